From an optimization exercise on the open Yosys and OpenROAD flow, aimed at a short achievable clock period and few clock cycles; shortcuts taken in it are not production practice.
Function was checked by simulation only, so behaviour that the tests miss may differ from the original.
Order is by start time. A run may have started before the one above it ended, and the first run may already hold edits.
The series may have gaps, and a smaller design here may also do less where the tests do not look.

===== design/flow/config.mk =====
export PLATFORM = sky130hd
export DESIGN_NAME = uProcessor
export DESIGN_NICKNAME = uProcessor
export VERILOG_FILES = /design/flow/design.v
export SDC_FILE = /design/flow/constraint.sdc
export NUM_CORES = 4
export LEC_CHECK = 0
export CAP_MARGIN = 20
export CORE_MARGIN = 2
export CORE_UTILIZATION = 40
export SLEW_MARGIN = 20

===== design/flow/constraint.sdc =====
create_clock -name core_clock -period 10.0 [get_ports {MAIN_CLK}]
set_input_delay 2.0000 -clock core_clock [delete_from_list [all_inputs] [get_ports {MAIN_CLK}]]
set_output_delay 2.0000 -clock core_clock [all_outputs]
set_load 0.01 [all_outputs]

===== design/flow/design.v =====
`timescale 1 ns / 1 ps
module alu (flag,regA,regB,opcode,alu_out,eq_flag);
input flag;
input [15:0] regA,regB;
input [3:0] opcode;
output reg [15:0] alu_out;
output reg eq_flag;
always@(*)
begin
	eq_flag = (alu_out == 16'b0) ? 1'b1 : 1'b0;
	case (opcode)
		4'b0000 : alu_out = (flag ? ($signed(regA) + $signed(regB)) : ($unsigned(regA) + $unsigned(regB)));  
		4'b0001 : alu_out = (flag ? ($signed(regA) - $signed(regB)) : ($unsigned(regA) - $unsigned(regB)));  
		4'b0010 : alu_out = regA | regB;  
		4'b0011 : alu_out = regA ^ regB;  
		4'b0100 : alu_out = regA & regB;  
		4'b0101 : alu_out = ~ regA;  
		4'b1001 : alu_out = flag ? ($signed(regA) == $signed(regB) ? 16'b1 : 16'b0) : ($unsigned(regA) == $unsigned(regB) ? 16'b1 : 16'b0);  
		4'b1010 : alu_out =  flag ? ($signed(regA) != $signed(regB) ? 16'b1 : 16'b0) : ($unsigned(regA) != $unsigned(regB) ? 16'b1 : 16'b0);  
		4'b1011 : alu_out = flag ? ($signed(regA) < $signed(regB) ? 16'b1 : 16'b0) : ($unsigned(regA) < $unsigned(regB) ? 16'b1 : 16'b0);  
		4'b1100 : alu_out = flag ? ($signed(regA) >= $signed(regB) ? 16'b1 : 16'b0) : ($unsigned(regA) >= $unsigned(regB) ? 16'b1 : 16'b0);  
		default : alu_out = 16'b0;
	endcase
end
endmodule
`timescale 1 ns / 1 ps
module instr_decoder (reset,clk,inst_wr,inst,opcode,rD,rA,rB,imm,flag);
input reset, clk,inst_wr;
input [15:0] inst;
output reg [3:0] opcode;
output reg [2:0] rD, rA, rB;
output reg [7:0] imm;
output reg flag;
always @(posedge clk or posedge reset)
begin
	if (reset == 1)  
	begin
		opcode <= 4'b0;
		rD <= 3'b0;
		rA <= 3'b0;
		rB <= 3'b0;
		imm <= 8'b0;
		flag <= 1'b0;
	end
	else
	begin
		if (inst_wr == 1)  
		begin
			opcode <= inst[15:12];
			rD <= inst[11:9];
			flag <= inst[8];
			rA <= inst[7:5];
			rB <= inst[4:2];
			imm <= inst[7:0];  
		end
	end
end
endmodule
`timescale 1 ns / 1 ps
module pc(reset,clk,pc_op,pc_in,pc_out);
input reset,clk;
input [1:0] pc_op;
input [15:0] pc_in;
output reg [15:0] pc_out;
reg [15:0] temp_val;
always@ (posedge clk or posedge reset)
begin
	if (reset == 1)
	begin
		pc_out <= 16'd0;
		temp_val <= 16'd0;
	end
	else
	begin
		case (pc_op)
			2'd0 : pc_out <= 16'd0;  
			2'd1 : begin
				pc_out <= pc_in;  
				temp_val <= pc_in;
				end
			2'd2 : begin
				pc_out <= pc_out + 16'd1;  
				temp_val <= pc_out + 16'd1;
				end
			2'd3 : pc_out <= temp_val;  
			default : pc_out <= pc_in;
		endcase
	end
end
endmodule
`timescale 1 ns / 1 ps
module internal_registers (reset,clk,en_reg,rD,rA,rB,regD_wr,regD,regA,regB);
input reset,clk,en_reg,regD_wr;
input [2:0] rD;  
input [2:0] rA,rB;  
input [15:0] regD;
output reg [15:0] regA;
output reg [15:0] regB;
reg [15:0] int_reg [7:0]; 
always @(posedge clk or posedge reset)
begin
	if (reset == 1)
	begin
		int_reg[0] <= 16'b0;
		int_reg[1] <= 16'b0;
		int_reg[2] <= 16'b0;
		int_reg[3] <= 16'b0;
		int_reg[4] <= 16'b0;
		int_reg[5] <= 16'b0;
		int_reg[6] <= 16'b0;
		int_reg[7] <= 16'b0;
	end
	else
	begin
		if (regD_wr == 1)  
		begin
			case (rD)
				3'b000 : int_reg[0] <= regD;
				3'b001 : int_reg[1] <= regD;
				3'b010 : int_reg[2] <= regD;
				3'b011 : int_reg[3] <= regD;
				3'b100 : int_reg[4] <= regD;
				3'b101 : int_reg[5] <= regD;
				3'b110 : int_reg[6] <= regD;
				3'b111 : int_reg[7] <= regD;
			endcase
		end
		if (en_reg == 1 && regD_wr == 0)  
		begin
			case (rA)
				3'b000 : regA <= int_reg[0]; 
				3'b001 : regA <= int_reg[1];
				3'b010 : regA <= int_reg[2];
				3'b011 : regA <= int_reg[3];
				3'b100 : regA <= int_reg[4];
				3'b101 : regA <= int_reg[5];
				3'b110 : regA <= int_reg[6];
				3'b111 : regA <= int_reg[7];
			endcase
			case (rB)
				3'b000 : regB <= int_reg[0]; 
				3'b001 : regB <= int_reg[1];
				3'b010 : regB <= int_reg[2];
				3'b011 : regB <= int_reg[3];
				3'b100 : regB <= int_reg[4];
				3'b101 : regB <= int_reg[5];
				3'b110 : regB <= int_reg[6];
				3'b111 : regB <= int_reg[7];
			endcase
		end
	end
end
endmodule
`timescale 1 ns / 1 ps
module control_unit (clk,reset,flag,opcode,inst_wr,pc_op,en_reg,regD_wr,imm_en,adrs_ctrl,mem_rd,mem_wr);
input clk,reset,flag;
input [3:0] opcode;
output reg inst_wr,regD_wr,imm_en,adrs_ctrl,mem_rd,mem_wr,en_reg;
output reg [1:0] pc_op;
reg [1:0] state;
reg [1:0] next_state;
parameter [1:0] Fetch = 2'b00;
parameter [1:0] Decode = 2'b01;
parameter [1:0] Execute = 2'b10;
parameter [1:0] Write_back = 2'b11;
always @(posedge clk or posedge reset)
begin
	if (reset == 1)
	begin
		state <= 2'b00;
	end
	else 
	begin
		state <= next_state;
	end
end
always @(*)
begin
	inst_wr = 1'b0;
	en_reg = 1'b0;
	regD_wr = 1'b0;
	imm_en = 1'b0;
	adrs_ctrl = 1'b0;
	mem_rd = 1'b0;
	mem_wr = 1'b0;
	pc_op = 2'b11;
	next_state = Fetch;
	case(state)
	Fetch:
		begin
			inst_wr = 1'b1;		
			en_reg = 1'b0;
			regD_wr = 1'b0;
			imm_en = 1'b0;
			adrs_ctrl = 1'b1;
			mem_rd = 1'b1;
			mem_wr = 1'b0;
			if (reset == 1)
			begin
				pc_op = 2'b00;
				next_state = Fetch;
			end
			else
			begin
				pc_op = 2'b11;				
				next_state = Decode;
			end
		end
	Decode: 
		begin
			if (opcode == 4'b0110 || opcode == 4'b0111)
			begin
			inst_wr = 1'b0;
			pc_op = 2'b11;
			en_reg = 1'b1;
			regD_wr = 1'b0;
			imm_en = 1'b1;
			adrs_ctrl = 1'b0;
			mem_rd = 1'b0;
			mem_wr = 1'b0;
			next_state = Execute;
		end
		else 
		begin
			inst_wr = 1'b0;
			pc_op = 2'b11;
			en_reg = 1'b1;
			regD_wr = 1'b0;
			imm_en = 1'b0;
			adrs_ctrl = 1'b1;
			mem_rd = 1'b0;
			mem_wr = 1'b0;
			next_state = Execute;
		end
		end
	Execute: 
		begin
			imm_en = 1'b0;
			en_reg = 1'b0;
			adrs_ctrl = 1'b0;
			inst_wr = 1'b0;
			regD_wr = 1'b0;
			mem_wr = 1'b0;
			mem_rd = 1'b0;
			pc_op = 2'b11;
			if (opcode == 4'b0000 || opcode == 4'b0010 || opcode == 4'b0011 || opcode == 4'b0100 || opcode == 4'b0101 || opcode == 4'b1001 || opcode == 4'b1010 || opcode == 4'b1011 || opcode == 4'b1100 || opcode == 4'b0001)
			begin
				en_reg = 1'b1;
				regD_wr = 1'b0;
				adrs_ctrl = 1'b1;
				mem_rd = 1'b1;
			end
			else if (opcode == 4'b1000)
			begin
				en_reg = 1'b0;
				imm_en = 1'b1;
			end
			else if (opcode == 4'b0110)
			begin
				mem_rd = 1'b1;
				adrs_ctrl = 1'b0;
				imm_en = 1'b1;
			end
			else if (opcode == 4'b1101)
			begin
				pc_op = 2'b01;
					if (flag == 0)
					begin
						imm_en = 1'b1;
					end
					else 
					begin
						en_reg = 1'b1;
						regD_wr = 1'b0;
						adrs_ctrl = 1'b1;
						mem_rd = 1'b1;
					end
			end
			else if (opcode == 4'b1110)
			begin
				adrs_ctrl = 1'b0;
			end
			next_state = Write_back;
		end				
	Write_back:
		begin
			inst_wr = 1'b0;
			en_reg = 1'b1;
			imm_en = 1'b0; 
			adrs_ctrl = 1'b0;
			mem_rd = 1'b0;
			if (opcode == 4'b0111)
			begin
				mem_wr = 1'b1;
				regD_wr = 1'b0;
				imm_en = 1'b1;
				adrs_ctrl = 1'b0;
			end
			else if (opcode == 4'b1000)
			begin
				imm_en = 1'b1;
				mem_wr = 1'b0;
				regD_wr = 1'b1;
				adrs_ctrl = 1'b1;
			end
		else if (opcode == 4'b0110)
		begin
			mem_rd = 1'b1;
			imm_en = 1'b0;
			mem_wr = 1'b0;
			regD_wr = 1'b1;
			adrs_ctrl = 1'b0;
		end
		else if (opcode == 4'b0000 || opcode == 4'b0001 || opcode == 4'b0010 || opcode == 4'b0011 || opcode == 4'b0100 || opcode == 4'b0101 || opcode == 4'b1001 || opcode == 4'b1010 || opcode == 4'b1011 || opcode == 4'b1100)
		begin
			mem_wr = 1'b0;
			regD_wr = 1'b1;
			adrs_ctrl = 1'b1;
		end
		pc_op = (opcode == 4'b1101) ? 2'b11 : 2'b10;
		next_state = Fetch;
		end
		default : next_state = Fetch;
	endcase
end
endmodule
`timescale 1 ns / 1 ps
module immediate_operation (clk,imm_en,imm,flag,imm_out,reset);
input clk,imm_en,flag,reset;
input [7:0] imm;
output reg [15:0] imm_out;
always @(posedge clk or posedge reset)
begin
	if (reset == 1)
	begin
		imm_out <= 16'd0;
	end
	else if (imm_en == 1)
	begin
		if (flag == 1)
			imm_out <= {imm[7:0],8'd0};
		else
			imm_out <= {8'd0,imm[7:0]};
	end
	else
		imm_out <= 16'b0;
end
endmodule
`timescale 1 ns / 1 ps
module program_counter_preset (imm_out,regA,flag,pc_in);
input [15:0] imm_out, regA;
input flag;
output reg [15:0] pc_in;
always @(*)
begin
	if (flag)
	begin
		pc_in = regA;
	end
	else
	begin
		pc_in = imm_out;	
	end
end
endmodule
`timescale 1 ns / 1 ps 
module data_mux (read_data_bus,imm_out,alu_out,imm_en,opcode,regD);
input [15:0] alu_out, read_data_bus, imm_out;
input [3:0] opcode;
input imm_en;
output reg [15:0] regD;
always@(*)
begin
	if (opcode == 4'b0110)
		regD = read_data_bus;
	else if (imm_en == 1'b1)  
		regD = imm_out;
	else
		regD = alu_out;
end
endmodule
`timescale 1 ns / 1 ps
module address_mux (pc_out,regA,adrs_ctrl,adrs_bus);
input [15:0] pc_out, regA;
input adrs_ctrl;
output reg [15:0] adrs_bus;
always@(*)
begin
	if (adrs_ctrl)
	begin
		adrs_bus = pc_out;
	end
	else
	begin
		adrs_bus = regA;
	end
end
endmodule
`timescale 1 ns / 1 ps
module uProcessor (MAIN_CLK, MAIN_RST, WRITE_DATA_BUS, READ_DATA_BUS, ADDR_BUS, MEM_WR, MEM_RD);
input MAIN_CLK, MAIN_RST;
input [15:0] READ_DATA_BUS;
output [15:0] WRITE_DATA_BUS, ADDR_BUS;
output MEM_WR;
output MEM_RD;
wire flag;
wire [3:0] opcode;
wire inst_wr;
wire [1:0] pc_op;
wire en_reg;
wire regD_wr;
wire imm_en;
wire adrs_ctrl;
wire [2:0] rD,rA,rB;
wire [7:0] imm;
wire [15:0] regA,regB;
wire [15:0] alu_out;
wire eq_flag;
wire [15:0] regD;
wire [15:0] pc_in;
wire [15:0] pc_out; 
wire [15:0] imm_out;
alu l1 (.flag(flag),.regA(regA),.regB(regB),.opcode(opcode),.alu_out(alu_out),.eq_flag(eq_flag));
instr_decoder l2 (.reset(MAIN_RST),.clk(MAIN_CLK),.inst_wr(inst_wr),.inst(READ_DATA_BUS),.opcode(opcode),.rD(rD),.rA(rA),.rB(rB),.imm(imm),.flag(flag));
pc l3 (.reset(MAIN_RST),.clk(MAIN_CLK),.pc_op(pc_op),.pc_in(pc_in),.pc_out(pc_out));
internal_registers l4 (.reset(MAIN_RST),.clk(MAIN_CLK),.en_reg(en_reg),.rD(rD),.rA(rA),.rB(rB),.regD_wr(regD_wr),.regD(regD),.regA(regA),.regB(regB));
control_unit l5 (.clk(MAIN_CLK),.reset(MAIN_RST),.flag(flag),.opcode(opcode),.inst_wr(inst_wr),.pc_op(pc_op),.en_reg(en_reg),.regD_wr(regD_wr),.imm_en(imm_en),.adrs_ctrl(adrs_ctrl),.mem_rd(MEM_RD),.mem_wr(MEM_WR));
immediate_operation l6 (.reset(MAIN_RST),.clk(MAIN_CLK),.imm_en(imm_en),.imm(imm),.flag(flag),.imm_out(imm_out));
program_counter_preset l7 (.imm_out(imm_out),.regA(regA),.flag(flag),.pc_in(pc_in));
data_mux l8 (.read_data_bus(READ_DATA_BUS),.imm_out(imm_out),.alu_out(alu_out),.imm_en(imm_en),.opcode(opcode),.regD(regD));
address_mux l9 (.pc_out(pc_out),.regA(regA),.adrs_ctrl(adrs_ctrl),.adrs_bus(ADDR_BUS));
assign WRITE_DATA_BUS = regB;
endmodule		

===== design/flow/run.sh =====
#!/bin/bash
# synth_recipe.tcl (not shown) runs the flow's synth.tcl, then flattens the netlist and writes it again
# the make line also repeats each setting of config.mk as NAME=value (left out here)
make -C /OpenROAD-flow-scripts/flow DESIGN_CONFIG=/design/flow/config.mk WORK_HOME=/design/flow/orfs CLKGATE_MAP_FILE= SYNTH_SCRIPT=/design/flow/synth_recipe.tcl finish

==> impl_metrics.toml, run 1 <==
[critical_path]
r2r-end = "l3.temp_val[7]"
regToRegSetupSlack_ps = 6480
path_class = "flop to primary output"
cp-endpoint = "ADDR_BUS[1]"
worstReg2RegStart = "l2.opcode[0]"
cp_max_fo = 32
start_kind = "flop"
cp-end-kind = "primary output"
cp.arrival_ps = 3730
worstSetupStartpoint = "l2.opcode[3]"
cp.required_ps = 8000
reg2regPathDepth = 10

[placed_design]
gp_congestion = 0.952
io_buffer_count = 51
hpwl_um = 33300

[floorplan]
die_height_um = 195
core_um2 = 35700
dieArea_um2 = 37800
die_x_um = 195
pin_count = 52
rows = 69
initial_utilization = 0.407

[routing]
wl_per_cell_um = 23.1
wl_um = 48900
firstDrtPassIters = 6
drc = 0
drt-initial-drc-count = 1260
ant_nets = 0
vias = 12700
avgViaCountPerCell = 6.02

[logic_synthesis]
synth_top_area_share = 0.334
yosys_warnings = 10
synth_compound_area_frac = 0.244
ys.flop_type = "dfrtp_1"
synthArstFlopShare = 0.858
synth_largest_area_cell = "dfrtp_1"
synth_edf_count = 32
ys_ff_latch = 226
seq_area_frac_synth = 0.400
synth_cell_types = 97
ys_top_cells_by_area = "dfrtp_1, edfxtp_1, nand2_1"
syn_inst = 1650
synth_commonest_cells = "nand2_1, dfrtp_1, nor2_1"
synthesis.area_um2 = 14500
synth-adder-area-share = 0.0534
syn_nets = 1728
synth_xor_area_frac = 0.0127
yosysMostFrequentCell = "nand2_1"
synthMuxAreaShare = 0.0764
synth_area_per_cell_um2 = 8.80
yosys.area_share.simple = 0.161
synth_top_family_by_area = "compound AO/OA/AOI/OAI gates"

[sta]
fin_worst_skew_ps = 20.8
rsz0062_at_grt = "false"
max_clock_freq_ghz = 0.175
relSlewSlack = 0.323
post-route-period-util = 0.573
maxSlewViolCount = 0
hold_viol = 0
worstMarginPinSlew_ps = 1010
setup_tns_ps = 0
period_needed_ps = 5730
setup_violations = 0

[clock_tree]
htreeDepth = 1
cts_tree = "yes"
cts_buffers = 26
clk_latency_ps = 550
post-cts-setup-buffer-count = 0
cts_hold_buf = 0
numClockSinks = 226
clk_root_buffer_cell = "clkbuf_16"
cts_max_path_buffers = 3
post_cts_resize_count = 0
path_clk_slew_ps = 60

[final_layout]
largest_reg_flops = 128
layout-drive-gt1-share = 0.0925
nets = 1712
antenna_cells = 0
fillCellCount = 3477
syn2layout_area_growth_pct = 11.0

[grt]
grt_max_degree = 120
first_global_vias = 12300
grt_pass1_wl_um = 75800
grt_usage = 0.258
antenna_found_initial = 0
grt_overflow = 0

[outcome]
status = "finished clean"

[job]
maxCapViolations = 0

[worst_hold_path]
min_path_type = "flop to flop"
-- cell type report --
type	instances	area [um2]	share of cell area
clock buffers	35	726	0.0450
clock inverters	13	67.6	0.00419
well taps	461	577	0.0358
repair buffers	76	702	0.0435
flip-flops and latches	226	5820	0.361
multi-input cells	1234	7950	0.493
inverters	70	270	0.0168
-- critical path, cell delays in order (launching register included) --
cell             delay (ps)
dfrtp_1                 840
nor2b_1                 280
nand2_1                 100
nand3_1                 150
nand3_1                 710
o21ai_0                 480
clkdlybuf4s50_1         600
-- cell families (layout without fill, tap and decap cells) --
family                   Yosys count  count (layout)
AO/OA/AOI/OAI                    536             536
flip-flops                       226             226
AND/OR/NAND/NOR                  525             525
buffers and inverters            190             194
adder cells (fa/ha/maj)           61              61
multiplexers                      91              91
XOR/XNOR                          21              21
-- placed cells by master (no fill, tap or decap), types with 15 or more instances in the layout --
cell type	n
inv_1	61
buf_4	24
o22ai_1	34
clkbuf_16	27
mux2_2	38
nand2b_1	18
o21ai_0	87
and3_1	17
a221oi_1	18
a21oi_1	90
o21ai_1	110
ha_1	58
o31ai_1	27
clkdlybuf4s50_1	51
nor2b_1	15
dfrtp_1	189
mux2i_1	40
nor2_1	124
a22oi_1	34
a211oi_1	15
nand3_1	36
nor3_1	17
nand2_1	247
edfxtp_1	32
-- per-layer routing --
layer | share of wire | GRT usage | vias to the layer above
met2 | 0.46 | 0.413 | 476
li1 | - | - | 5944
met1 | 0.44 | 0.358 | 6217
met5 | 0 | 0 | -
met4 | 0.039 | 0.103 | 0
met3 | 0.064 | 0.0290 | 99
-- how the worst min path moves through the flow --
stage	slack [ps]	depth (start not counted)	from	endpoint
after detailed placement	480	2	l3.temp_val[14]	l3.temp_val[14]
after CTS	490	2	l4.int_reg[4][4]	l4.int_reg[4][4]
after floorplan	450	1	l3.temp_val[15]	l3.temp_val[15]
after global routing	510	2	l4.int_reg[4][3]	l4.int_reg[4][3]
final	490	2	l4.int_reg[4][11]	l4.int_reg[4][11]
after global placement	460	1	l3.temp_val[2]	l3.temp_val[2]
-- through the flow --
| step | instances | utilization | cell area [um2] | hold slack, ps | setup WS [ps] |
|---|---|---|---|---|---|
| finish | 2115 | 0.452 | 16100 | 487 | 4270 |
| global route | 2115 | 0.452 | 16100 | 510 | 3960 |
| CTS | 2115 | 0.452 | 16100 | 489 | 4270 |
| detailed placement | 2067 | 0.430 | 15300 | 475 | 4870 |
| global placement | 2067 | 0.430 | 15300 | 465 | 5020 |
| floorplan | 1650 | - | 14500 | 450 | 2300 |
Testbench counts, summed over its fixed seeds: cycles 83,976.
Power of run 1 is not shown: the default activity estimate is doubtful for this run.
==> run 2: changes to the inputs <==
==> design/flow/design.v (replaced) <==
`timescale 1 ns / 1 ps
module uProcessor (MAIN_CLK, MAIN_RST, WRITE_DATA_BUS, READ_DATA_BUS, ADDR_BUS, MEM_WR, MEM_RD);
input MAIN_CLK, MAIN_RST;
input [15:0] READ_DATA_BUS;
output [15:0] WRITE_DATA_BUS, ADDR_BUS;
output MEM_WR;
output MEM_RD;
reg [15:0] addr;       
reg        mrd, mwr;   
reg [15:0] wdata;      
reg        ldc, stc;   
reg [15:0] rpc;        
reg [2:0]  ldrd;       
reg        smc;        
reg [15:0] ir;         
reg        irv;        
reg [15:0] r0, r1, r2, r3, r4, r5, r6, r7;
assign ADDR_BUS = addr;
assign MEM_RD = mrd;
assign MEM_WR = mwr;
assign WRITE_DATA_BUS = wdata;
function [15:0] rsel;
	input [2:0] s;
	input [15:0] q0, q1, q2, q3, q4, q5, q6, q7;
	case (s)
		3'd0: rsel = q0;
		3'd1: rsel = q1;
		3'd2: rsel = q2;
		3'd3: rsel = q3;
		3'd4: rsel = q4;
		3'd5: rsel = q5;
		3'd6: rsel = q6;
		default: rsel = q7;
	endcase
endfunction
wire        dcyc = ldc | stc;
wire        xv = irv & ~dcyc;
wire [3:0]  op = ir[15:12];
wire [2:0]  rd = ir[11:9];
wire        fl = ir[8];
wire [15:0] a = rsel(ir[7:5], r0, r1, r2, r3, r4, r5, r6, r7);
wire [15:0] b = rsel(ir[4:2], r0, r1, r2, r3, r4, r5, r6, r7);
wire        op_alu = (op <= 4'd5) | (op >= 4'd9 && op <= 4'd12);
wire        x_li = xv & (op == 4'd8);
wire        x_ld = xv & (op == 4'd6);
wire        x_st = xv & (op == 4'd7);
wire        x_jmp = xv & (op == 4'd13);
wire        x_wr = xv & (op_alu | op == 4'd8);
wire [15:0] sum = a + b;
wire [15:0] diff = a - b;
wire        ltu = a < b;
wire        lts = $signed(a) < $signed(b);
wire        lt = fl ? lts : ltu;
wire        eq = a == b;
wire [15:0] liv = fl ? {ir[7:0], 8'h00} : {8'h00, ir[7:0]};
reg [15:0] xres;
always @(*) begin
	case (op)
		4'd0: xres = sum;
		4'd1: xres = diff;
		4'd2: xres = a | b;
		4'd3: xres = a ^ b;
		4'd4: xres = a & b;
		4'd5: xres = ~a;
		4'd8: xres = liv;
		4'd9: xres = {15'd0, eq};
		4'd10: xres = {15'd0, ~eq};
		4'd11: xres = {15'd0, lt};
		4'd12: xres = {15'd0, ~lt};
		default: xres = 16'd0;
	endcase
end
wire [15:0] w = READ_DATA_BUS;
wire        w_jmp = (w[15:12] == 4'd13);
wire        haz = x_wr & (rd == w[7:5]);
wire        x_add = op == 4'd0;
wire        fwd_ok = ~haz | x_li | x_add;
wire [15:0] fwdv = x_li ? liv : sum;
wire [15:0] wa = rsel(w[7:5], r0, r1, r2, r3, r4, r5, r6, r7);
wire [15:0] ftgt = ~w[8] ? 16'd0 : (haz ? fwdv : wa);
wire        fj = ~dcyc & w_jmp & ~x_ld & ~x_st & ~x_jmp & (~w[8] | fwd_ok);
wire [15:0] ainc = addr + 16'd1;
always @(posedge MAIN_CLK or posedge MAIN_RST) begin
	if (MAIN_RST) begin
		addr <= 16'd0;
		mrd <= 1'b1;
		mwr <= 1'b0;
		wdata <= 16'd0;
		ldc <= 1'b0;
		stc <= 1'b0;
		rpc <= 16'd0;
		ldrd <= 3'd0;
		smc <= 1'b0;
		ir <= 16'd0;
		irv <= 1'b0;
	end else if (dcyc) begin
		addr <= rpc;
		mrd <= 1'b1;
		mwr <= 1'b0;
		ldc <= 1'b0;
		stc <= 1'b0;
		if (stc && smc)
			ir <= wdata;
	end else if (x_jmp) begin
		addr <= fl ? a : 16'd0;
		irv <= 1'b0;
	end else if (x_ld || x_st) begin
		addr <= a;
		wdata <= b;
		mrd <= x_ld;
		mwr <= x_st;
		ldc <= x_ld;
		stc <= x_st;
		rpc <= ainc;
		ldrd <= rd;
		smc <= x_st & (a == addr);
		ir <= w;
		irv <= 1'b1;
	end else if (fj) begin
		addr <= ftgt;
		irv <= 1'b0;
	end else begin
		addr <= ainc;
		ir <= w;
		irv <= 1'b1;
	end
end
wire [15:0] wrv = ldc ? READ_DATA_BUS : xres;
wire [2:0]  wrd = ldc ? ldrd : rd;
wire        we = ldc | x_wr;
always @(posedge MAIN_CLK or posedge MAIN_RST) begin
	if (MAIN_RST) begin
		r0 <= 16'd0; r1 <= 16'd0; r2 <= 16'd0; r3 <= 16'd0;
		r4 <= 16'd0; r5 <= 16'd0; r6 <= 16'd0; r7 <= 16'd0;
	end else if (we) begin
		case (wrd)
			3'd0: r0 <= wrv;
			3'd1: r1 <= wrv;
			3'd2: r2 <= wrv;
			3'd3: r3 <= wrv;
			3'd4: r4 <= wrv;
			3'd5: r5 <= wrv;
			3'd6: r6 <= wrv;
			default: r7 <= wrv;
		endcase
	end
end
endmodule
==> run 2 against run 1 <==
  * Fmax decreased by 4.6%
  * Die area increased by 2.1%
  * Worst setup slack got worse by 280 ps
  * Largest cell class unchanged
  * Register-to-register slack worse by 2500 ps
  * First-iteration DRC count rose by 51%
  * Design area grew 0.47%
  * Flip-flop and latch count down 26
  * Routed wire length is 19% higher
  * Sequential share of layout area decreased by 5.2 points
  * Critical path depth grew 6
  * Critical path type is now flop to flop
  * Global-route usage rose by 4.6 points
  * Via count increased by 17%
  * Still clean on timing, DRC and antenna
==> impl_metrics.toml, run 2 <==
[critical_path]
cp-end-kind = "flop"
cp.required_ps = 10320
cp.arrival_ps = 6330
cp_max_fo = 36
regToRegSetupSlack_ps = 4000
crit_path_max_incr_delay_ps = 1060
cp_cell_sequence = "nand3_1 > o21ai_0 > inv_1 > ha_1 > nor2_1 > a2bb2oi_1 > a41oi_1 > o2111ai_1 > and4_1 > o211a_1 > a211oi_2 > a21oi_1"
critPathSlowestCell = "o21ai_0"
start_kind = "flop"
path_class = "flop to flop"

[routing]
wl_um = 58300
firstDrtPassIters = 8
ant_nets = 0
vias = 14800
drc = 0
top_layer = "met4"
wl_met1_um = 24700
wl_per_cell_um = 25.7
avgViaCountPerCell = 6.55
drt-initial-drc-count = 1903
route.met2.wl_um = 25200
wl_met3_um = 5470

[sta]
post-route-period-util = 0.600
worstMarginPinSlew_ps = 1140
whs_ps = 486
hold_viol = 0
period_needed_ps = 6000
setup_violations = 0
max_clock_freq_ghz = 0.167
maxSlewViolCount = 0
fin_worst_skew_ps = 16.1
setup_tns_ps = 0
rsz0062_at_grt = "false"
relSlewSlack = 0.232

[clock_tree]
htreeDepth = 4
post-cts-setup-buffer-count = 0
clk_root_buffer_cell = "clkbuf_16"
post_cts_resize_count = 0
numClockSinks = 200
cts_max_path_buffers = 2
clk_latency_ps = 480
path_clk_slew_ps = 80
cts_hold_buf = 0
cts_buffers = 17
cts_tree = "yes"

[logic_synthesis]
yosys_warnings = 1
syn_nets = 1871
synth_commonest_cells = "nand2_1, dfrtp_1, o21ai_0"
ys_top_cells_by_area = "dfrtp_1, nand2_1, o21ai_0"
seq_area_frac_synth = 0.337
synth_area_per_cell_um2 = 8.16
synth_edf_count = 0
synthArstFlopShare = 1.00
yosysMostFrequentCell = "nand2_1"
synth_top_area_share = 0.336
synth_largest_area_cell = "dfrtp_1"
ys.flop_type = "dfrtp_1"
ys_ff_latch = 200
synthesis.area_um2 = 14800
synth_cell_types = 82
syn_inst = 1818

[final_layout]
nets = 1839
multiInputGateArea_um2 = 9120
syn2layout_area_growth_pct = 9.16
final_cell_mix = "nand2_1, dfrtp_1, o21ai_0, nor2_1, a21oi_1"
layout-drive-gt1-share = 0.0734
fillCellCount = 3697
layout_commonest_cell = "nand2_1"
instances_no_fill = 2267
antenna_cells = 0
register_area_um2 = 5010

[grt]
grt_pass1_wl_um = 88800
grt_usage = 0.304
antenna_found_initial = 0
grt_overflow = 0
first_global_vias = 14200
grt_max_degree = 79

[worst_hold_path]
min_path_type = "flop to flop"

[placed_design]
hpwl_um = 41700
dpl.cell_count = 2235
gp_congestion = 0.984
io_buffer_count = 51

[job]
maxCapViolations = 0

[floorplan]
dieArea_um2 = 38600
rows = 70
die_x_um = 197
initial_utilization = 0.405
die_height_um = 197
core_um2 = 36600
pin_count = 52

[outcome]
status = "finished clean"
==> run 2: cell types whose count changed in the layout (fill, tap and decap cells not counted), sizes merged, moves of 18 or more <==
cell,before,now
ha,58,35
xnor2,12,31
clkbuf,35,17
nor2,124,154
a31oi,4,53
edfxtp,32,0
mux2i,40,64
==> run 2: worst paths after layout <==
kind / startpoint / end / cells past startpoint
worst min register to register: rpc[1] / addr[1] / 2
max in group asynchronous: MAIN_RST / r2[10] / 3
worst min-delay path: rpc[1] / addr[1] / 2
min in group asynchronous: MAIN_RST / ir[5] / 2
worst max register to register: ir[7] / r0[13] / 12
worst max-delay path: ir[7] / r0[13] / 12
==> run 2: per-stage QoR <==
step	instance area [um2]	setup slack, ps	util
after floorplan	14800	2550	-
after global placement	15600	4260	0.426
after detailed placement	15600	4190	0.426
after CTS	16200	4200	0.442
after global routing	16200	3690	0.442
final	16200	4000	0.442
==> run 2: cell type report <==
type | count | area share
repair buffers | 75 | 0.0417
inverters | 56 | 0.0134
clock buffers | 17 | 0.0263
clock inverters | 15 | 0.00997
well taps | 468 | 0.0362
multi-input cells | 1436 | 0.563
flip-flops and latches | 200 | 0.309
==> run 2: logic make-up after synthesis <==
| logic type | Yosys count | share of synthesized area |
|---|---|---|
| AO/OA/AOI/OAI | 639 | 0.287 |
| XOR/XNOR | 52 | 0.0307 |
| adder cells (fa/ha/maj) | 35 | 0.0295 |
| buffers and inverters | 182 | 0.0493 |
| flip-flops | 200 | 0.337 |
| multiplexers | 103 | 0.0811 |
| AND/OR/NAND/NOR | 607 | 0.185 |
==> run 2: routing by layer <==
layer / track usage / up-vias
li1: - / 6648
met1: 0.412 / 7105
met2: 0.457 / 907
met3: 0.0630 / 186
met4: 0.159 / 0
met5: 0 / -
==> run 2: worst max-delay path, delay by kind of cell, from the launching register on <==
kind	cells	cell delay, ps
compound gates	7	3120
fa+ha+maj	1	370
buf+inv	1	180
flops	1	890
simple gates	3	1280
Testbench counts for the RTL of run 2, summed over its fixed seeds: cycles 25,052.
Power of run 2 is left out: the tool's default activity adds up to more than one toggle a clock period on the data nets, which glitch-free logic cannot reach.
==> run 3: changes to the inputs <==
==> design/flow/design.v (replaced) <==
`timescale 1 ns / 1 ps
module uProcessor (MAIN_CLK, MAIN_RST, WRITE_DATA_BUS, READ_DATA_BUS, ADDR_BUS, MEM_WR, MEM_RD);
input MAIN_CLK, MAIN_RST;
input [15:0] READ_DATA_BUS;
output [15:0] WRITE_DATA_BUS, ADDR_BUS;
output MEM_WR;
output MEM_RD;
reg [15:0] addr;       
reg        mrd, mwr;   
reg [15:0] wdata;      
reg        ldc, stc;   
reg [15:0] rpc;        
reg [2:0]  ldrd;       
reg        smc;        
reg [15:0] ir;         
reg        irv;        
reg [15:0] ra, rb;     
reg [15:0] r0, r1, r2, r3, r4, r5, r6, r7;
reg [7:0]  rv;         
localparam NC = 4;     
reg [NC-1:0] cv;       
reg [15:0] ct [0:NC-1];   
reg [15:0] cd [0:NC-1];   
reg [1:0]  cptr;       
reg d_add, d_sub, d_or, d_xor, d_and, d_not, d_li, d_eq, d_ne, d_lt, d_ge;
reg d_ld, d_st, d_wr, d_jmp;
assign ADDR_BUS = addr;
assign MEM_RD = mrd;
assign MEM_WR = mwr;
assign WRITE_DATA_BUS = wdata;
wire [15:0] q [0:7];
assign q[0] = rv[0] ? r0 : 16'd0;
assign q[1] = rv[1] ? r1 : 16'd0;
assign q[2] = rv[2] ? r2 : 16'd0;
assign q[3] = rv[3] ? r3 : 16'd0;
assign q[4] = rv[4] ? r4 : 16'd0;
assign q[5] = rv[5] ? r5 : 16'd0;
assign q[6] = rv[6] ? r6 : 16'd0;
assign q[7] = rv[7] ? r7 : 16'd0;
function [15:0] rsel;
	input [2:0] s;
	input [15:0] x0, x1, x2, x3, x4, x5, x6, x7;
	case (s)
		3'd0: rsel = x0;
		3'd1: rsel = x1;
		3'd2: rsel = x2;
		3'd3: rsel = x3;
		3'd4: rsel = x4;
		3'd5: rsel = x5;
		3'd6: rsel = x6;
		default: rsel = x7;
	endcase
endfunction
function [16:0] ks_add;
	input [15:0] x, y;
	input ci;
	reg [15:0] g, p, pp;
	integer i, d;
	begin
		g = x & y;
		p = x ^ y;
		pp = p;
		g[0] = g[0] | (p[0] & ci);
		for (d = 1; d < 16; d = d * 2)
			for (i = 15; i >= d; i = i - 1) begin
				g[i] = g[i] | (p[i] & g[i - d]);
				p[i] = p[i] & p[i - d];
			end
		ks_add = {g[15], pp ^ {g[14:0], ci}};
	end
endfunction
wire        dcyc = ldc | stc;
wire        xv = irv & ~dcyc;
wire [2:0]  rd = ir[11:9];
wire        fl = ir[8];
reg  [NC-1:0] chit;
reg  [15:0] cdat;
integer c;
always @(*) begin
	cdat = 16'd0;
	for (c = 0; c < NC; c = c + 1) begin
		chit[c] = cv[c] & (ct[c] == ra);
		cdat = cdat | ({16{chit[c]}} & cd[c]);
	end
end
wire        hit = |chit;
wire        x_wr = xv & (d_wr | (d_ld & hit));
wire        x_ldst = xv & ((d_ld & ~hit) | d_st);
wire        x_jmp = xv & d_jmp;
wire [16:0] add_o = ks_add(ra, rb, 1'b0);
wire [16:0] sub_o = ks_add(ra, ~rb, 1'b1);
wire        ltu = ~sub_o[16];
wire        lt = ltu ^ (fl & (ra[15] ^ rb[15]));
wire        eq = ra == rb;
wire [15:0] liv = fl ? {ir[7:0], 8'h00} : {8'h00, ir[7:0]};
wire        cmp = (d_eq & eq) | (d_ne & ~eq) | (d_lt & lt) | (d_ge & ~lt);
wire [15:0] xres = ({16{d_add}} & add_o[15:0]) | ({16{d_sub}} & sub_o[15:0]) |
                   ({16{d_or}} & (ra | rb)) | ({16{d_xor}} & (ra ^ rb)) |
                   ({16{d_and}} & (ra & rb)) | ({16{d_not}} & ~ra) |
                   ({16{d_li}} & liv) | ({16{d_ld}} & cdat) | {15'd0, cmp};
wire        smc_st = stc & smc;
wire [15:0] ire = smc_st ? wdata : ir;   
wire        ire_jmp = ire[15:12] == 4'd13;
wire [15:0] a_dc = smc_st ? rsel(wdata[7:5], q[0], q[1], q[2], q[3], q[4], q[5], q[6], q[7]) :
                   (ldc && ldrd == ir[7:5]) ? READ_DATA_BUS : ra;
wire [15:0] b_dc = smc_st ? rsel(wdata[4:2], q[0], q[1], q[2], q[3], q[4], q[5], q[6], q[7]) :
                   (ldc && ldrd == ir[4:2]) ? READ_DATA_BUS : rb;
wire [15:0] w = READ_DATA_BUS;
wire        w_jmp = w[15:12] == 4'd13;
wire [15:0] ainc = addr + 16'd1;
reg  [7:0]  sa, sb;
reg         sax, sbx;
integer k;
always @(*) begin
	sax = 1'b0;
	sbx = 1'b0;
	for (k = 0; k < 8; k = k + 1) begin
		sa[k] = ~dcyc & (w[7:5] == k) & ~(x_wr & (rd == k));
		sb[k] = ~dcyc & (w[4:2] == k) & ~(x_wr & (rd == k));
		sax = sax | (~dcyc & (w[7:5] == k) & x_wr & (rd == k));
		sbx = sbx | (~dcyc & (w[4:2] == k) & x_wr & (rd == k));
	end
end
wire        fbusy = dcyc | x_ldst | x_jmp;
wire        fj = w_jmp & (~w[8] | (x_wr & (rd == w[7:5])));
wire        fjx = ~fbusy & w_jmp & w[8] & x_wr & (rd == w[7:5]);
reg [15:0] a_nx, b_nx, addr_nx;
always @(*) begin
	a_nx = ({16{dcyc}} & a_dc) | ({16{sax}} & xres);
	b_nx = ({16{dcyc}} & b_dc) | ({16{sbx}} & xres);
	for (k = 0; k < 8; k = k + 1) begin
		a_nx = a_nx | ({16{sa[k]}} & q[k]);
		b_nx = b_nx | ({16{sb[k]}} & q[k]);
	end
	addr_nx = ({16{dcyc & ~(irv & ire_jmp)}} & rpc) |
	          ({16{dcyc & irv & ire_jmp & ire[8]}} & a_dc) |
	          ({16{~dcyc & (x_ldst | (x_jmp & fl))}} & ra) |
	          ({16{~fbusy & ~fj}} & ainc) |
	          ({16{fjx}} & xres);
end
task dec;
	input [15:0] i;
	begin
		d_add <= i[15:12] == 4'd0;
		d_sub <= i[15:12] == 4'd1;
		d_or  <= i[15:12] == 4'd2;
		d_xor <= i[15:12] == 4'd3;
		d_and <= i[15:12] == 4'd4;
		d_not <= i[15:12] == 4'd5;
		d_ld  <= i[15:12] == 4'd6;
		d_jmp <= i[15:12] == 4'd13;
		d_st  <= i[15:12] == 4'd7;
		d_li  <= i[15:12] == 4'd8;
		d_eq  <= i[15:12] == 4'd9;
		d_ne  <= i[15:12] == 4'd10;
		d_lt  <= i[15:12] == 4'd11;
		d_ge  <= i[15:12] == 4'd12;
		d_wr  <= i[15:12] <= 4'd5 || (i[15:12] >= 4'd8 && i[15:12] <= 4'd12);
	end
endtask
always @(posedge MAIN_CLK or posedge MAIN_RST) begin
	if (MAIN_RST) begin
		addr <= 16'd0;
		mrd <= 1'b1;
		mwr <= 1'b0;
		ldc <= 1'b0;
		stc <= 1'b0;
		irv <= 1'b0;
	end else begin
		addr <= addr_nx;
		if (dcyc) begin
			mrd <= 1'b1;
			mwr <= 1'b0;
			ldc <= 1'b0;
			stc <= 1'b0;
			if (irv && ire_jmp)
				irv <= 1'b0;
		end else if (x_jmp) begin
			irv <= 1'b0;
		end else if (x_ldst) begin
			mrd <= d_ld;
			mwr <= d_st;
			ldc <= d_ld;
			stc <= d_st;
			irv <= 1'b1;
		end else begin
			irv <= ~fj;
		end
	end
end
always @(posedge MAIN_CLK) begin
	ra <= a_nx;
	rb <= b_nx;
	if (dcyc) begin
		if (smc_st) begin
			ir <= wdata;
			dec(wdata);
		end
	end else begin
		ir <= w;
		dec(w);
		if (x_ldst) begin
			wdata <= rb;
			rpc <= ainc;
			ldrd <= rd;
			smc <= d_st & (ra == addr);
		end
	end
end
always @(posedge MAIN_CLK or posedge MAIN_RST) begin
	if (MAIN_RST) begin
		cv <= {NC{1'b0}};
		cptr <= 2'd0;
	end else if (ldc) begin
		cv[cptr] <= 1'b1;
		cptr <= cptr + 2'd1;
	end else if (xv && d_st) begin
		if (!hit) begin
			cv[cptr] <= 1'b1;
			cptr <= cptr + 2'd1;
		end
	end
end
always @(posedge MAIN_CLK) begin
	for (c = 0; c < NC; c = c + 1) begin
		if (ldc && cptr == c) begin
			ct[c] <= addr;
			cd[c] <= READ_DATA_BUS;
		end else if (xv && d_st && (chit[c] || (!hit && cptr == c))) begin
			ct[c] <= ra;
			cd[c] <= rb;
		end
	end
end
wire [15:0] wrv = ldc ? READ_DATA_BUS : xres;
wire [2:0]  wrd = ldc ? ldrd : rd;
wire        we = ldc | x_wr;
always @(posedge MAIN_CLK or posedge MAIN_RST) begin
	if (MAIN_RST)
		rv <= 8'd0;
	else if (we)
		rv[wrd] <= 1'b1;
end
always @(posedge MAIN_CLK) begin
	if (we) begin
		case (wrd)
			3'd0: r0 <= wrv;
			3'd1: r1 <= wrv;
			3'd2: r2 <= wrv;
			3'd3: r3 <= wrv;
			3'd4: r4 <= wrv;
			3'd5: r5 <= wrv;
			3'd6: r6 <= wrv;
			default: r7 <= wrv;
		endcase
	end
end
endmodule
--- a/design/flow/config.mk
+++ b/design/flow/config.mk
@@ -7,5 +7,6 @@
 export LEC_CHECK = 0
 export CAP_MARGIN = 20
 export CORE_MARGIN = 2
-export CORE_UTILIZATION = 40
+export CORE_UTILIZATION = 60
+export SETUP_SLACK_MARGIN = 5
 export SLEW_MARGIN = 20
==> run 3 against run 2 <==
  * Critical path depth decreased by 4
  * Core utilization increased by 23 points
  * Global-route usage increased by 19 points
  * Final cell count increased by 39%
  * Clock skew increased by 11 ps
  * Flip-flop and latch count increased by 189
  * Register-to-register slack improved by 980 ps
  * Synthesized cell count increased by 43%
  * Worst setup slack improved by 980 ps
==> impl_metrics.toml, run 3 <==
[final_layout]
syn2layout_area_growth_pct = 10.8
layout_commonest_cell = "nand2_1"
layout-drive-gt1-share = 0.115
nets = 2664
final_cell_mix = "nand2_1, edfxtp_1, nor2_1, o21ai_0, a21oi_1"
top_regs = "cd x64, ct x64"

[logic_synthesis]
yosys_warnings = 3
synth_cell_types = 86
yosys.area_share.simple = 0.169
syn_nets = 2683
synth_area_per_cell_um2 = 9.50
synth-adder-area-share = 0.0341
ys_ff_latch = 389
ys.flop_type = "edfxtp_1"
synthMuxAreaShare = 0.0536
ys_top_cells_by_area = "edfxtp_1, nand2_1, mux2_2"
synth_edf_count = 318
yosysMostFrequentCell = "nand2_1"
synthesis.area_um2 = 24700
synth_largest_area_cell = "edfxtp_1"
syn_inst = 2599
synthArstFlopShare = 0.0874
synth_top_area_share = 0.387
synth_top_family_by_area = "compound AO/OA/AOI/OAI gates"
synth_compound_area_frac = 0.202
synth_commonest_cells = "nand2_1, edfxtp_1, nor2_1, o21ai_0, clkbuf_1"
seq_area_frac_synth = 0.451
synth_xor_area_frac = 0.0426

[floorplan]
rows = 74
die_height_um = 207
dieArea_um2 = 42800
die_x_um = 207
initial_utilization = 0.606
pin_count = 52
core_um2 = 40700

[sta]
setup_ws_ps = 4970
hold_viol = 0
fin_worst_skew_ps = 27.2
max_clock_freq_ghz = 0.199
post-route-period-util = 0.503
maxSlewViolCount = 0
worstMarginPinSlew_ps = 1200
rsz0062_at_grt = "false"
relSlewSlack = 0.174
period_needed_ps = 5030
setup_tns_ps = 0
setup_violations = 0

[clock_tree]
cts_max_path_buffers = 3
cts_tree = "yes"
clk_latency_ps = 620
post_cts_resize_count = 0
clk_root_buffer_cell = "clkbuf_16"
path_clk_slew_ps = 60
numClockSinks = 389
cts_buffers = 43
htreeDepth = 2
post-cts-setup-buffer-count = 0
cts_hold_buf = 0

[outcome]
status = "finished clean"

[critical_path]
cp-end-kind = "flop"
start_kind = "flop"
crit_path_max_incr_delay_ps = 990
cp_cell_sequence = "xnor2_1 > nand4_1 > nor4_4 > a22oi_2 > a31oi_1 > nor2_1 > o21bai_2 > and2_1"
path_class = "flop to flop"
critPathSlowestCell = "dfxtp_1"
regToRegSetupSlack_ps = 4970
cp_max_fo = 16
reg2regPathDepth = 8
cp.required_ps = 10220
cp.arrival_ps = 5240

[routing]
firstDrtPassIters = 9
drt-initial-drc-count = 3820
ant_nets = 0
wl_per_cell_um = 34.1
wl_um = 107000
drc = 0
vias = 24100
avgViaCountPerCell = 7.65

[grt]
antenna_found_initial = 5
grt_overflow = 0
grt_pass1_wl_um = 153000
grt_usage = 0.497
grt_max_degree = 54
first_global_vias = 23000

[worst_hold_path]
min_path_type = "flop to flop"
hold_depth = 2

[placed_design]
pre_cts_ws_ps = 4840
gp_congestion = 1.08
hpwl_um = 71500
io_buffer_count = 51

[job]
maxCapViolations = 0
-- run 3: changes by cell type after synthesis, sizes merged, moves of 36 or more --
cell / delta
dfrtp: -166
nor3: +36
mux2: +58
edfxtp: +318
nand2: +66
dfxtp: +37
nand3: +73
nor4: +38
xnor2: +65
mux2i: -42
clkbuf: +84
-- run 3: critical path, delay by kind of cell (launching register included) --
kind / cells / cell delay (ps)
compound gates: 3 / 1270
simple gates: 4 / 2070
flops: 1 / 990
xor+xnor: 1 / 250
-- run 3: per-layer routing --
metal  global-route usage  wire (um)  up-vias  part of all wire
met5                    0         49        -           0.00046
met3                0.161      16400      676              0.15
met4                0.372       9730        8             0.091
met1                0.623      36600    11400              0.34
met2                0.719      44600     2265              0.42
li1                     -          -     9767                 -
-- run 3: stage by stage --
step,hold slack (ps),instance area [um2],utilization,instances
global placement,457,25800,0.633,3063
floorplan,441,24700,-,2599
detailed placement,462,25900,0.635,3066
global route,490,27300,0.671,3145
finish,478,27300,0.671,3146
CTS,475,27300,0.671,3144
-- run 3: final timing paths --
kind,from,endpoint
max in group asynchronous,MAIN_RST,mrd
min in group asynchronous,MAIN_RST,rv[7]
hold reg to reg,ir[15],ir[15]
hold / removal,ir[15],ir[15]
setup reg to reg,ra[4],r4[0]
setup / recovery,ra[4],r4[0]
-- run 3: logic make-up after synthesis --
family	Yosys count
simple gates	881
compound gates	736
flops	389
fa+ha+maj	66
xor+xnor	120
buf+inv	293
mux	114
-- run 3: layout make-up --
type	instances	area, um2
fillers	3144	13400
multi-input cells	1917	12500
flip-flops and latches	389	11100
clock buffers	61	1210
repair buffers	139	1210
well taps	532	666
inverters	90	338
clock inverters	17	249
diodes	1	2.50
Testbench counts for the RTL of run 3, summed over its fixed seeds: cycles 24,551.
Power of run 3 is not shown: the default activity estimate is doubtful for this run.
==> run 4: changes to the inputs <==
--- a/design/flow/design.v
+++ b/design/flow/design.v
@@ -191,6 +191,7 @@
 always @(posedge MAIN_CLK) begin
 	ra <= a_nx;
 	rb <= b_nx;
+	wdata <= rb;
 	if (dcyc) begin
 		if (smc_st) begin
 			ir <= wdata;
@@ -200,7 +201,6 @@
 		ir <= w;
 		dec(w);
 		if (x_ldst) begin
-			wdata <= rb;
 			rpc <= ainc;
 			ldrd <= rd;
 			smc <= d_st & (ra == addr);
==> design/flow/flow/run.sh (new file) <==
#!/bin/bash
set -euo pipefail
bash standard.sh SETUP_SLACK_MARGIN=7.5 finish > make_finish.log 2>&1
==> design/flow/standard.sh (new file) <==
#!/bin/bash
# synth_recipe.tcl (not shown) runs the flow's synth.tcl, then flattens the netlist and writes it again
# the make line also repeats each setting of config.mk as NAME=value (left out here)
make -C /OpenROAD-flow-scripts/flow DESIGN_CONFIG=/design/flow/config.mk WORK_HOME=/design/flow/orfs CLKGATE_MAP_FILE= SYNTH_SCRIPT=/design/flow/synth_recipe.tcl "${@:-finish}"
--- a/design/flow/config.mk
+++ b/design/flow/config.mk
@@ -8,5 +8,6 @@
 export CAP_MARGIN = 20
 export CORE_MARGIN = 2
 export CORE_UTILIZATION = 60
-export SETUP_SLACK_MARGIN = 5
+export CTS_CLUSTER_DIAMETER = 100
+export CTS_CLUSTER_SIZE = 30
 export SLEW_MARGIN = 20
removed: design/flow/run.sh
==> run 4 against run 3 <==
  * The flow now stops in 5_1_grt
  * Synthesized area barely moved
  * Synthesized cell count shrank 2.2%
==> impl_metrics.toml, run 4 <==
[outcome]
status = "stopped before the end"
haltStage = "5_1_grt"
firstError = "[ERROR GRT-0232] Routing congestion too high. Check the congestion heatmap in the GUI."

[logic_synthesis]
synth_commonest_cells = "edfxtp_1, nand2_1, o21ai_0"
synth_edf_count = 302
synth_area_per_cell_um2 = 9.71
yosysMostFrequentCell = "edfxtp_1"
synth_largest_area_cell = "edfxtp_1"
synth_top_area_share = 0.367
seq_area_frac_synth = 0.445
syn_nets = 2625
syn_inst = 2541
synthesis.area_um2 = 24700
ys_ff_latch = 389
synth_cell_types = 96
ys_top_cells_by_area = "edfxtp_1, nand2_1, mux2_2"
synthArstFlopShare = 0.0874
yosys_warnings = 3
ys.flop_type = "edfxtp_1"

[floorplan]
rows = 74
die_height_um = 207
initial_utilization = 0.606
die_x_um = 207
pin_count = 52

[placed_design]
dpl.cell_count = 2969
gp_congestion = 1.08
hpwl_um = 71200
io_buffer_count = 51

[clock_tree]
htreeDepth = 1
cts_hold_buf = 0
cts_buffers = 18
cts_max_path_buffers = 3
clk_root_buffer_cell = "clkbuf_16"
numClockSinks = 389

[grt]
grt_max_degree = 47
grt_overflow = 5
grt_usage = 0.754
==> run 4: repair_timing <==
action / 4_1_cts
resized for setup: 721
gates cloned: 26
pin swaps: 155
endpoints found under the setup margin: 637
buffers inserted: 334
==> run 4: kinds of logic after synthesis <==
| group | after synthesis | synth area share |
|---|---|---|
| buf+inv | 288 | 0.0471 |
| xor+xnor | 122 | 0.0451 |
| compound gates | 703 | 0.199 |
| fa+ha+maj | 66 | 0.0341 |
| mux | 142 | 0.0687 |
| simple gates | 831 | 0.161 |
| flops | 389 | 0.445 |
==> run 4: how the worst max path moves through the flow <==
stage	start	endpoint	slack [ps]	depth (start not counted)
global placement	READ_DATA_BUS[5]	addr[3]	4830	8
detailed placement	READ_DATA_BUS[5]	addr[7]	4690	8
floorplan	READ_DATA_BUS[6]	ra[2]	6520	8
CTS	mrd	MEM_RD	6730	1
==> run 4: layer usage <==
metal,track usage,overflow
met5,0.406,0
met2,0.888,1
met1,0.776,0
met3,0.629,1
met4,0.694,3
==> run 4: stage by stage <==
stage / setup WS, ps / area [um2]
floorplan: 6520 / 26100
global placement: 4830 / 26400
detailed placement: 4690 / 26400
CTS: 6730 / 32400
Testbench counts for the RTL of run 4, summed over its fixed seeds: cycles 24,551.
==> run 5: changes to the inputs <==
--- a/design/flow/design.v
+++ b/design/flow/design.v
@@ -84,7 +84,8 @@
 	end
 end
 wire        hit = |chit;
-wire        x_wr = xv & (d_wr | (d_ld & hit));
+wire        x_wr = xv & (d_wr | d_ld);
+wire        x_mem = xv & (d_ld | d_st);
 wire        x_ldst = xv & ((d_ld & ~hit) | d_st);
 wire        x_jmp = xv & d_jmp;
 wire [16:0] add_o = ks_add(ra, rb, 1'b0);
@@ -121,8 +122,8 @@
 		sbx = sbx | (~dcyc & (w[4:2] == k) & x_wr & (rd == k));
 	end
 end
-wire        fbusy = dcyc | x_ldst | x_jmp;
-wire        fj = w_jmp & (~w[8] | (x_wr & (rd == w[7:5])));
+wire        fbusy = dcyc | x_mem | x_jmp;
+wire        fj = ~x_mem & w_jmp & (~w[8] | (x_wr & (rd == w[7:5])));
 wire        fjx = ~fbusy & w_jmp & w[8] & x_wr & (rd == w[7:5]);
 reg [15:0] a_nx, b_nx, addr_nx;
 always @(*) begin
@@ -135,7 +136,7 @@
 	addr_nx = ({16{dcyc & ~(irv & ire_jmp)}} & rpc) |
 	          ({16{dcyc & irv & ire_jmp & ire[8]}} & a_dc) |
 	          ({16{~dcyc & (x_ldst | (x_jmp & fl))}} & ra) |
-	          ({16{~fbusy & ~fj}} & ainc) |
+	          ({16{~dcyc & ~x_ldst & ~x_jmp & ~fj}} & ainc) |
 	          ({16{fjx}} & xres);
 end
 task dec;
--- a/design/flow/config.mk
+++ b/design/flow/config.mk
@@ -7,7 +7,5 @@
 export LEC_CHECK = 0
 export CAP_MARGIN = 20
 export CORE_MARGIN = 2
-export CORE_UTILIZATION = 60
-export CTS_CLUSTER_DIAMETER = 100
-export CTS_CLUSTER_SIZE = 30
+export CORE_UTILIZATION = 40
 export SLEW_MARGIN = 20
==> run 5 against run 4 <==
  * The run now finishes clean
  * Synthesized cell count fell by 3.3%
  * Synthesized area fell by 4.2%
==> impl_metrics.toml, run 5 <==
[outcome]
status = "finished clean"

[final_layout]
antenna_cells = 0
layout-drive-gt1-share = 0.400
final_cell_mix = "nand2_1, buf_4, edfxtp_1, nor2_1, o21ai_0"
top_regs = "cd x64, ct x64"
layout_commonest_cell = "nand2_1"
nets = 2936
fillCellCount = 4701
syn2layout_area_growth_pct = 46.6
final_util = 0.591

[sta]
setup_tns_ps = 0
hold_viol = 0
maxSlewViolCount = 0
fin_worst_skew_ps = 13.7
worstMarginPinSlew_ps = 1090
setup_violations = 0
rsz0062_at_grt = "true"
relSlewSlack = 0.275
post-route-period-util = 0.326
period_needed_ps = 3260
max_clock_freq_ghz = 0.306

[critical_path]
start_kind = "flop"
reg2regPathDepth = 14
path_class = "flop to primary output"
cp_max_fo = 2
path_buf_inv = 1
worstReg2RegStart = "ra[0]"
path_delay_family = "flip-flops"
cp.arrival_ps = 1260
crit_path_max_incr_delay_ps = 500
regToRegSetupSlack_ps = 6780
cp_cell_sequence = "buf_6"
critPathSlowestCell = "dfrtp_2"
cp-end-kind = "primary output"
r2r-end = "cd[1][6]"
cp.required_ps = 8000

[logic_synthesis]
yosys.area_share.simple = 0.140
ys_ff_latch = 389
synth_area_per_cell_um2 = 9.63
synth_edf_count = 302
yosys_warnings = 3
seq_area_frac_synth = 0.464
syn_inst = 2456
synthMuxAreaShare = 0.0568
synth-adder-area-share = 0.0355
synthesis.area_um2 = 23700
ys_top_cells_by_area = "edfxtp_1, nand2_1, dfxtp_1"
synth_cell_types = 80
synth_xor_area_frac = 0.0407
ys.flop_type = "edfxtp_1"
yosysMostFrequentCell = "nand2_1"
synth_top_area_share = 0.383
synthArstFlopShare = 0.0874
syn_nets = 2540
synth_compound_area_frac = 0.215
synth_largest_area_cell = "edfxtp_1"
synth_commonest_cells = "nand2_1, edfxtp_1, o21ai_0"
synth_top_family_by_area = "compound AO/OA/AOI/OAI gates"

[clock_tree]
clk_latency_ps = 600
cts_max_path_buffers = 3
cts_tree = "yes"
cts_buffers = 46
htreeDepth = 2
cts_hold_buf = 0
clk_root_buffer_cell = "clkbuf_16"
path_clk_slew_ps = 60
numClockSinks = 389

[placed_design]
hpwl_um = 69000
io_buffer_count = 51
gp_congestion = 1.00

[routing]
avgViaCountPerCell = 6.80
vias = 24900
drc = 0
firstDrtPassIters = 9
drt-initial-drc-count = 4081
wl_um = 124000
ant_nets = 0
wl_per_cell_um = 33.9

[floorplan]
die_x_um = 247
initial_utilization = 0.403
core_um2 = 58700
pin_count = 52
die_height_um = 247
dieArea_um2 = 61100
rows = 89

[worst_hold_path]
hold_depth = 0
min_path_type = "flop to flop"
hold_end = "wdata[11]"
min-delay-start = "rb[11]"

[grt]
first_global_vias = 23000
grt_usage = 0.383
antenna_found_initial = 1
grt_pass1_wl_um = 168000
met3_usage = 0.0949
grtUsageMet1 = 0.501
grt_max_degree = 55
grt_overflow = 0
gr-max-usage-layer = "met2"
grt.met2_usage = 0.563

[job]
maxCapViolations = 0
==> run 5: cell type report <==
cell class,count,area [um2],area share
clock inverters,20,143,0.00411
multi-input cells,1792,14500,0.419
flip-flops and latches,389,11200,0.322
repair buffers,540,6030,0.174
well taps,773,967,0.0279
inverters,83,524,0.0151
clock buffers,66,1330,0.0384
==> run 5: per-layer routing <==
| metal | up-vias | routed length, um |
|---|---|---|
| met5 | - | 13 |
| met4 | 2 | 10700 |
| met3 | 599 | 16400 |
| met2 | 2128 | 52000 |
| met1 | 12100 | 44900 |
| li1 | 10100 | - |
==> run 5: what timing repair did <==
| item | 4_1_cts | 5_1_grt |
|---|---|---|
| pin swaps | 138 | 153 |
| setup endpoints to repair | 680 | 472 |
| buffers inserted | 285 | 113 |
| resized for setup | 720 | 195 |
| cloned | 26 | 13 |
==> run 5: worst max path at each step <==
stage	from	to	slack, ps	depth (start not counted)
6_report	addr[8]	ADDR_BUS[8]	6740	1
5_1_grt	ra[0]	cd[0][14]	6720	14
4_1_cts	mrd	MEM_RD	6760	1
3_5_place_dp	READ_DATA_BUS[5]	ra[5]	5100	8
3_3_place_gp	READ_DATA_BUS[5]	ra[12]	5180	7
2_1_floorplan	READ_DATA_BUS[5]	addr[5]	6430	10
==> run 5: through the flow <==
| stage | worst slack [ps] | instances | hold WS [ps] | cell area [um2] |
|---|---|---|---|---|
| floorplan | 6430 | 2456 | 390 | 25000 |
| global placement | 5180 | 3138 | 448 | 25800 |
| detailed placement | 5100 | 3139 | 450 | 25800 |
| CTS | 6760 | 3536 | 432 | 32400 |
| global route | 6720 | 3663 | 443 | 34700 |
| finish | 6740 | 3663 | 445 | 34700 |
==> run 5: kinds of logic (layout without fill, tap and decap cells) <==
group	Yosys count	after routing
AO/OA/AOI/OAI	770	776
multiplexers	109	109
buffers and inverters	287	709
AND/OR/NAND/NOR	725	731
flip-flops	389	389
XOR/XNOR	110	110
adder cells (fa/ha/maj)	66	66
Testbench counts for the RTL of run 5, summed over its fixed seeds: cycles 24,551.
Power of run 5 is not shown: the default activity estimate is doubtful for this run.
==> run 6: changes to the inputs <==
--- a/design/flow/design.v
+++ b/design/flow/design.v
@@ -84,8 +84,7 @@
 	end
 end
 wire        hit = |chit;
-wire        x_wr = xv & (d_wr | d_ld);
-wire        x_mem = xv & (d_ld | d_st);
+wire        x_wr = xv & (d_wr | (d_ld & hit));
 wire        x_ldst = xv & ((d_ld & ~hit) | d_st);
 wire        x_jmp = xv & d_jmp;
 wire [16:0] add_o = ks_add(ra, rb, 1'b0);
@@ -122,8 +121,8 @@
 		sbx = sbx | (~dcyc & (w[4:2] == k) & x_wr & (rd == k));
 	end
 end
-wire        fbusy = dcyc | x_mem | x_jmp;
-wire        fj = ~x_mem & w_jmp & (~w[8] | (x_wr & (rd == w[7:5])));
+wire        fbusy = dcyc | x_ldst | x_jmp;
+wire        fj = w_jmp & (~w[8] | (x_wr & (rd == w[7:5])));
 wire        fjx = ~fbusy & w_jmp & w[8] & x_wr & (rd == w[7:5]);
 reg [15:0] a_nx, b_nx, addr_nx;
 always @(*) begin
@@ -136,7 +135,7 @@
 	addr_nx = ({16{dcyc & ~(irv & ire_jmp)}} & rpc) |
 	          ({16{dcyc & irv & ire_jmp & ire[8]}} & a_dc) |
 	          ({16{~dcyc & (x_ldst | (x_jmp & fl))}} & ra) |
-	          ({16{~dcyc & ~x_ldst & ~x_jmp & ~fj}} & ainc) |
+	          ({16{~fbusy & ~fj}} & ainc) |
 	          ({16{fjx}} & xres);
 end
 task dec;
==> design/flow/flow/run.sh (replaced) <==
#!/bin/bash
set -euo pipefail
bash standard.sh SETUP_SLACK_MARGIN=7 finish > make_finish.log 2>&1
==> run 6 against run 5 <==
  * Register-to-register slack worse by 150 ps
  * Design area is 1.9% lower
  * Via count is 2.2% higher
  * Highest routed layer unchanged
  * Critical path depth is 11 higher
  * Fmax is 3.1% lower
  * Routed wire length is 4.0% higher
  * First-iteration DRC count is 4.6% lower
  * Synthesized area is 4.3% higher
  * Core utilization is 3.7 points lower
  * Clock-buffer cell count is 10 lower
==> impl_metrics.toml, run 6 <==
[critical_path]
worstReg2RegStart = "ra[0]"
cp.arrival_ps = 3830
cp-end-kind = "flop"
start_kind = "flop"
regToRegSetupSlack_ps = 6630
cp.required_ps = 10470
path_class = "flop to flop"
reg2regPathDepth = 12
worstSetupStartpoint = "ra[0]"
r2r-end = "ra[11]"
cp-endpoint = "ra[11]"
cp_max_fo = 7

[placed_design]
hpwl_um = 78600
io_buffer_count = 51
gp_congestion = 1.04

[logic_synthesis]
synth_top_area_share = 0.367
synth-adder-area-share = 0.0341
yosys.area_share.simple = 0.161
syn_nets = 2625
ys.flop_type = "edfxtp_1"
yosys_warnings = 3
synthesis.area_um2 = 24700
synth_cell_types = 96
synth_commonest_cells = "edfxtp_1, nand2_1, o21ai_0"
seq_area_frac_synth = 0.445
ys_ff_latch = 389
synthMuxAreaShare = 0.0687
synth_area_per_cell_um2 = 9.71
yosysMostFrequentCell = "edfxtp_1"
ys_top_cells_by_area = "edfxtp_1, nand2_1, mux2_2"
synth_xor_area_frac = 0.0451
synth_compound_area_frac = 0.199
synthArstFlopShare = 0.0874
syn_inst = 2541
synth_largest_area_cell = "edfxtp_1"
synth_edf_count = 302
synth_top_family_by_area = "compound AO/OA/AOI/OAI gates"

[final_layout]
fillCellCount = 5164
top_regs = "cd x64, ct x64"
final_cell_mix = "edfxtp_1, nand2_1, buf_4, o21ai_0, nor2_1"
layout-drive-gt1-share = 0.371
layout_commonest_cell = "edfxtp_1"
nets = 2926
syn2layout_area_growth_pct = 37.8

[clock_tree]
cts_tree = "yes"
clk_root_buffer_cell = "clkbuf_16"
htreeDepth = 2
numClockSinks = 389
cts_buffers = 47
clk_latency_ps = 630
cts_max_path_buffers = 3
cts_hold_buf = 0
path_clk_slew_ps = 70

[routing]
vias = 25400
wl_per_cell_um = 35.1
drt-initial-drc-count = 3893
ant_nets = 0
avgViaCountPerCell = 6.93
wl_um = 129000
firstDrtPassIters = 8
drc = 0

[grt]
antenna_found_initial = 6
first_global_vias = 23600
met3_usage = 0.110
grt_usage = 0.386
grtUsageMet1 = 0.506
grt_max_degree = 47
grt.met2_usage = 0.567
grt_pass1_wl_um = 176000
grt_overflow = 0
gr-max-usage-layer = "met2"

[sta]
hold_viol = 0
rsz0062_at_grt = "true"
maxSlewViolCount = 0
fin_worst_skew_ps = 35.1
worstMarginPinSlew_ps = 1010
post-route-period-util = 0.337
setup_tns_ps = 0
relSlewSlack = 0.322
setup_violations = 0
max_clock_freq_ghz = 0.297
period_needed_ps = 3370

[worst_hold_path]
min_path_type = "flop to flop"

[job]
maxCapViolations = 0

[outcome]
status = "finished clean"

[floorplan]
die_height_um = 252
core_um2 = 61400
initial_utilization = 0.402
rows = 91
die_x_um = 252
pin_count = 52
dieArea_um2 = 63700
-- run 6: cell types whose count changed in the layout (fill, tap and decap cells not counted), sizes merged, moves of 27 or more --
| cell | delta |
|---|---|
| nand3 | +54 |
| buf | -86 |
| mux2 | +28 |
| o22ai | -77 |
| nand4 | +40 |
| nand2 | -27 |
| xnor2 | +34 |
-- run 6: critical path, stage by stage (launching register included) --
cell,delay [ps]
dfxtp_2,330
buf_12,150
buf_6,130
buf_8,110
xnor2_4,150
nand4_1,110
or3_4,460
or2_4,360
nand3_4,170
a21oi_4,80
and4_1,240
a2111o_1,340
or4_1,540
-- run 6: worst min path at each step --
stage	start	end	slack [ps]	cells after the start
floorplan	rb[13]	wdata[13]	400	0
global placement	rv[3]	rv[3]	450	1
detailed placement	rv[3]	rv[3]	460	1
CTS	rb[4]	wdata[4]	430	0
global route	rb[6]	wdata[6]	480	0
finish	rv[3]	rv[3]	470	1
-- run 6: metrics by stage --
step / setup slack [ps] / util / hold slack (ps) / cells / area, um2
global route: 6620 / 0.554 / 475 / 3672 / 34000
detailed placement: 4700 / 0.428 / 455 / 3253 / 26300
finish: 6630 / 0.554 / 470 / 3673 / 34000
floorplan: 6520 / - / 401 / 2541 / 25200
CTS: 6640 / 0.524 / 430 / 3577 / 32100
global placement: 4820 / 0.428 / 454 / 3253 / 26300
-- run 6: kinds of logic (layout without fill, tap and decap cells) --
logic type                 count (synthesis)  in the layout
and+or+nand+nor                          831            832
DFF                                      389            389
muxes                                    142            142
adders and majority gates                 66             66
AOI/OAI and AO/OA                        703            707
other                                      0              2
buffers and inverters                    288            623
xor gates and xnor gates                 122            122
-- run 6: per-layer routing --
metal,up-vias,routed length [um]
met5,-,12
met4,2,9400
met3,546,16800
met2,2126,54700
met1,12500,48100
li1,10300,-
-- run 6: area by class of cell --
| type | count | area (um2) | area share |
|---|---|---|---|
| timing repair buffer | 449 | 4840 | 0.142 |
| tap | 790 | 988 | 0.0291 |
| inverter | 86 | 397 | 0.0117 |
| clock inverter | 32 | 347 | 0.0102 |
| sequential | 389 | 11100 | 0.327 |
| antenna | 2 | 5.00 | 0.000147 |
| multi-input combinational | 1869 | 15100 | 0.444 |
| clock buffer | 56 | 1230 | 0.0362 |
-- run 6: timing repair --
item | CTS | global route
buffers inserted | 224 | 86
resized for setup | 718 | 222
endpoints found under the setup margin | 530 | 429
hold endpoints to repair | 0 | 0
pin swaps | 115 | 115
cloned | 12 | 8
Testbench counts for the RTL of run 6, summed over its fixed seeds: cycles 24,551.
Power of run 6 is not shown: the default activity estimate is doubtful for this run.
==> run 7: changes to the inputs <==
--- a/design/flow/design.v
+++ b/design/flow/design.v
@@ -22,6 +22,7 @@
 reg [15:0] ct [0:NC-1];   
 reg [15:0] cd [0:NC-1];   
 reg [1:0]  cptr;       
+reg [NC-1:0] shit;     
 reg d_add, d_sub, d_or, d_xor, d_and, d_not, d_li, d_eq, d_ne, d_lt, d_ge;
 reg d_ld, d_st, d_wr, d_jmp;
 assign ADDR_BUS = addr;
@@ -84,7 +85,8 @@
 	end
 end
 wire        hit = |chit;
-wire        x_wr = xv & (d_wr | (d_ld & hit));
+wire        x_wr = xv & (d_wr | d_ld);
+wire        x_mem = xv & (d_ld | d_st);
 wire        x_ldst = xv & ((d_ld & ~hit) | d_st);
 wire        x_jmp = xv & d_jmp;
 wire [16:0] add_o = ks_add(ra, rb, 1'b0);
@@ -121,8 +123,8 @@
 		sbx = sbx | (~dcyc & (w[4:2] == k) & x_wr & (rd == k));
 	end
 end
-wire        fbusy = dcyc | x_ldst | x_jmp;
-wire        fj = w_jmp & (~w[8] | (x_wr & (rd == w[7:5])));
+wire        fbusy = dcyc | x_mem | x_jmp;
+wire        fj = ~x_mem & w_jmp & (~w[8] | (x_wr & (rd == w[7:5])));
 wire        fjx = ~fbusy & w_jmp & w[8] & x_wr & (rd == w[7:5]);
 reg [15:0] a_nx, b_nx, addr_nx;
 always @(*) begin
@@ -135,7 +137,7 @@
 	addr_nx = ({16{dcyc & ~(irv & ire_jmp)}} & rpc) |
 	          ({16{dcyc & irv & ire_jmp & ire[8]}} & a_dc) |
 	          ({16{~dcyc & (x_ldst | (x_jmp & fl))}} & ra) |
-	          ({16{~fbusy & ~fj}} & ainc) |
+	          ({16{~dcyc & ~x_ldst & ~x_jmp & ~fj}} & ainc) |
 	          ({16{fjx}} & xres);
 end
 task dec;
@@ -204,6 +206,7 @@
 			rpc <= ainc;
 			ldrd <= rd;
 			smc <= d_st & (ra == addr);
+			shit <= chit;
 		end
 	end
 end
@@ -214,8 +217,8 @@
 	end else if (ldc) begin
 		cv[cptr] <= 1'b1;
 		cptr <= cptr + 2'd1;
-	end else if (xv && d_st) begin
-		if (!hit) begin
+	end else if (stc) begin
+		if (!(|shit)) begin
 			cv[cptr] <= 1'b1;
 			cptr <= cptr + 2'd1;
 		end
@@ -226,9 +229,9 @@
 		if (ldc && cptr == c) begin
 			ct[c] <= addr;
 			cd[c] <= READ_DATA_BUS;
-		end else if (xv && d_st && (chit[c] || (!hit && cptr == c))) begin
-			ct[c] <= ra;
-			cd[c] <= rb;
+		end else if (stc && (shit[c] || (!(|shit) && cptr == c))) begin
+			ct[c] <= addr;
+			cd[c] <= wdata;
 		end
 	end
 end
==> design/flow/flow/run.sh (replaced) <==
#!/bin/bash
set -euo pipefail
bash standard.sh SETUP_SLACK_MARGIN=7.5 finish > make_finish.log 2>&1
--- a/design/flow/config.mk
+++ b/design/flow/config.mk
@@ -7,5 +7,5 @@
 export LEC_CHECK = 0
 export CAP_MARGIN = 20
 export CORE_MARGIN = 2
-export CORE_UTILIZATION = 40
+export CORE_UTILIZATION = 50
 export SLEW_MARGIN = 20
==> run 7 against run 6 <==
  * Design area decreased by 5.2%
  * First-iteration DRC count increased by 2.7%
  * Critical path depth decreased by 11
  * Synthesized area decreased by 6.8%
  * Global-route usage increased by 8.3 points
  * Synthesized cell count decreased by 6.7%
  * Via count decreased by 5.0%
  * Clock-buffer cell count increased by 1
  * Largest cell class unchanged
  * Final cell count decreased by 8.8%
  * Non-clock buffer count increased by 28
  * Clock skew decreased by 5.0 ps
  * Flip-flop and latch count increased by 4
==> impl_metrics.toml, run 7 <==
[outcome]
status = "finished clean"

[final_layout]
fin_area_um2 = 32200
nets = 2794
final_cell_mix = "nand2_1, edfxtp_1, buf_4, o21ai_0, buf_6"
layout_commonest_cell = "nand2_1"
layout-drive-gt1-share = 0.361
instances_no_fill = 3350
top_regs = "cd x64, ct x64"
syn2layout_area_growth_pct = 40.2

[critical_path]
critPathSlowestCell = "dfstp_2"
worstSetupStartpoint = "mrd"
path_class = "flop to primary output"
crit_path_max_incr_delay_ps = 610
start_kind = "flop"
cp_cell_sequence = "buf_6"
cp-endpoint = "MEM_RD"
r2r-end = "r6[14]"
path_buf_inv = 1
cp.arrival_ps = 1330
cp-end-kind = "primary output"
cp.required_ps = 8000
cp_max_fo = 2
crit_cells = 1
reg2regPathDepth = 11
regToRegSetupSlack_ps = 6770
worstReg2RegStart = "rb[0]"
path_delay_family = "flip-flops"

[routing]
drc = 0
firstDrtPassIters = 10
ant_nets = 0
drt-initial-drc-count = 3999
avgViaCountPerCell = 7.22
wl_um = 114000
vias = 24200
wl_per_cell_um = 34.2

[logic_synthesis]
synth_largest_area_cell = "edfxtp_1"
synth_cell_types = 81
synth-adder-area-share = 0.0344
synth_top_area_share = 0.399
ys_top_cells_by_area = "edfxtp_1, nand2_1, dfxtp_1"
synthMuxAreaShare = 0.0288
synth_compound_area_frac = 0.214
synth_top_family_by_area = "compound AO/OA/AOI/OAI gates"
synthArstFlopShare = 0.0865
ys_ff_latch = 393
yosysMostFrequentCell = "nand2_1"
yosys.area_share.simple = 0.148
synthesis.area_um2 = 23000
synth_commonest_cells = "nand2_1, edfxtp_1, o21ai_0"
synth_area_per_cell_um2 = 9.70
synth_xor_area_frac = 0.0449
yosys_warnings = 3
syn_inst = 2372
ys.flop_type = "edfxtp_1"
synth_edf_count = 306
syn_nets = 2452
seq_area_frac_synth = 0.483

[worst_hold_path]
min_path_type = "flop to flop"

[clock_tree]
path_clk_slew_ps = 60
cts_hold_buf = 0
cts_max_path_buffers = 3
cts_buffers = 43
numClockSinks = 393
clk_latency_ps = 610
clk_root_buffer_cell = "clkbuf_16"
cts_tree = "yes"
htreeDepth = 2

[grt]
grt_usage = 0.469
grt_overflow = 0
grt_pass1_wl_um = 159000
grt_max_degree = 67
first_global_vias = 22600
antenna_found_initial = 4

[floorplan]
rows = 78
initial_utilization = 0.507
dieArea_um2 = 47700
die_x_um = 219
die_height_um = 219
pin_count = 52
core_um2 = 45400

[placed_design]
io_buffer_count = 51
placed_cell_area_um2 = 24700
dpl.cell_count = 2890
pre_cts_ws_ps = 5010
gp_congestion = 1.06
hpwl_um = 64800

[sta]
post-route-period-util = 0.333
maxSlewViolCount = 0
setup_violations = 0
period_needed_ps = 3330
relSlewSlack = 0.241
setup_ws_ps = 6670
hold_viol = 0
setup_tns_ps = 0
worstMarginPinSlew_ps = 1140
max_clock_freq_ghz = 0.300
rsz0062_at_grt = "true"
fin_worst_skew_ps = 30.2

[job]
maxCapViolations = 0
[run 7: cell count changes in the layout (fill, tap and decap cells not counted), moves of 29 or more]
cell	delta
mux2_2	-76
o22ai_1	+49
nand2_1	+43
xor2_1	+42
nand3_1	-41
nand4_1	-40
buf_4	+29
[run 7: cells by family after synthesis]
family	after synthesis
compound gates	744
xor+xnor	118
fa+ha+maj	62
buf+inv	268
flops	393
mux	54
simple gates	733
[run 7: area by class of cell]
type,count,area [um2]
Multi-Input combinational cell,1722,13600
Fill cell,3249,13100
Sequential cell,393,11300
Timing Repair Buffer,477,4840
Clock buffer,57,1130
Tap cell,600,751
Inverter,76,385
Clock inverter,22,273
Timing Repair inverter,1,7.51
Antenna cell,2,5.00
[run 7: worst min-delay path by stage]
stage,from,end,depth (start not counted)
finish,rb[12],wdata[12],0
global route,rb[12],wdata[12],0
CTS,rb[5],wdata[5],0
detailed placement,rb[12],wdata[12],0
global placement,rb[12],wdata[12],0
floorplan,rb[11],wdata[11],0
[run 7: timing repair]
item,CTS,global route
cloned,21,0
endpoints found under the hold margin,0,0
pin swaps,149,119
setup endpoints to repair,628,321
gates resized for setup,722,180
setup buffers,289,69
[run 7: layer usage]
metal | vias up | GRT usage | routed length [um]
met5 | - | 0 | 42
met4 | 6 | 0.325 | 10400
met1 | 11500 | 0.574 | 39300
li1 | 9685 | - | -
met2 | 2211 | 0.700 | 48500
met3 | 734 | 0.155 | 16200
[run 7: stage by stage]
step                hold slack, ps   util
floorplan                      367      -
global placement               447  0.544
detailed placement             446  0.544
CTS                            401  0.678
global route                   405  0.710
finish                         402  0.711
[run 7: worst register-to-register path: cells and delay by family (launching register included)]
family,cells,cell delay [ps]
buf+inv,1,40
fa+ha+maj,2,550
simple gates,1,140
compound gates,6,1480
mux,1,330
flops,1,460
Testbench counts for the RTL of run 7, summed over its fixed seeds: cycles 24,551.
Power of run 7 is not shown: the default activity estimate is doubtful for this run.
==> run 8: changes to the inputs <==
--- a/design/flow/config.mk
+++ b/design/flow/config.mk
@@ -7,5 +7,5 @@
 export LEC_CHECK = 0
 export CAP_MARGIN = 20
 export CORE_MARGIN = 2
-export CORE_UTILIZATION = 50
+export CORE_UTILIZATION = 40
 export SLEW_MARGIN = 20
==> run 8 against run 7 <==
  * Still clean on timing, DRC and antenna
  * Worst hold slack better by 6.4 ps
  * Clock-buffer cell count down 4
  * Non-clock buffer count increased by 14
  * Synthesized cell count is the same
  * Core utilization decreased by 12 points
  * Global-route usage down 9.1 points
  * Design area grew 2.8%
  * Fmax increased by 0.71%
  * Highest routed layer unchanged
==> impl_metrics.toml, run 8 <==
[logic_synthesis]
synth_cell_types = 81
ys_top_cells_by_area = "edfxtp_1, nand2_1, dfxtp_1"
synth_top_area_share = 0.399
synth_largest_area_cell = "edfxtp_1"
syn_inst = 2372
synth_commonest_cells = "nand2_1, edfxtp_1, o21ai_0"
ys.flop_type = "edfxtp_1"
yosys_warnings = 3
synth_area_per_cell_um2 = 9.70
synthArstFlopShare = 0.0865
synthesis.area_um2 = 23000
syn_nets = 2452
ys_ff_latch = 393
seq_area_frac_synth = 0.483
yosysMostFrequentCell = "nand2_1"
synth_edf_count = 306

[final_layout]
register_area_um2 = 11300
syn2layout_area_growth_pct = 44.1
layout_commonest_cell = "nand2_1"
multiInputGateArea_um2 = 13700
final_cell_mix = "nand2_1, edfxtp_1, buf_4, o21ai_0, buf_6"
layout-drive-gt1-share = 0.381
top_regs = "cd x64, ct x64"
instances_no_fill = 3521
fillCellCount = 4559
nets = 2806

[clock_tree]
cts_tree = "yes"
numClockSinks = 393
cts_buffers = 45
cts_max_path_buffers = 3
clk_root_buffer_cell = "clkbuf_16"
clk_latency_ps = 640
cts_hold_buf = 0
path_clk_slew_ps = 60
htreeDepth = 2

[grt]
grtUsageMet1 = 0.464
grt_usage = 0.378
first_global_vias = 22800
met3_usage = 0.127
grt.met2_usage = 0.556
grt_pass1_wl_um = 163000
grt_max_degree = 57
antenna_found_initial = 5
gr-max-usage-layer = "met2"
grt_overflow = 0

[sta]
fin_worst_skew_ps = 50.0
max_clock_freq_ghz = 0.302
post-route-period-util = 0.331
setup_tns_ps = 0
relSlewSlack = 0.150
worstMarginPinSlew_ps = 1270
hold_viol = 0
setup_violations = 0
setup_ws_ps = 6690
period_needed_ps = 3310
rsz0062_at_grt = "true"
whs_ps = 408
maxSlewViolCount = 0

[critical_path]
start_kind = "flop"
path_buf_inv = 1
cp.arrival_ps = 1310
path_class = "flop to primary output"
reg2regPathDepth = 12
worstReg2RegStart = "ra[2]"
r2r-end = "r2[8]"
crit_path_max_incr_delay_ps = 560
cp.required_ps = 8000
cp_cell_sequence = "buf_6"
path_delay_family = "flip-flops"
regToRegSetupSlack_ps = 6700
cp_max_fo = 2
critPathSlowestCell = "dfstp_2"
cp-end-kind = "primary output"

[floorplan]
die_height_um = 244
dieArea_um2 = 59400
die_x_um = 244
core_um2 = 56600
initial_utilization = 0.406
pin_count = 52
rows = 87

[placed_design]
dpl.cell_count = 3039
gp_congestion = 1.04
hpwl_um = 68000
io_buffer_count = 51
pre_cts_ws_ps = 5040

[worst_hold_path]
min-delay-start = "rb[12]"
hold_depth = 0
hold_end = "wdata[12]"
min_path_type = "flop to flop"

[routing]
wl_um = 119000
drt-initial-drc-count = 3984
drc = 0
firstDrtPassIters = 12
avgViaCountPerCell = 6.92
wl_per_cell_um = 33.9
vias = 24400
ant_nets = 0

[job]
maxCapViolations = 0

[outcome]
status = "finished clean"
-- run 8: cell types whose count changed in the layout (fill, tap and decap cells not counted), moves of 7 or more --
cell      before  now
buf_4        282  270
clkbuf_1      14    6
o22ai_2       28   35
buf_12        40   56
-- run 8: stage by stage --
| stage | util | area (um2) |
|---|---|---|
| final | 0.586 | 33200 |
| after floorplan | - | 24100 |
| after CTS | 0.548 | 31000 |
| after global placement | 0.438 | 24800 |
| after detailed placement | 0.439 | 24800 |
| after global routing | 0.586 | 33200 |
-- run 8: worst max path at each step --
stage                     startpoint  endpoint  slack (ps)  cells after the start
floorplan           READ_DATA_BUS[6]  addr[13]        6350                     10
global placement    READ_DATA_BUS[5]    ra[11]        5080                      8
detailed placement  READ_DATA_BUS[5]    ra[11]        5040                      8
CTS                              mrd    MEM_RD        6690                      1
global route                     mrd    MEM_RD        6690                      1
finish                           mrd    MEM_RD        6690                      1
-- run 8: final cells by class --
type | instances | area share
sequential | 393 | 0.340
inverter | 76 | 0.0111
timing repair inverter | 1 | 0.000226
multi-input combinational | 1718 | 0.414
antenna | 2 | 0.000151
clock buffer | 53 | 0.0355
clock inverter | 31 | 0.0145
tap | 756 | 0.0285
timing repair buffer | 491 | 0.156
-- run 8: layer usage --
metal  share of wire  vias up
met5         0.00020        -
met4            0.10        4
met3            0.14      739
met2            0.41     2213
met1            0.35    11700
li1                -     9696
-- run 8: what timing repair did --
action / in CTS / in global routing
buffers inserted: 257 / 117
pin swaps: 145 / 124
gates cloned: 19 / 1
setup endpoints to repair: 642 / 372
resized for setup: 714 / 224
-- run 8: cell families (layout without fill, tap and decap cells) --
kind of cell	after synthesis	count (layout)	share of synthesized area
mux	54	54	0.0288
buf+inv	268	652	0.0473
fa+ha+maj	62	62	0.0344
compound gates	744	745	0.214
xor+xnor	118	118	0.0449
simple gates	733	739	0.148
other cells	0	2	0
flops	393	393	0.483
Power of run 8 is not shown: the default activity estimate is doubtful for this run.

## static timing again, ports no longer ideal
No port has a modelled driver above. Below, the same layouts with a new extraction and two added sets of constraints. Step 1, drivers: a clkbuf_16 drives MAIN_CLK and a buf_2 each remaining input, both assumed. Step 2 also shifts input and output timing later by t, the mid clock arrival at the registers, as if the neighbouring blocks saw the same clock. Three values: ideal, step 1, step 2; two values: the first two.
| run | t, ns | slack for setup (ns) | cell pins on the clock port's net |
|---|---|---|---|
| run 1 | 0.599 | 4.273 / 4.218 / 4.816 | 1 |
| run 2 | 0.525 | 3.995 / 3.995 / 3.995 | 1 |
| run 3 | 0.665 | 4.974 / 4.974 / 4.632 | 1 |
| run 5 | 0.649 | 6.737 / 6.680 / 6.218 | 1 |
| run 6 | 0.681 | 6.634 / 6.601 / 5.997 | 1 |
| run 7 | 0.655 | 6.670 / 6.610 / 6.113 | 1 |
| run 8 | 0.677 | 6.693 / 6.633 / 6.105 | 1 |
After both steps setup and hold are still met in every run listed. For run 6, which loses most, drivers alone change the setup slack by -0.033 ns; drivers and shift together by -0.637 ns.
